This design comes from an exercise in tuning for small area, a short achievable clock period and few clock cycles on the open sky130 flow, not from production work. Function was checked by simulation only, so behaviour that the tests miss may differ from the original. The runs stand in the order in which they began. Some may have run side by side, so a run need not build on the results above it, and the first need not be the original design. The series may have gaps, and a smaller design here may also do less where the tests do not look. Power is estimated from default activity; no workload was simulated.

`flow/config.mk`:
```
export PLATFORM = sky130hd
export DESIGN_NAME = matrix_inv_2x2
export DESIGN_NICKNAME = matrix_inv_2x2
export VERILOG_FILES = /design/flow/design.v
export SDC_FILE = /design/flow/constraint.sdc
export NUM_CORES = 4
export LEC_CHECK = 0
export CAP_MARGIN = 20
export CORE_MARGIN = 2
export CORE_UTILIZATION = 45
export PLACE_DENSITY = 0.6
export SETUP_SLACK_MARGIN = 5
export SLEW_MARGIN = 20
```
`flow/design.v`:
```
`timescale 1ns / 1ps
module matrix_inv_2x2(
    input                   I_sys_clk       ,
    input                   I_sys_rstn      ,
    input                   I_s_valid       ,
    input       [7:0]       I_ch_a          ,
    input       [7:0]       I_ch_b          ,
    output                  O_s_ready       ,
    output  reg             O_A_inv_valid   ,
    output      [63:0]      O_A11_inv       ,
    output      [63:0]      O_A12_inv       ,
    output      [63:0]      O_A21_inv       ,
    output      [63:0]      O_A22_inv
    );
    localparam KS = 2;           
    localparam KW = 2;           
    localparam D  = 8;           
    localparam YW   = ((32 + D - 1) / D) * D;       
    localparam N12  = (12 + D - 1) / D;             
    localparam N16  = (16 + D - 1) / D;
    localparam N17  = (17 + D - 1) / D;
    localparam N24  = (24 + D - 1) / D;
    localparam N32  = (32 + D - 1) / D;
    localparam NSQ  = 16 / KS;
    localparam NWD  = 18 / KW;   
    localparam PW   = 24 + D + 2;                   
    localparam  PH_ACC   = 5'd0,
                PH_LAST  = 5'd1,
                PH_AMP   = 5'd2,
                PH_AMPW  = 5'd3,
                PH_SQ1   = 5'd4,
                PH_W11   = 5'd5,
                PH_S     = 5'd6,
                PH_SW    = 5'd7,
                PH_SQ2   = 5'd8,
                PH_PREP  = 5'd9,
                PH_WDIV  = 5'd10,
                PH_P12   = 5'd11,
                PH_P22   = 5'd12,
                PH_P11   = 5'd13,
                PH_R22   = 5'd14,
                PH_R11   = 5'd15,
                PH_R12   = 5'd16,
                PH_P2    = 5'd17,
                PH_P2W   = 5'd18,
                PH_PREP2 = 5'd19,
                PH_DV12  = 5'd20,
                PH_DV11  = 5'd21,
                PH_DV22  = 5'd22,
                PH_A21   = 5'd23,
                PH_A22   = 5'd24,
                PH_A11   = 5'd25,
                PH_A12   = 5'd26,
                PH_A12W  = 5'd27;
    localparam  M_AMP = 0, M_S = 1, M_P12 = 2, M_P22 = 3, M_P11 = 4, M_R22 = 5,
                M_R11 = 6, M_R12 = 7, M_P2 = 8, M_A21 = 9, M_A22 = 10, M_A11 = 11,
                M_A12 = 12, NM = 13;
    localparam  W_NONE = 3'd0, W_H12 = 3'd1, W_H22 = 3'd2, W_H11 = 3'd3, W_R22 = 3'd4,
                W_R11 = 3'd5, W_R12 = 3'd6, W_A21 = 3'd7;
    localparam  W_A22 = 4'd8, W_A11 = 4'd9;
    reg     [4:0]       ph, ph_n;
    reg                 fin;
    reg     [NM-1:0]    ms, ms_n;    
    reg     [3:0]       cnt;         
    reg     [2:0]       scnt;        
    assign  O_s_ready = (ph == PH_ACC);
    wire    s_fire    = I_s_valid && O_s_ready;
    reg     [7:0]       xa_r, xb_r;
    reg                 v_r, first_r;
    reg     [15:0]      a11, a12, a22;
    always @(posedge I_sys_clk) begin
        xa_r    <= I_ch_a;
        xb_r    <= I_ch_b;
        first_r <= (scnt == 3'd0);
    end
    wire    [15:0]      m_aa = $signed(xa_r) * $signed(xa_r);
    wire    [15:0]      m_ab = $signed(xa_r) * $signed(xb_r);
    wire    [15:0]      m_bb = $signed(xb_r) * $signed(xb_r);
    always @(posedge I_sys_clk) begin
        if (v_r) begin
            a11 <= (first_r ? 16'd0 : a11) + m_aa;
            a12 <= (first_r ? 16'd0 : a12) + m_ab;
            a22 <= (first_r ? 16'd0 : a22) + m_bb;
        end
    end
    reg     [43:0]      acc;             
    reg     [PW-1:0]    prd;             
    reg     [YW-1:0]    ysh1, ysh2;
    reg     [15:0]      root;            
    reg     [16:0]      sq_rem;
    reg     [16:0]      wr1, wr2;        
    reg     [1:0]       wn1, wn2;        
    reg                 wneg1, wneg2, dz;
    reg     [16:0]      q1, q2;          
    reg     [11:0]      H11, H12, H22;   
    reg     [23:0]      R11, R12, R22;   
    reg     [23:0]      rr;              
    reg     [31:0]      qa;              
    reg     [4:0]       bi;              
    reg                 s11, s22, s12, n11, n22, z12;
    reg     [43:0]      A11;
    reg     [28:0]      A21, A22;
    wire    [15:0]      w11m = {wr1[13:0], wn1};    
    function [YW-1:0] yal;
        input [31:0] v;
        input integer n;
        reg   [63:0] t;
        begin
            t   = {{32{v[31]}}, v} << (YW - n * D);
            yal = t[YW-1:0];
        end
    endfunction
    wire    [23:0]  xa11 = {{8{a11[15]}}, a11};
    wire    [23:0]  xa12 = {{8{a12[15]}}, a12};
    wire    [23:0]  xa22 = {{8{a22[15]}}, a22};
    wire    [23:0]  xh11 = {{12{H11[11]}}, H11};
    wire    [23:0]  xh12 = {{12{H12[11]}}, H12};
    wire    [23:0]  xh22 = {{12{H22[11]}}, H22};
    wire    [23:0]  X1 = ({24{ms[M_AMP]}} & xa11) |
                         ({24{ms[M_S]}}   & {8'd0, w11m}) |
                         ({24{ms[M_P12] | ms[M_P11]}} & {7'd0, q1}) |
                         ({24{ms[M_P22]}} & {7'd0, q2}) |
                         ({24{ms[M_R11]}} & xa11) |
                         ({24{ms[M_R22] | ms[M_R12]}} & xa12) |
                         ({24{ms[M_P2]}}  & R22) |
                         ({24{ms[M_A21] | ms[M_A11]}} & xh12) |
                         ({24{ms[M_A22] | ms[M_A12]}} & xh22);
    wire    [23:0]  X2 = ({24{ms[M_AMP] | ms[M_S] | ms[M_R11]}} & xa12) |
                         ({24{ms[M_R22] | ms[M_R12]}} & xa22) |
                         ({24{ms[M_A11]}} & xh11) |
                         ({24{ms[M_A12]}} & xh12);
    wire    [YW-1:0] Y1 = ({YW{ms[M_AMP]}} & yal({{16{a11[15]}}, a11}, N16)) |
                          ({YW{ms[M_S]}}   & yal({16'd0, w11m}, N16)) |
                          ({YW{ms[M_P11]}} & yal({15'd0, q1}, N17)) |
                          ({YW{ms[M_P12] | ms[M_P22]}} & yal({15'd0, q2}, N17)) |
                          ({YW{ms[M_R22]}} & yal({{20{H12[11]}}, H12}, N12)) |
                          ({YW{ms[M_R11] | ms[M_R12]}} & yal({{20{H11[11]}}, H11}, N12)) |
                          ({YW{ms[M_P2]}}  & yal({{8{R11[23]}}, R11}, N24)) |
                          ({YW{ms[M_A21] | ms[M_A22]}} & yal({15'd0, q2}, N17)) |
                          ({YW{ms[M_A11] | ms[M_A12]}} & yal(qa, N32));
    wire    [YW-1:0] Y2 = ({YW{ms[M_AMP] | ms[M_S]}} & yal({{16{a12[15]}}, a12}, N16)) |
                          ({YW{ms[M_R22]}} & yal({{20{H22[11]}}, H22}, N12)) |
                          ({YW{ms[M_R11] | ms[M_R12]}} & yal({{20{H12[11]}}, H12}, N12)) |
                          ({YW{ms[M_A11] | ms[M_A12]}} & yal({15'd0, q1}, N32));
    wire            y1s = ms[M_AMP] | ms[M_R22] | ms[M_R11] | ms[M_R12] | ms[M_P2];
    wire            y2s = ms[M_AMP] | ms[M_S] | ms[M_R22] | ms[M_R11] | ms[M_R12];
    reg     [3:0]   mul_n;
    always @* begin
        mul_n = 4'd1;
        if (ms[M_AMP] | ms[M_S])                           mul_n = N16;
        if (ms[M_P12] | ms[M_P22] | ms[M_P11])              mul_n = N17;
        if (ms[M_R22] | ms[M_R11] | ms[M_R12])              mul_n = N12;
        if (ms[M_P2])                                      mul_n = N24;
        if (ms[M_A21] | ms[M_A22])                         mul_n = N17;
        if (ms[M_A11] | ms[M_A12])                         mul_n = N32;
    end
    wire            mul_on = |ms;
    wire            mfirst = (cnt == 4'd0);
    wire            mul_last = (cnt == mul_n - 4'd1);
    wire    [D-1:0] d1 = mfirst ? Y1[YW-1 -: D] : ysh1[YW-1 -: D];
    wire    [D-1:0] d2 = mfirst ? Y2[YW-1 -: D] : ysh2[YW-1 -: D];
    wire    [D:0]   sd1 = {mfirst & y1s & d1[D-1], d1};
    wire    [D:0]   sd2 = {mfirst & y2s & d2[D-1], d2};
    wire signed [PW-1:0] pr1 = $signed(X1) * $signed(sd1);
    wire signed [PW-1:0] pr2 = $signed(X2) * $signed(sd2);
    reg             b_on, b_first, b_last, r_rdy;
    reg     [3:0]   b_dst, r_dst;
    reg     [3:0]   dst;             
    always @* begin
        dst = W_NONE;
        if (ms[M_P12]) dst = W_H12;
        if (ms[M_P22]) dst = W_H22;
        if (ms[M_P11]) dst = W_H11;
        if (ms[M_R22]) dst = W_R22;
        if (ms[M_R11]) dst = W_R11;
        if (ms[M_R12]) dst = W_R12;
        if (ms[M_A21]) dst = W_A21;
        if (ms[M_A22]) dst = W_A22;
        if (ms[M_A11]) dst = W_A11;
    end
    reg     [31:0]  sq_op_n;
    reg     [16:0]  sq_rem_n;
    reg     [15:0]  sq_root_n;
    reg     [18:0]  sq_sh, sq_tr;
    reg     [19:0]  sq_df;
    integer         k;
    always @* begin
        sq_op_n = acc[31:0]; sq_rem_n = sq_rem; sq_root_n = root;
        for (k = 0; k < KS; k = k + 1) begin
            sq_sh = {sq_rem_n, sq_op_n[31:30]};
            sq_tr = {1'b0, sq_root_n, 2'b01};
            sq_df = {1'b0, sq_sh} - {1'b0, sq_tr};
            sq_rem_n  = sq_df[19] ? sq_sh[16:0] : sq_df[16:0];
            sq_root_n = {sq_root_n[14:0], ~sq_df[19]};
            sq_op_n   = {sq_op_n[29:0], 2'b00};
        end
    end
    wire    [16:0]  wdv = {1'b0, root};
    reg     [16:0]  wr1_n, wr2_n, q1_n, q2_n;
    reg     [1:0]   wn1_n, wn2_n;
    reg     [17:0]  wsh1, wsh2;
    reg     [18:0]  wdf1, wdf2;
    always @* begin
        wr1_n = wr1; wr2_n = wr2; wn1_n = wn1; wn2_n = wn2; q1_n = q1; q2_n = q2;
        for (k = 0; k < KW; k = k + 1) begin
            wsh1  = {wr1_n, wn1_n[1]};
            wsh2  = {wr2_n, wn2_n[1]};
            wn1_n = {wn1_n[0], 1'b0};
            wn2_n = {wn2_n[0], 1'b0};
            wdf1  = {1'b0, wsh1} - {2'b0, wdv};
            wdf2  = {1'b0, wsh2} - {2'b0, wdv};
            wr1_n = wdf1[18] ? wsh1[16:0] : wdf1[16:0];
            wr2_n = wdf2[18] ? wsh2[16:0] : wdf2[16:0];
            q1_n  = {q1_n[15:0], ~wdf1[18] & ~dz};
            q2_n  = {q2_n[15:0], ~wdf2[18] & ~dz};
        end
    end
    wire            dv_r12 = (ph == PH_DV12);
    wire    [23:0]  rdv = dv_r12 ? acc[23:0] : ((ph == PH_DV11) ? R11 : R22);
    wire    [7:0]   nb8 = dv_r12 ? R12[23:16] :
                          ((bi >= 5'd16 && bi <= 5'd23) ? (8'd1 << (5'd23 - bi)) : 8'd0);
    wire            nb1 = dv_r12 ? R12[23] : (bi == 5'd16);
    wire    [24:0]  rsh = {rr, nb1};
    wire    [25:0]  rdf = {1'b0, rsh} - {2'b0, rdv};
    wire            rge = ~rdf[25];
    wire            skip8 = (bi >= 5'd7) && (rr[23:16] == 8'd0) && ({rr[15:0], nb8} < rdv);
    wire            rdone = skip8 ? (bi == 5'd7) : (bi == 5'd0);
    wire            in_div = (ph == PH_DV12) || (ph == PH_DV11) || (ph == PH_DV22);
    assign O_A11_inv = {{20{A11[43]}}, A11};
    assign O_A12_inv = {{20{acc[43]}}, acc};     
    assign O_A21_inv = {{35{A21[28]}}, A21};
    assign O_A22_inv = {{35{A22[28]}}, A22};
    wire    [15:0]  w11  = a11 - root;
    wire    [15:0]  w11a = w11[15] ? -w11 : w11;
    wire    [15:0]  a12a = a12[15] ? -a12 : a12;
    wire    [23:0]  p2v  = acc[31:8];
    wire    [23:0]  p1v  = 24'd0 - R12;
    wire    [23:0]  p1a  = p1v[23] ? -p1v : p1v;
    wire    [23:0]  p2a  = p2v[23] ? -p2v : p2v;
    wire    [23:0]  r11a = R11[23] ? -R11 : R11;
    wire    [23:0]  r22a = R22[23] ? -R22 : R22;
    wire            c11  = R11[23];
    wire            c22  = R22[23];
    wire            c12  = (p1v[23] ^ p2v[23]) | ((p1a == 24'h800000) && (p2a == 24'd1));
    wire            cn22 = (R22 != 24'd0) && (r22a <= 24'h010000);
    wire            cf   = cn22 ? c22 : c12;     
    wire    [11:0]  H11n = -H11;
    wire    [11:0]  H12n = -H12;
    wire    [11:0]  H22n = -H22;
    always @(posedge I_sys_clk) begin
        if (mul_on) begin
            prd  <= pr1 + pr2;
            ysh1 <= (mfirst ? Y1 : ysh1) << D;
            ysh2 <= (mfirst ? Y2 : ysh2) << D;
        end
        if (b_on)
            acc <= (b_first ? 44'd0 : (acc << D)) + {{(44-PW){prd[PW-1]}}, prd};
        else if (ph == PH_SQ1 || ph == PH_SQ2)
            acc[31:0] <= sq_op_n;
        else if (ph == PH_PREP2)
            acc[23:0] <= p2a;
        if (ph == PH_AMPW || ph == PH_SW) begin
            sq_rem <= 17'd0;
            root   <= 16'd0;
        end
        else if (ph == PH_SQ1 || ph == PH_SQ2) begin
            sq_rem <= sq_rem_n;
            root   <= sq_root_n;
        end
        else if (ph == PH_PREP) begin
            root <= root[15] ? -root : root;
            dz   <= (root == 16'd0);
        end
        if (ph == PH_W11) begin
            {wr1, wn1} <= {3'd0, w11a};
            {wr2, wn2} <= {3'd0, a12a};
            wneg1 <= w11[15];
            wneg2 <= a12[15];
        end
        else if (ph == PH_WDIV) begin
            wr1 <= wr1_n; wr2 <= wr2_n; wn1 <= wn1_n; wn2 <= wn2_n;
        end
        if (ph == PH_PREP || ph == PH_PREP2) begin
            q1 <= 17'd0; q2 <= 17'd0;
        end
        else if (ph == PH_WDIV) begin
            q1 <= q1_n; q2 <= q2_n;
        end
        else if (ph == PH_DV11) begin
            q1 <= skip8 ? {q1[8:0], 8'd0} : {q1[15:0], rge};
        end
        else if (ph == PH_DV22) begin
            q2 <= skip8 ? {q2[8:0], 8'd0} : {q2[15:0], rge};
        end
        if (r_rdy) begin
            case (r_dst)
                W_H12: H12 <= (wneg1 ^ wneg2) ? {acc[34:24], 1'b0} + {(acc[23:0] != 24'd0), 1'b0}
                                              : 12'd0 - {acc[34:24], 1'b0};
                W_H22: H22 <= 12'h100 - {acc[34:24], 1'b0};
                W_H11: H11 <= 12'h100 - {acc[34:24], 1'b0};
                W_R22: R22 <= acc[23:0];
                W_R11: R11 <= acc[23:0];
                W_R12: R12 <= acc[23:0];
                W_A21: A21 <= acc[28:0];
                W_A22: A22 <= acc[28:0];
                W_A11: A11 <= acc;
                default: ;
            endcase
        end
        if (ph == PH_PREP2) begin
            H11 <= c11 ? H11n : H11;
            H12 <= cf  ? H12n : H12;
            H22 <= cf  ? H22n : H22;
        end
        if (ph == PH_A21 && mul_last && (s22 ^ s12)) H12 <= H12n;
        if (ph == PH_A22 && mul_last && (s22 ^ s12)) H22 <= H22n;
        if (ph == PH_A11 && mul_last && (s12 ^ s11)) H12 <= H12n;
        if (ph == PH_PREP2) begin
            R11 <= r11a;
            R22 <= r22a;
            R12 <= p1a;                              
            s11 <= c11;
            s22 <= c22;
            s12 <= c12;
            z12 <= (p1v == 24'd0) || (p2v == 24'd0);
            n11 <= (R11 != 24'd0) && (r11a <= 24'h010000);
            n22 <= cn22;
            qa  <= 32'd0;
            A21 <= 29'd0;
            A22 <= 29'd0;
        end
        if (in_div && ph_n != ph) begin              
            rr <= 24'd0;
            bi <= 5'd16;
        end
        else if (in_div) begin
            if (skip8) begin
                rr <= {rr[15:0], nb8};
                bi <= bi - 5'd8;
            end
            else begin
                rr <= rge ? rdf[23:0] : rsh[23:0];
                bi <= bi - 5'd1;
            end
        end
        else begin
            rr <= 24'd0;
            bi <= (ph == PH_PREP2) ? 5'd31 : 5'd16;
        end
        if (ph == PH_DV12 && !z12) begin
            qa  <= skip8 ? {qa[23:0], 8'd0} : {qa[30:0], rge};
            R12 <= skip8 ? {R12[15:0], 8'd0} : {R12[22:0], 1'b0};
        end
    end
    always @* begin
        ph_n = ph; fin = 1'b0;
        case (ph)
            PH_ACC:   if (s_fire && scnt == 3'd7) ph_n = PH_LAST;
            PH_LAST:  ph_n = PH_AMP;
            PH_AMP:   if (mul_last) ph_n = PH_AMPW;
            PH_AMPW:  ph_n = PH_SQ1;
            PH_SQ1:   if (cnt == NSQ - 1) ph_n = PH_W11;
            PH_W11:   ph_n = PH_S;
            PH_S:     if (mul_last) ph_n = PH_SW;
            PH_SW:    ph_n = PH_SQ2;
            PH_SQ2:   if (cnt == NSQ - 1) ph_n = PH_PREP;
            PH_PREP:  ph_n = PH_WDIV;
            PH_WDIV:  if (cnt == NWD - 1) ph_n = PH_P12;
            PH_P12:   if (mul_last) ph_n = PH_P22;
            PH_P22:   if (mul_last) ph_n = PH_P11;
            PH_P11:   if (mul_last) ph_n = PH_R22;
            PH_R22:   if (mul_last) ph_n = PH_R11;
            PH_R11:   if (mul_last) ph_n = PH_R12;
            PH_R12:   if (mul_last) ph_n = PH_P2;
            PH_P2:    if (mul_last) ph_n = PH_P2W;
            PH_P2W:   ph_n = PH_PREP2;
            PH_PREP2: ph_n = PH_DV12;
            PH_DV12:  if (z12 || rdone) ph_n = n11 ? PH_DV11 : (n22 ? PH_DV22 : PH_A11);
            PH_DV11:  if (rdone) ph_n = n22 ? PH_DV22 : PH_A11;
            PH_DV22:  if (rdone) ph_n = PH_A21;
            PH_A21:   if (mul_last) ph_n = PH_A22;
            PH_A22:   if (mul_last) ph_n = PH_A11;
            PH_A11:   if (mul_last) ph_n = PH_A12;
            PH_A12:   if (mul_last) ph_n = PH_A12W;
            PH_A12W:  begin ph_n = PH_ACC; fin = 1'b1; end
            default:  ph_n = PH_ACC;
        endcase
        ms_n = {NM{1'b0}};
        case (ph_n)
            PH_AMP: ms_n[M_AMP] = 1'b1;
            PH_S:   ms_n[M_S]   = 1'b1;
            PH_P12: ms_n[M_P12] = 1'b1;
            PH_P22: ms_n[M_P22] = 1'b1;
            PH_P11: ms_n[M_P11] = 1'b1;
            PH_R22: ms_n[M_R22] = 1'b1;
            PH_R11: ms_n[M_R11] = 1'b1;
            PH_R12: ms_n[M_R12] = 1'b1;
            PH_P2:  ms_n[M_P2]  = 1'b1;
            PH_A21: ms_n[M_A21] = 1'b1;
            PH_A22: ms_n[M_A22] = 1'b1;
            PH_A11: ms_n[M_A11] = 1'b1;
            PH_A12: ms_n[M_A12] = 1'b1;
            default: ;
        endcase
    end
    always @(posedge I_sys_clk or negedge I_sys_rstn) begin
        if (!I_sys_rstn) begin
            ph            <= PH_ACC;
            ms            <= {NM{1'b0}};
            cnt           <= 4'd0;
            scnt          <= 3'd0;
            v_r           <= 1'b0;
            b_on          <= 1'b0;
            b_first       <= 1'b0;
            b_last        <= 1'b0;
            b_dst         <= 4'd0;
            r_rdy         <= 1'b0;
            r_dst         <= 4'd0;
            O_A_inv_valid <= 1'b0;
        end
        else begin
            v_r           <= s_fire;
            O_A_inv_valid <= fin;
            ph            <= ph_n;
            ms            <= ms_n;
            cnt           <= (ph_n != ph) ? 4'd0 : cnt + 4'd1;
            if (s_fire) scnt <= scnt + 3'd1;
            b_on          <= mul_on;
            b_first       <= mul_on & mfirst;
            b_last        <= mul_on & mul_last;
            b_dst         <= dst;
            r_rdy         <= b_last;
            r_dst         <= b_dst;
        end
    end
endmodule
```
`flow/constraint.sdc`:
```
create_clock -name core_clock -period 12.0 [get_ports {I_sys_clk}]
set_input_delay 2.4000 -clock core_clock [delete_from_list [all_inputs] [get_ports {I_sys_clk}]]
set_output_delay 2.4000 -clock core_clock [all_outputs]
set_load 0.01 [all_outputs]
```
`flow/run.sh`:
```
#!/bin/bash
# synth_recipe.tcl (not shown) runs the flow's synth.tcl, then flattens the netlist and writes it again
# the make line also repeats each setting of config.mk as NAME=value (left out here)
make -C /OpenROAD-flow-scripts/flow DESIGN_CONFIG=/design/flow/config.mk WORK_HOME=/design/flow/orfs CLKGATE_MAP_FILE= SYNTH_SCRIPT=/design/flow/synth_recipe.tcl finish
```
==> results.json, run 1 <==
{
  "start_util_pct": 45.2,
  "hold_ws_ns": 0.343,
  "place.port_buffers": 276,
  "synth_top_area_share_pct": 18.9,
  "antenna_found_initial": 3,
  "grt_max_degree": 71,
  "cts_sinks": 612,
  "area_growth_pct": 15.5,
  "clkPwrFrac_pct": 38.7,
  "wl_met2_mm": 96.8,
  "post-route-period-util_pct": 66.7,
  "netlist_top_cells_area": "edfxtp_1 19%, fa_1 18%, ha_1 9.4%",
  "drtIter0Drc": 5936,
  "internal_power_mw": 4.43,
  "p_comb_share_pct": 23.9,
  "p_switching_mw": 1.85,
  "ys_ff_latch": 612,
  "critical_path_arrival_ns": 8.44,
  "synthDistinctLibCells": 105,
  "dr_total_vias": 54100,
  "gp_congestion": 0.983,
  "placed_cell_area_mm2": 0.0671,
  "die_h_um": 378,
  "grt_pass1_vias": 52200,
  "ios": 277,
  "rsz0062_at_grt": "yes",
  "crit_path_max_fanout": 7,
  "grt_pass1_wl_mm": 327,
  "met1_length_mm": 91.4,
  "cts_tree": "built",
  "wirelength_mm": 220,
  "dieArea_mm2": 0.143,
  "synth_cells": 7065,
  "endpoint_kind": "register",
  "numCtsBuffers": 76,
  "first_pass_iters": 10,
  "core-area_mm2": 0.139,
  "syn_area_mm2": 0.0630,
  "hold_class": "register to register",
  "sequentialPowerShare_pct": 37.4,
  "crit_required_ns": 12.44,
  "mostFrequentLayoutCell": "nand2_1",
  "grt_overflow": 0,
  "drive_gt1_share_pct": 10.5,
  "num_rows": 137,
  "critPathKind": "register to register",
  "setup-violations-final": 0,
  "fin_crit_ns": 8.00,
  "synth_top_cell_by_area": "edfxtp_1",
  "fp.dieW_um": 378,
  "fin_skew_ns": 0.0622,
  "dp.cells": 8866,
  "cts_root_buffer": "clkbuf_16",
  "finalMaxSlewViolations": 0,
  "ys_seq_area_share_pct": 26.1,
  "finalSetupTns_ns": 0,
  "hold_violations": 0,
  "clkSlewWorstSetupHoldPaths_ns": 0.06,
  "ant_nets": 0,
  "nets": 8344,
  "outcome": "no timing/DRC/antenna violations",
  "instances_no_fill": 9228,
  "wl_per_cell_um": 23.9,
  "drc": 0,
  "max_cap_violations": 0,
  "worstMarginPinSlew_ns": 1.11,
  "mostFrequentLayoutCells": "890 x nand2_1, 729 x inv_1, 560 x fa_1",
  "clock.fmax_ghz": 0.125,
  "synth_ff_type": "edfxtp_1",
  "p_per_area_mw_per_mm2": 86.4,
  "slew_headroom_pct": 25.8,
  "start_kind": "register",
  "synth_edf_count": 396,
  "total_power_mw": 6.28,
  "fill_cells": 12800,
  "dpl.hpwl_mm": 162,
  "cts_buffer_depth": 3,
  "grt_usage_pct": 30.1,
  "async_flop_share_pct": 6.37,
  "fin_area_mm2": 0.0727,
  "total_leakage_power_nw": 31.1,
  "synth_warnings": 1,
  "met3_length_mm": 20.7,
  "synth.avg_cell_area_um2": 8.91,
  "p_sw_share_pct": 29.4,
  "clk_latency_ns": 0.73,
  "highest_layer": "met5",
  "vias_per_cell": 5.86,
  "htreeDepth": 3,
  "peakVddDrop_mv": 0.102
}
[synthesized netlist by cell type, types with 12 or more instances]
| master | number |
|---|---|
| nand2b_1 | 70 |
| nand4_1 | 28 |
| fa_1 | 570 |
| buf_4 | 113 |
| o211ai_1 | 30 |
| xnor2_1 | 279 |
| mux2i_1 | 66 |
| nor3_1 | 99 |
| o41ai_1 | 15 |
| mux2_2 | 23 |
| o31ai_1 | 39 |
| or4_1 | 23 |
| buf_1 | 36 |
| a21o_1 | 68 |
| a22o_1 | 26 |
| nor2b_1 | 120 |
| nor2_1 | 562 |
| dfrtp_1 | 39 |
| a222oi_1 | 57 |
| a22oi_1 | 22 |
| and3_1 | 60 |
| or3_1 | 52 |
| a31oi_1 | 49 |
| a211oi_1 | 31 |
| dfxtp_1 | 177 |
| edfxtp_1 | 396 |
| a21oi_1 | 541 |
| o21ai_0 | 277 |
| nor4_1 | 31 |
| clkbuf_1 | 289 |
| nand3_1 | 93 |
| a32oi_1 | 13 |
| o21a_1 | 49 |
| and2_1 | 94 |
| ha_1 | 472 |
| xor2_1 | 150 |
| and4_1 | 12 |
| or2_2 | 24 |
| nand2_1 | 912 |
| inv_1 | 751 |
| a221oi_1 | 49 |
| o21bai_1 | 34 |
[worst paths after layout]
| kind | startpoint | end | slack (ns) | depth (start not counted) |
|---|---|---|---|---|
| setup / recovery | ms[6] | prd[33] | 4.00 | 25 |
| min in group asynchronous | I_sys_rstn | ms[1] | 1.82 | 2 |
| setup reg to reg | ms[6] | prd[33] | 4.00 | 25 |
| hold / removal | b_dst[0] | r_dst[0] | 0.34 | 0 |
| hold reg to reg | b_dst[0] | r_dst[0] | 0.34 | 0 |
| max in group asynchronous | I_sys_rstn | ms[0] | 9.67 | 2 |
[what timing repair did]
| action | CTS | global route |
|---|---|---|
| cloned | 7 | 8 |
| resized for setup | 125 | 158 |
| pin swaps | 57 | 85 |
| buffers inserted | 91 | 108 |
| hold buffers | 0 | 0 |
| setup endpoints to repair | 58 | 55 |
[worst max-delay path, stage by stage, from the launching register on]
cell	delay, ns
dfrtp_4	0.53
buf_6	0.17
a222oi_1	0.91
nand2_1	0.25
or3_4	0.51
nor2_4	0.11
fa_1	0.42
inv_2	0.07
fa_1	0.41
fa_1	0.54
inv_2	0.04
fa_1	0.57
fa_1	0.44
fa_1	0.56
ha_4	0.23
ha_4	0.24
a21o_1	0.19
a21oi_2	0.14
nor2b_1	0.06
o21ai_1	0.12
nand2b_1	0.09
a221o_1	0.39
a311o_1	0.33
a21oi_2	0.18
o21ai_1	0.07
nor3b_1	0.14
[flip-flops by register name, summed over array words and instances (netlist names), 16 cells and up]
| name | count |
|---|---|
| A11 | 44 |
| acc | 44 |
| prd | 34 |
| qa | 32 |
| A21 | 29 |
| A22 | 29 |
| R11 | 24 |
| R12 | 24 |
| R22 | 24 |
| rr | 24 |
| ysh1 | 24 |
| ysh2 | 24 |
| q1 | 17 |
| q2 | 17 |
| sq_rem | 17 |
| wr1 | 17 |
| wr2 | 17 |
| a11 | 16 |
| a12 | 16 |
| a22 | 16 |
| root | 16 |
[stage by stage]
step                      utilization [%]  setup WS, ns
after global routing                 52.2          3.87
after CTS                            51.0          4.31
after detailed placement             48.2          3.16
after global placement               48.2          3.22
final                                52.2          4.00
after floorplan                         -          4.52
[logic make-up after synthesis]
group                    count (synthesis)  share of synthesized area, %
buffers and inverters                 1211                          7.97
AND/OR/NAND/NOR                       2233                          16.3
flip-flops                             612                          26.1
adder cells (fa/ha/maj)               1042                          27.5
multiplexers                            91                          1.50
XOR/XNOR                               429                          5.97
AO/OA/AOI/OAI                         1447                          14.7
[power by group through the flow]
| stage | Combinational [mW] | Clock [mW] | Sequential, mW |
|---|---|---|---|
| 4_1_cts | 1.53 | 2.46 | 2.35 |
| 3_3_place_gp | 1.48 | 0 | 2.39 |
| 6_report | 1.50 | 2.43 | 2.35 |
| 3_5_place_dp | 1.51 | 0 | 2.39 |
| 5_1_grt | 1.76 | 2.53 | 2.35 |
| 2_1_floorplan | 1.25 | 0 | 2.38 |
[layer usage]
| metal | track usage, % | vias to the layer above |
|---|---|---|
| met5 | 0 | - |
| met3 | 5.80 | 510 |
| met4 | 13.4 | 2 |
| li1 | - | 24400 |
| met2 | 46.6 | 2594 |
| met1 | 41.0 | 26600 |
[cell type report]
type | instances | area, um^2 | share of cell area, %
Inverter | 757 | 2870 | 3.94
Multi-Input combinational cell | 5248 | 43000 | 59.1
Tap cell | 1876 | 2350 | 3.23
Clock inverter | 38 | 515 | 0.709
Sequential cell | 612 | 16400 | 22.6
Timing Repair Buffer | 586 | 5480 | 7.53
Antenna cell | 6 | 15.0 | 0.0206
Timing Repair inverter | 2 | 12.5 | 0.0172
Clock buffer | 103 | 2050 | 2.82
Testbench counts, summed over its fixed seeds: cycles 16,363.
==> inputs of run 2 (changes only) <==
==> flow/design.v (replaced) <==
`timescale 1ns / 1ps
module matrix_inv_2x2(
    input                   I_sys_clk       ,
    input                   I_sys_rstn      ,
    input                   I_s_valid       ,
    input       [7:0]       I_ch_a          ,
    input       [7:0]       I_ch_b          ,
    output                  O_s_ready       ,
    output  reg             O_A_inv_valid   ,
    output      [63:0]      O_A11_inv       ,
    output      [63:0]      O_A12_inv       ,
    output      [63:0]      O_A21_inv       ,
    output      [63:0]      O_A22_inv
    );
    localparam KS = 2;           
    localparam KW = 2;           
    localparam D  = 8;           
    localparam YW   = ((32 + D - 1) / D) * D;       
    localparam N12  = (12 + D - 1) / D;             
    localparam N16  = (16 + D - 1) / D;
    localparam N17  = (17 + D - 1) / D;
    localparam N24  = (24 + D - 1) / D;
    localparam N32  = (32 + D - 1) / D;
    localparam NSQ  = 16 / KS;
    localparam NWD  = 18 / KW;   
    localparam PW   = 24 + D + 2;                   
    localparam  PH_ACC   = 5'd0,
                PH_LAST  = 5'd1,
                PH_LAST2 = 5'd2,
                PH_AMP   = 5'd3,
                PH_AMPW  = 5'd4,
                PH_SQ1   = 5'd5,
                PH_W11   = 5'd6,
                PH_S     = 5'd7,
                PH_SW    = 5'd8,
                PH_SQ2   = 5'd9,
                PH_PREP  = 5'd10,
                PH_WDIV  = 5'd11,
                PH_WB    = 5'd12,
                PH_P11   = 5'd13,
                PH_P12   = 5'd14,
                PH_P22   = 5'd15,
                PH_R11   = 5'd16,
                PH_R22   = 5'd17,
                PH_R12   = 5'd18,
                PH_P2    = 5'd19,
                PH_P2W   = 5'd20,
                PH_PREP2 = 5'd21,
                PH_DV12  = 5'd22,
                PH_DV11  = 5'd23,
                PH_DV22  = 5'd24,
                PH_AB    = 5'd25,
                PH_A21   = 5'd26,
                PH_A22   = 5'd27,
                PH_A11   = 5'd28,
                PH_A12   = 5'd29,
                PH_A12W  = 5'd30;
    localparam  M_AMP = 0, M_S = 1, M_P11 = 2, M_P12 = 3, M_P22 = 4, M_R11 = 5,
                M_R22 = 6, M_R12 = 7, M_P2 = 8, M_A21 = 9, M_A22 = 10, M_A11 = 11,
                M_A12 = 12, NM = 13;
    reg     [4:0]       ph, ph_n;
    reg                 fin;
    reg     [NM-1:0]    ms, ms_n;    
    reg     [3:0]       cnt;         
    reg     [2:0]       scnt;        
    assign  O_s_ready = (ph == PH_ACC);
    wire    s_fire    = I_s_valid && O_s_ready;
    reg     [7:0]       xa_r, xb_r;
    reg                 v_r, first_r;
    reg     [15:0]      a11, a12, a22;
    always @(posedge I_sys_clk) begin
        xa_r    <= I_ch_a;
        xb_r    <= I_ch_b;
        first_r <= (scnt == 3'd0);
    end
    wire    [15:0]      m_aa = $signed(xa_r) * $signed(xa_r);
    wire    [15:0]      m_ab = $signed(xa_r) * $signed(xb_r);
    wire    [15:0]      m_bb = $signed(xb_r) * $signed(xb_r);
    always @(posedge I_sys_clk) begin
        if (v_r) begin
            a11 <= (first_r ? 16'd0 : a11) + m_aa;
            a12 <= (first_r ? 16'd0 : a12) + m_ab;
            a22 <= (first_r ? 16'd0 : a22) + m_bb;
        end
    end
    reg     [43:0]      acc;             
    reg     [PW-1:0]    prd;             
    reg     [23:0]      xr1;             
    reg     [15:0]      xr2;
    reg     [D:0]       dg1, dg2;        
    reg     [YW-1:0]    ysh1, ysh2;      
    reg     [15:0]      root;            
    reg     [16:0]      sq_rem;
    reg     [16:0]      wr1, wr2;        
    reg     [1:0]       wn1, wn2;        
    reg                 wneg1, wneg2, dz;
    reg     [16:0]      q1, q2;          
    reg     [11:0]      H11, H12, H22;
    reg     [23:0]      R11, R22;        
    reg     [31:0]      R12;             
    reg     [23:0]      rr;              
    wire    [31:0]      qa = R12;        
    reg     [4:0]       bi;              
    reg                 s11, s22, s12, n11, n22, z12, hi11, hi12;
    wire                ashort = !hi11 && !hi12;
    reg     [43:0]      A11;
    reg     [28:0]      A21, A22;
    wire    [15:0]  w11  = a11 - root;
    wire    [15:0]  w11a = w11[15] ? -w11 : w11;
    wire    [15:0]  a12a = a12[15] ? -a12 : a12;
    function [YW-1:0] yal;
        input [31:0] v;
        input integer n;
        reg   [63:0] t;
        begin
            t   = {{32{v[31]}}, v} << (YW - n * D);
            yal = t[YW-1:0];
        end
    endfunction
    wire    [23:0]  xa11 = {{8{a11[15]}}, a11};
    wire    [23:0]  xa12 = {{8{a12[15]}}, a12};
    wire    [12:0]  h11s = {H11[11], H11};
    wire    [12:0]  h12s = {H12[11], H12};
    wire    [12:0]  h22s = {H22[11], H22};
    wire    [12:0]  g11_11 = s11 ? -h11s : h11s;
    wire    [12:0]  g12_11 = s11 ? -h12s : h12s;
    wire    [12:0]  g12_12 = s12 ? -h12s : h12s;
    wire    [12:0]  g22_12 = s12 ? -h22s : h22s;
    wire    [12:0]  g12_22 = s22 ? -h12s : h12s;
    wire    [12:0]  g22_22 = s22 ? -h22s : h22s;
    wire    [23:0]  X1n = ({24{ms_n[M_AMP] | ms_n[M_R11]}} & xa11) |
                          ({24{ms_n[M_S]}}   & {8'd0, w11a}) |
                          ({24{ms_n[M_P11] | ms_n[M_P12]}} & {7'd0, q1}) |
                          ({24{ms_n[M_P22]}} & {7'd0, q2}) |
                          ({24{ms_n[M_R22] | ms_n[M_R12]}} & xa12) |
                          ({24{ms_n[M_P2]}}  & R22) |
                          ({24{ms_n[M_A21]}} & {{11{g12_22[12]}}, g12_22}) |
                          ({24{ms_n[M_A22]}} & {{11{g22_22[12]}}, g22_22}) |
                          ({24{ms_n[M_A11]}} & {{11{g12_12[12]}}, g12_12}) |
                          ({24{ms_n[M_A12]}} & {{11{g22_12[12]}}, g22_12});
    wire    [15:0]  X2n = ({16{ms_n[M_AMP] | ms_n[M_S] | ms_n[M_R11]}} & a12) |
                          ({16{ms_n[M_R22] | ms_n[M_R12]}} & a22) |
                          ({16{ms_n[M_A11]}} & {{3{g11_11[12]}}, g11_11}) |
                          ({16{ms_n[M_A12]}} & {{3{g12_11[12]}}, g12_11});
    wire    [YW-1:0] Y1n = ({YW{ms_n[M_AMP]}} & yal({{16{a11[15]}}, a11}, N16)) |
                           ({YW{ms_n[M_S]}}   & yal({16'd0, w11a}, N16)) |
                           ({YW{ms_n[M_P11]}} & yal({15'd0, q1}, N17)) |
                           ({YW{ms_n[M_P12] | ms_n[M_P22] | ms_n[M_A21] | ms_n[M_A22]}} & yal({15'd0, q2}, N17)) |
                           ({YW{ms_n[M_R22]}} & yal({{20{H12[11]}}, H12}, N12)) |
                           ({YW{ms_n[M_R11] | ms_n[M_R12]}} & yal({{20{H11[11]}}, H11}, N12)) |
                           ({YW{ms_n[M_P2]}}  & yal({{8{R11[23]}}, R11}, N24)) |
                           ({YW{ms_n[M_A11] | ms_n[M_A12]}} & (ashort ? yal(qa, 2) : yal(qa, N32)));
    wire    [YW-1:0] Y2n = ({YW{ms_n[M_AMP] | ms_n[M_S]}} & yal({{16{a12[15]}}, a12}, N16)) |
                           ({YW{ms_n[M_R22]}} & yal({{20{H22[11]}}, H22}, N12)) |
                           ({YW{ms_n[M_R11] | ms_n[M_R12]}} & yal({{20{H12[11]}}, H12}, N12)) |
                           ({YW{ms_n[M_A11] | ms_n[M_A12]}} & (ashort ? yal({15'd0, q1}, 2) : yal({15'd0, q1}, N32)));
    wire            y1s_n = ms_n[M_AMP] | ms_n[M_R22] | ms_n[M_R11] | ms_n[M_R12] | ms_n[M_P2];
    wire            y2s_n = ms_n[M_AMP] | ms_n[M_S] | ms_n[M_R22] | ms_n[M_R11] | ms_n[M_R12];
    reg     [3:0]   mul_n;
    always @* begin
        mul_n = 4'd1;
        if (ms[M_AMP] | ms[M_S])                           mul_n = N16;
        if (ms[M_P11] | ms[M_P12] | ms[M_P22])             mul_n = N17;
        if (ms[M_R11] | ms[M_R22] | ms[M_R12])             mul_n = N12;
        if (ms[M_P2])                                      mul_n = N24;
        if (ms[M_A21] | ms[M_A22])                         mul_n = N17;
        if (ms[M_A11] | ms[M_A12])                         mul_n = ashort ? 4'd2 : N32;
    end
    wire            mul_on   = |ms;
    wire            mfirst   = (cnt == 4'd0);
    wire            mul_last = (cnt == mul_n - 4'd1);
    wire            mul_end  = mul_on & mul_last;
    always @* begin
        ms_n = {NM{1'b0}};
        ms_n[M_AMP] = (ph == PH_LAST2) | (ms[M_AMP] & ~mul_last);
        ms_n[M_S]   = (ph == PH_W11)   | (ms[M_S]   & ~mul_last);
        ms_n[M_P11] = (ph == PH_WB)    | (ms[M_P11] & ~mul_last);
        ms_n[M_P12] = (ms[M_P11] & mul_last) | (ms[M_P12] & ~mul_last);
        ms_n[M_P22] = (ms[M_P12] & mul_last) | (ms[M_P22] & ~mul_last);
        ms_n[M_R11] = (ms[M_P22] & mul_last) | (ms[M_R11] & ~mul_last);
        ms_n[M_R22] = (ms[M_R11] & mul_last) | (ms[M_R22] & ~mul_last);
        ms_n[M_R12] = (ms[M_R22] & mul_last) | (ms[M_R12] & ~mul_last);
        ms_n[M_P2]  = (ms[M_R12] & mul_last) | (ms[M_P2]  & ~mul_last);
        ms_n[M_A21] = (ph == PH_AB & n22)  | (ms[M_A21] & ~mul_last);
        ms_n[M_A22] = (ms[M_A21] & mul_last) | (ms[M_A22] & ~mul_last);
        ms_n[M_A11] = (ph == PH_AB & ~n22) | (ms[M_A22] & mul_last) | (ms[M_A11] & ~mul_last);
        ms_n[M_A12] = (ms[M_A11] & mul_last) | (ms[M_A12] & ~mul_last);
    end
    wire            ld_new = (ph == PH_LAST2) | (ph == PH_W11) | (ph == PH_WB) | (ph == PH_AB) |
                             (mul_end & ~(ms[M_AMP] | ms[M_S] | ms[M_P2] | ms[M_A12]));
    wire signed [PW-1:0] pr1 = $signed(xr1) * $signed(dg1);
    wire signed [PW-1:0] pr2 = $signed(xr2) * $signed(dg2);
    reg             b_on, b_first, b_last;
    reg     [NM-1:0] b_ms;
    wire    [43:0]  acc_nx = (b_first ? 44'd0 : (acc << D)) + {{(44-PW){prd[PW-1]}}, prd};
    reg     [31:0]  sq_op_n;
    reg     [16:0]  sq_rem_n;
    reg     [15:0]  sq_root_n;
    reg     [18:0]  sq_sh, sq_tr;
    reg     [19:0]  sq_df;
    integer         k;
    always @* begin
        sq_op_n = acc[31:0]; sq_rem_n = sq_rem; sq_root_n = root;
        for (k = 0; k < KS; k = k + 1) begin
            sq_sh = {sq_rem_n, sq_op_n[31:30]};
            sq_tr = {1'b0, sq_root_n, 2'b01};
            sq_df = {1'b0, sq_sh} - {1'b0, sq_tr};
            sq_rem_n  = sq_df[19] ? sq_sh[16:0] : sq_df[16:0];
            sq_root_n = {sq_root_n[14:0], ~sq_df[19]};
            sq_op_n   = {sq_op_n[29:0], 2'b00};
        end
    end
    wire    [16:0]  wdv = {1'b0, root};
    reg     [16:0]  wr1_n, wr2_n, q1_n, q2_n;
    reg     [1:0]   wn1_n, wn2_n;
    reg     [17:0]  wsh1, wsh2;
    reg     [18:0]  wdf1, wdf2;
    always @* begin
        wr1_n = wr1; wr2_n = wr2; wn1_n = wn1; wn2_n = wn2; q1_n = q1; q2_n = q2;
        for (k = 0; k < KW; k = k + 1) begin
            wsh1  = {wr1_n, wn1_n[1]};
            wsh2  = {wr2_n, wn2_n[1]};
            wn1_n = {wn1_n[0], 1'b0};
            wn2_n = {wn2_n[0], 1'b0};
            wdf1  = {1'b0, wsh1} - {2'b0, wdv};
            wdf2  = {1'b0, wsh2} - {2'b0, wdv};
            wr1_n = wdf1[18] ? wsh1[16:0] : wdf1[16:0];
            wr2_n = wdf2[18] ? wsh2[16:0] : wdf2[16:0];
            q1_n  = {q1_n[15:0], ~wdf1[18] & ~dz};
            q2_n  = {q2_n[15:0], ~wdf2[18] & ~dz};
        end
    end
    wire            dv_r12 = (ph == PH_DV12);
    wire    [23:0]  rdv = dv_r12 ? acc[23:0] : ((ph == PH_DV11) ? R11 : R22);
    wire    [7:0]   nb8 = dv_r12 ? R12[31:24] :
                          ((bi >= 5'd16 && bi <= 5'd23) ? (8'd1 << (5'd23 - bi)) : 8'd0);
    wire            nb1 = dv_r12 ? R12[31] : (bi == 5'd16);
    wire    [24:0]  rsh = {rr, nb1};
    wire    [25:0]  rdf = {1'b0, rsh} - {2'b0, rdv};
    wire            rge = ~rdf[25];
    wire            skip8 = (bi >= 5'd7) && (rr[23:16] == 8'd0) && ({rr[15:0], nb8} < rdv);
    wire            rdone = skip8 ? (bi == 5'd7) : (bi == 5'd0);
    wire            in_div = (ph == PH_DV12) || (ph == PH_DV11) || (ph == PH_DV22);
    assign O_A11_inv = {{20{A11[43]}}, A11};
    assign O_A12_inv = {{20{acc[43]}}, acc};     
    assign O_A21_inv = {{35{A21[28]}}, A21};
    assign O_A22_inv = {{35{A22[28]}}, A22};
    wire    [23:0]  p2v  = acc[31:8];
    wire    [23:0]  p1v  = 24'd0 - R12[23:0];
    wire    [23:0]  p1a  = p1v[23] ? -p1v : p1v;
    wire    [23:0]  p2a  = p2v[23] ? -p2v : p2v;
    wire    [23:0]  r11a = R11[23] ? -R11 : R11;
    wire    [23:0]  r22a = R22[23] ? -R22 : R22;
    always @(posedge I_sys_clk) begin
        if (ld_new) begin
            xr1  <= X1n;
            xr2  <= X2n;
            dg1  <= {y1s_n & Y1n[YW-1], Y1n[YW-1 -: D]};
            dg2  <= {y2s_n & Y2n[YW-1], Y2n[YW-1 -: D]};
            ysh1 <= Y1n << D;
            ysh2 <= Y2n << D;
        end
        else begin
            dg1  <= {1'b0, ysh1[YW-1 -: D]};
            dg2  <= {1'b0, ysh2[YW-1 -: D]};
            ysh1 <= ysh1 << D;
            ysh2 <= ysh2 << D;
        end
        if (mul_on)
            prd  <= pr1 + pr2;
        if (b_on)
            acc <= acc_nx;
        else if (ph == PH_SQ1 || ph == PH_SQ2)
            acc[31:0] <= sq_op_n;
        else if (ph == PH_PREP2)
            acc[23:0] <= p2a;
        if (ph == PH_AMPW || ph == PH_SW) begin
            sq_rem <= 17'd0;
            root   <= 16'd0;
        end
        else if (ph == PH_SQ1 || ph == PH_SQ2) begin
            sq_rem <= sq_rem_n;
            root   <= sq_root_n;
        end
        else if (ph == PH_PREP) begin
            root <= root[15] ? -root : root;
            dz   <= (root == 16'd0);
        end
        if (ph == PH_W11) begin
            {wr1, wn1} <= {3'd0, w11a};
            {wr2, wn2} <= {3'd0, a12a};
            wneg1 <= w11[15];
            wneg2 <= a12[15];
        end
        else if (ph == PH_WDIV) begin
            wr1 <= wr1_n; wr2 <= wr2_n; wn1 <= wn1_n; wn2 <= wn2_n;
        end
        if (ph == PH_PREP || ph == PH_PREP2) begin
            q1 <= 17'd0; q2 <= 17'd0;
        end
        else if (ph == PH_WDIV) begin
            q1 <= q1_n; q2 <= q2_n;
        end
        else if (ph == PH_DV11) begin
            q1 <= skip8 ? {q1[8:0], 8'd0} : {q1[15:0], rge};
            if (!skip8 && rge && bi == 5'd16) hi11 <= 1'b1;
        end
        else if (ph == PH_DV22) begin
            q2 <= skip8 ? {q2[8:0], 8'd0} : {q2[15:0], rge};
        end
        if (b_last) begin
            if (b_ms[M_P11]) H11 <= 12'h100 - {acc_nx[34:24], 1'b0};
            if (b_ms[M_P12]) H12 <= (wneg1 ^ wneg2) ? {acc_nx[34:24], 1'b0} + {(acc_nx[23:0] != 24'd0), 1'b0}
                                                    : 12'd0 - {acc_nx[34:24], 1'b0};
            if (b_ms[M_P22]) H22 <= 12'h100 - {acc_nx[34:24], 1'b0};
            if (b_ms[M_R11]) R11 <= acc_nx[23:0];
            if (b_ms[M_R22]) R22 <= acc_nx[23:0];
            if (b_ms[M_R12]) R12[23:0] <= acc_nx[23:0];
            if (b_ms[M_A21]) A21 <= acc_nx[28:0];
            if (b_ms[M_A22]) A22 <= acc_nx[28:0];
            if (b_ms[M_A11]) A11 <= acc_nx;
        end
        if (ph == PH_PREP2) begin
            R11 <= r11a;
            R22 <= r22a;
            R12 <= {p1a, 8'd0};                      
            hi11 <= 1'b0;
            hi12 <= 1'b0;
            s11 <= R11[23];
            s22 <= R22[23];
            s12 <= (p1v[23] ^ p2v[23]) | ((p1a == 24'h800000) && (p2a == 24'd1));
            z12 <= (p1v == 24'd0) || (p2v == 24'd0);
            n11 <= (R11 != 24'd0) && (r11a <= 24'h010000);
            n22 <= (R22 != 24'd0) && (r22a <= 24'h010000);
            A21 <= 29'd0;
            A22 <= 29'd0;
        end
        if (in_div && ph_n != ph) begin              
            rr <= 24'd0;
            bi <= 5'd16;
        end
        else if (in_div) begin
            if (skip8) begin
                rr <= {rr[15:0], nb8};
                bi <= bi - 5'd8;
            end
            else begin
                rr <= rge ? rdf[23:0] : rsh[23:0];
                bi <= bi - 5'd1;
            end
        end
        else begin
            rr <= 24'd0;
            bi <= (ph == PH_PREP2) ? 5'd31 : 5'd16;
        end
        if (ph == PH_DV12 && z12)
            R12 <= 32'd0;
        else if (ph == PH_DV12) begin
            R12 <= skip8 ? {R12[23:0], 8'd0} : {R12[30:0], rge};
            if (!skip8 && rge && bi >= 5'd16) hi12 <= 1'b1;
        end
    end
    always @* begin
        ph_n = ph; fin = 1'b0;
        case (ph)
            PH_ACC:   if (s_fire && scnt == 3'd7) ph_n = PH_LAST;
            PH_LAST:  ph_n = PH_LAST2;
            PH_LAST2: ph_n = PH_AMP;
            PH_AMP:   if (mul_last) ph_n = PH_AMPW;
            PH_AMPW:  ph_n = PH_SQ1;
            PH_SQ1:   if (cnt == NSQ - 1) ph_n = PH_W11;
            PH_W11:   ph_n = PH_S;
            PH_S:     if (mul_last) ph_n = PH_SW;
            PH_SW:    ph_n = PH_SQ2;
            PH_SQ2:   if (cnt == NSQ - 1) ph_n = PH_PREP;
            PH_PREP:  ph_n = PH_WDIV;
            PH_WDIV:  if (cnt == NWD - 1) ph_n = PH_WB;
            PH_WB:    ph_n = PH_P11;
            PH_P11:   if (mul_last) ph_n = PH_P12;
            PH_P12:   if (mul_last) ph_n = PH_P22;
            PH_P22:   if (mul_last) ph_n = PH_R11;
            PH_R11:   if (mul_last) ph_n = PH_R22;
            PH_R22:   if (mul_last) ph_n = PH_R12;
            PH_R12:   if (mul_last) ph_n = PH_P2;
            PH_P2:    if (mul_last) ph_n = PH_P2W;
            PH_P2W:   ph_n = PH_PREP2;
            PH_PREP2: ph_n = PH_DV12;
            PH_DV12:  if (z12 || rdone) ph_n = n11 ? PH_DV11 : (n22 ? PH_DV22 : PH_AB);
            PH_DV11:  if (rdone) ph_n = n22 ? PH_DV22 : PH_AB;
            PH_DV22:  if (rdone) ph_n = PH_AB;
            PH_AB:    ph_n = n22 ? PH_A21 : PH_A11;
            PH_A21:   if (mul_last) ph_n = PH_A22;
            PH_A22:   if (mul_last) ph_n = PH_A11;
            PH_A11:   if (mul_last) ph_n = PH_A12;
            PH_A12:   if (mul_last) ph_n = PH_A12W;
            PH_A12W:  begin ph_n = PH_ACC; fin = 1'b1; end
            default:  ph_n = PH_ACC;
        endcase
    end
    always @(posedge I_sys_clk or negedge I_sys_rstn) begin
        if (!I_sys_rstn) begin
            ph            <= PH_ACC;
            ms            <= {NM{1'b0}};
            cnt           <= 4'd0;
            scnt          <= 3'd0;
            v_r           <= 1'b0;
            b_on          <= 1'b0;
            b_first       <= 1'b0;
            b_last        <= 1'b0;
            b_ms          <= {NM{1'b0}};
            O_A_inv_valid <= 1'b0;
        end
        else begin
            v_r           <= s_fire;
            O_A_inv_valid <= fin;
            ph            <= ph_n;
            ms            <= ms_n;
            cnt           <= (ph_n != ph) ? 4'd0 : cnt + 4'd1;
            if (s_fire) scnt <= scnt + 3'd1;
            b_on          <= mul_on;
            b_first       <= mul_on & mfirst;
            b_last        <= mul_end;
            b_ms          <= ms;
        end
    end
endmodule
==> run 2 against run 1 <==
- worst hold slack improved by 0.072 ns
- critical path type unchanged
- sequential cell count increased by 36
- largest power group unchanged
- clock power increased by 9.5%
- first-iteration DRC count is 1.6% higher
- via count is 1.7% higher
- die area is 3.0% higher
- count of clock-buffer cells in the layout increased by 3
- largest cell class unchanged
- still clean on timing, DRC and antenna
==> results.json, run 2 <==
{
  "cts_root_buffer": "clkbuf_16",
  "core-area_mm2": 0.143,
  "synth.avg_cell_area_um2": 8.94,
  "place.port_buffers": 276,
  "drive_gt1_share_pct": 5.73,
  "max_cap_violations": 0,
  "synth_warnings": 1,
  "fin_crit_ns": 6.72,
  "synthDistinctLibCells": 105,
  "syn_area_mm2": 0.0648,
  "cts_tree": "built",
  "wirelength_mm": 225,
  "grtUsageMet1_pct": 41.0,
  "clock.fmax_ghz": 0.149,
  "hold_ws_ns": 0.415,
  "outcome": "no timing/DRC/antenna violations",
  "setup-violations-final": 0,
  "dpl.hpwl_mm": 172,
  "met2_usage_pct": 47.2,
  "start_util_pct": 45.2,
  "dr_total_vias": 55000,
  "die_h_um": 384,
  "grt_overflow": 0,
  "netlist_top_cells_area": "fa_1 18%, edfxtp_1 15%, ha_1 8.9%",
  "fill_cells": 13600,
  "antenna_found_initial": 14,
  "final_util_pct": 50.0,
  "critPathKind": "register to register",
  "drtIter0Drc": 6032,
  "grt_busiest_layer": "met2",
  "fin_skew_ns": 0.0518,
  "synth_top_area_share_pct": 17.7,
  "vias_per_cell": 5.96,
  "drc": 0,
  "peakVddDrop_mv": 0.107,
  "synth_cells": 7255,
  "hold_violations": 0,
  "grt_pass1_wl_mm": 335,
  "post-place-ws_ns": 4.58,
  "gp_congestion": 1.03,
  "mostFrequentLayoutCells": "825 x nand2_1, 698 x inv_1, 571 x fa_1",
  "ant_nets": 0,
  "grt_usage_pct": 30.1,
  "synth_ff_type": "edfxtp_1",
  "critical_path_arrival_ns": 7.16,
  "wl_per_cell_um": 24.4,
  "rsz0062_at_grt": "no",
  "mostFrequentLayoutCell": "nand2_1",
  "cts_buffer_depth": 3,
  "finalWorstSetupSlack_ns": 5.28,
  "p_per_area_mw_per_mm2": 92.5,
  "first_pass_iters": 13,
  "start_kind": "register",
  "finalSetupTns_ns": 0,
  "synth_edf_count": 332,
  "endpoint_kind": "register",
  "hold_buffers": 0,
  "nets": 8296,
  "total_leakage_power_nw": 30.5,
  "ys_seq_area_share_pct": 25.4,
  "finalMaxSlewViolations": 0,
  "ys_ff_latch": 648,
  "reg.largest.list": "A11 (44), acc (44), prd (34)",
  "synth_common_cells": "827 x nand2_1, 700 x inv_1, 573 x fa_1",
  "cts_sinks": 648,
  "dieArea_mm2": 0.147,
  "num_rows": 139,
  "crit_path_max_fanout": 6,
  "worstMarginPinSlew_ns": 1.15,
  "synth_top_cell_by_area": "fa_1",
  "grt_max_degree": 84,
  "fp.dieW_um": 384,
  "clkSlewWorstSetupHoldPaths_ns": 0.06,
  "total_power_mw": 6.63,
  "numCtsBuffers": 81,
  "ios": 277,
  "htreeDepth": 3,
  "post-route-period-util_pct": 56.0,
  "use_met3_pct": 5.39,
  "yosysMostFrequentCell": "nand2_1",
  "slew_headroom_pct": 22.7,
  "crit_required_ns": 12.45,
  "async_flop_share_pct": 6.02,
  "area_growth_pct": 10.6,
  "grt_pass1_vias": 52400,
  "clk_latency_ns": 0.71,
  "hold_class": "register to register"
}
[run 2: path summary, 6_finish.rpt]
check	startpoint	end	cells after the start	slack, ns
max in group asynchronous	I_sys_rstn	b_on	2	9.68
setup / recovery	xr2[4]	prd[30]	21	5.28
hold reg to reg	ysh2[12]	ysh2[20]	2	0.41
hold / removal	ysh2[12]	ysh2[20]	2	0.41
min in group asynchronous	I_sys_rstn	O_A_inv_valid	2	1.81
setup reg to reg	xr2[4]	prd[30]	21	5.28
[run 2: area by class of cell]
type                    instances  area (um^2)  share of cell area (%)
multi-input cells            5406        43500                    60.7
flip-flops and latches        648        16500                    23.1
repair buffers                397         3680                    5.14
inverters                     708         2670                    3.72
well taps                    1903         2380                    3.32
clock buffers                 106         2330                    3.24
clock inverters                46          556                   0.775
diodes                          5         12.5                  0.0174
repair inverters                1         5.00                 0.00698
[run 2: timing repair]
| item | 4_1_cts | 5_1_grt |
|---|---|---|
| cloned | 0 | 1 |
| resized for setup | 21 | 32 |
| setup endpoints to repair | 9 | 67 |
| buffers inserted | 1 | 37 |
| pin swaps | 0 | 3 |
[run 2: kinds of logic (layout without fill, tap and decap cells)]
group                    after synthesis  after routing  synth area share, %
AO/OA/AOI/OAI                       1496           1496                 15.3
XOR/XNOR                             432            432                 5.84
adder cells (fa/ha/maj)             1035           1035                 26.6
buffers and inverters               1201           1258                 7.68
flip-flops                           648            648                 25.4
multiplexers                         137            137                 2.19
other                                  0              5                    0
AND/OR/NAND/NOR                     2306           2306                 16.9
[run 2: worst max-delay path: stages (launching register included)]
cell      delay, ns
edfxtp_1       0.49
and2_1         0.22
fa_1           0.51
inv_1          0.06
fa_1           0.53
inv_1          0.05
fa_1           0.55
fa_1           0.44
fa_1           0.46
fa_1           0.52
fa_1           0.42
ha_1           0.36
o21a_1         0.16
o21ai_1        0.11
nor4b_2        0.40
o31ai_2        0.13
o21ba_2        0.24
o21ai_2        0.20
a211oi_2       0.10
o21bai_1       0.24
and4_1         0.22
nor3_1         0.05
[run 2: stage by stage]
stage	instance area [um^2]	instances
6_report	71700	9220
4_1_cts	71300	9176
3_3_place_gp	68400	9023
2_1_floorplan	64800	7255
3_5_place_dp	68400	9023
5_1_grt	71700	9215
[run 2: routing by layer]
metal	vias to the layer above	share of wire (%)
met5	-	0.044
met1	27200	41
met4	2	4.7
li1	24800	-
met2	2532	45
met3	497	8.9
[run 2: report_power, final]
group | leakage [nW] | internal, mW | total [mW] | switching [mW]
Sequential | 5.90 | 2.42 | 2.44 | 0.0144
Clock | 1.42 | 1.56 | 2.66 | 1.10
Combinational | 23.2 | 0.764 | 1.54 | 0.773
Testbench counts for the RTL of run 2, summed over its fixed seeds: cycles 16,171.
==> inputs of run 3 (changes only) <==
--- a/flow/design.v
+++ b/flow/design.v
@@ -67,18 +67,12 @@
     wire    s_fire    = I_s_valid && O_s_ready;
-    reg     [7:0]       xa_r, xb_r;
-    reg                 v_r, first_r;
     reg     [15:0]      a11, a12, a22;
+    wire                first = (scnt == 3'd0);
+    wire    [15:0]      m_aa = $signed(I_ch_a) * $signed(I_ch_a);
+    wire    [15:0]      m_ab = $signed(I_ch_a) * $signed(I_ch_b);
+    wire    [15:0]      m_bb = $signed(I_ch_b) * $signed(I_ch_b);
     always @(posedge I_sys_clk) begin
-        xa_r    <= I_ch_a;
-        xb_r    <= I_ch_b;
-        first_r <= (scnt == 3'd0);
-    end
-    wire    [15:0]      m_aa = $signed(xa_r) * $signed(xa_r);
-    wire    [15:0]      m_ab = $signed(xa_r) * $signed(xb_r);
-    wire    [15:0]      m_bb = $signed(xb_r) * $signed(xb_r);
-    always @(posedge I_sys_clk) begin
-        if (v_r) begin
-            a11 <= (first_r ? 16'd0 : a11) + m_aa;
-            a12 <= (first_r ? 16'd0 : a12) + m_ab;
-            a22 <= (first_r ? 16'd0 : a22) + m_bb;
+        if (s_fire) begin
+            a11 <= (first ? 16'd0 : a11) + m_aa;
+            a12 <= (first ? 16'd0 : a12) + m_ab;
+            a22 <= (first ? 16'd0 : a22) + m_bb;
         end
@@ -174,3 +168,3 @@
         ms_n = {NM{1'b0}};
-        ms_n[M_AMP] = (ph == PH_LAST2) | (ms[M_AMP] & ~mul_last);
+        ms_n[M_AMP] = (ph == PH_LAST)  | (ms[M_AMP] & ~mul_last);
         ms_n[M_S]   = (ph == PH_W11)   | (ms[M_S]   & ~mul_last);
@@ -188,3 +182,3 @@
     end
-    wire            ld_new = (ph == PH_LAST2) | (ph == PH_W11) | (ph == PH_WB) | (ph == PH_AB) |
+    wire            ld_new = (ph == PH_LAST)  | (ph == PH_W11) | (ph == PH_WB) | (ph == PH_AB) |
                              (mul_end & ~(ms[M_AMP] | ms[M_S] | ms[M_P2] | ms[M_A12]));
@@ -247,3 +241,3 @@
     assign O_A22_inv = {{35{A22[28]}}, A22};
-    wire    [23:0]  p2v  = acc[31:8];
+    wire    [23:0]  p2v  = acc_nx[31:8];      
     wire    [23:0]  p1v  = 24'd0 - R12[23:0];
@@ -270,3 +264,5 @@
             prd  <= pr1 + pr2;
-        if (b_on)
+        if (ph == PH_PREP2)
+            acc[23:0] <= p2a;
+        else if (b_on)
             acc <= acc_nx;
@@ -274,4 +270,2 @@
             acc[31:0] <= sq_op_n;
-        else if (ph == PH_PREP2)
-            acc[23:0] <= p2a;
         if (ph == PH_AMPW || ph == PH_SW) begin
@@ -366,4 +360,3 @@
             PH_ACC:   if (s_fire && scnt == 3'd7) ph_n = PH_LAST;
-            PH_LAST:  ph_n = PH_LAST2;
-            PH_LAST2: ph_n = PH_AMP;
+            PH_LAST:  ph_n = PH_AMP;
             PH_AMP:   if (mul_last) ph_n = PH_AMPW;
@@ -384,4 +377,3 @@
             PH_R12:   if (mul_last) ph_n = PH_P2;
-            PH_P2:    if (mul_last) ph_n = PH_P2W;
-            PH_P2W:   ph_n = PH_PREP2;
+            PH_P2:    if (mul_last) ph_n = PH_PREP2;
             PH_PREP2: ph_n = PH_DV12;
@@ -405,3 +397,2 @@
             scnt          <= 3'd0;
-            v_r           <= 1'b0;
             b_on          <= 1'b0;
@@ -413,3 +404,2 @@
         else begin
-            v_r           <= s_fire;
             O_A_inv_valid <= fin;
==> run 3 against run 2 <==
- non-clock buffer count up 26
- synthesized area is 0.64% lower
- synthesized cell count increased by 0.61%
- register-to-register slack barely moved
- worst hold slack is essentially flat
- sequential share of layout area down 0.41 points
==> results.json, run 3 <==
{
  "outcome": "no timing/DRC/antenna violations",
  "area_growth_pct": 10.8,
  "grt_usage_pct": 29.7,
  "mostFrequentLayoutCells": "910 x nand2_1, 711 x inv_1, 570 x fa_1",
  "netlist_top_cells_area": "fa_1 18%, edfxtp_1 15%, ha_1 9.0%",
  "grt_pass1_vias": 52800,
  "setup-violations-final": 0,
  "place.port_buffers": 276,
  "sequentialPowerShare_pct": 36.3,
  "ys_ff_latch": 630,
  "hold_violations": 0,
  "async_flop_share_pct": 6.03,
  "p_sw_share_pct": 29.6,
  "vias_per_cell": 5.93,
  "yosysMostFrequentCell": "nand2_1",
  "cts_tree": "built",
  "core-area_mm2": 0.142,
  "start_kind": "primary input",
  "wirelength_mm": 221,
  "num_rows": 138,
  "gp_congestion": 1.00,
  "total_leakage_power_nw": 30.4,
  "clkPwrFrac_pct": 39.5,
  "synth_warnings": 1,
  "max_stage_delay_ns": 0.52,
  "synth_common_cells": "915 x nand2_1, 716 x inv_1, 572 x fa_1",
  "finalSetupTns_ns": 0,
  "p_comb_share_pct": 24.2,
  "first_pass_iters": 8,
  "dr_total_vias": 54900,
  "synth_edf_count": 332,
  "dieArea_mm2": 0.146,
  "slew_headroom_pct": 25.8,
  "r2r_start": "xr1[13]",
  "p_switching_mw": 1.92,
  "clock.fmax_ghz": 0.147,
  "hold_class": "register to register",
  "drtIter0Drc": 6358,
  "grt_max_degree": 108,
  "mostFrequentLayoutCell": "nand2_1",
  "rrSetupSlack_ns": 5.28,
  "worstMarginPinSlew_ns": 1.11,
  "antenna_found_initial": 7,
  "htreeDepth": 3,
  "fp.dieW_um": 382,
  "clkSlewWorstSetupHoldPaths_ns": 0.07,
  "hold_ws_ns": 0.414,
  "ant_nets": 0,
  "critical_path_arrival_ns": 7.22,
  "dpl.hpwl_mm": 167,
  "crit_required_ns": 12.43,
  "critPathKind": "primary input to register",
  "numCtsBuffers": 80,
  "nets": 8345,
  "crit_path_max_fanout": 8,
  "reg.largest.list": "A11 (44), acc (44), prd (34)",
  "wl_per_cell_um": 23.9,
  "grt_pass1_wl_mm": 331,
  "hold_buffers": 0,
  "ys_seq_area_share_pct": 25.0,
  "max_cap_violations": 0,
  "synthDistinctLibCells": 105,
  "r2r.worst_path.cells": 20,
  "crit-reg2reg-capture": "prd[33]",
  "cts_buffer_depth": 3,
  "rsz0062_at_grt": "yes",
  "grt_overflow": 0,
  "synth_cells": 7299,
  "fin_crit_ns": 6.79,
  "clk_latency_ns": 0.72,
  "worstHoldStart": "ysh2[14]",
  "cts_sinks": 630,
  "drive_gt1_share_pct": 6.51,
  "min_to": "ysh2[22]",
  "ios": 277,
  "finalMaxSlewViolations": 0,
  "syn_area_mm2": 0.0644,
  "drc": 0,
  "cts_root_buffer": "clkbuf_16",
  "internal_power_mw": 4.57,
  "synth_top_area_share_pct": 17.8,
  "die_h_um": 382,
  "peakVddDrop_mv": 0.266,
  "min_path_cells": 2,
  "p_per_area_mw_per_mm2": 91.0,
  "synth.avg_cell_area_um2": 8.83,
  "start_util_pct": 45.4,
  "endpoint_kind": "register",
  "cp_cell_sequence": "clkdlybuf4s50_1, buf_12, and2_1, fa_1, inv_1, fa_1, fa_1, fa_1, inv_1, ha_1, ha_1, a21oi_2, o21bai_1, a21oi_2, nand2b_1, a21oi_1, o21ai_0, nand2b_1, a21oi_2, o21ai_0, xnor2_1",
  "crit_slowest_cell": "fa_1",
  "synth_top_cell_by_area": "fa_1",
  "critPathMostFrequentCell": "fa_1",
  "fin_skew_ns": 0.0663,
  "post-route-period-util_pct": 56.6,
  "synth_ff_type": "edfxtp_1"
}
-- run 3: cell count changes after synthesis, moves of 18 or more --
cell,before,now
a21oi_1,467,494
or3_1,55,74
nor2_1,516,463
mux2i_1,102,76
nand2b_1,110,92
nor2b_1,124,97
clkbuf_1,328,363
nand2_1,827,915
and2_1,199,234
nor3_1,145,120
o21ai_0,255,275
nand3_1,90,145
and3_1,54,36
-- run 3: metrics by stage --
step | worst slack [ns] | area (um^2) | utilization [%] | instances | power (mW)
finish | 5.21 | 71400 | 50.4 | 9249 | 6.50
global route | 4.94 | 71400 | 50.4 | 9249 | 6.83
CTS | 4.95 | 71100 | 50.2 | 9224 | 6.51
detailed placement | 3.76 | 68100 | 48.0 | 9056 | 3.94
global placement | 3.83 | 68100 | 48.0 | 9055 | 3.92
floorplan | 5.00 | 64500 | - | 7299 | 3.66
-- run 3: power by group through the flow --
stage          clock network, mW  registers [mW]  logic, mW
6_report                    2.56            2.36       1.57
2_1_floorplan                  0            2.41       1.25
3_3_place_gp                   0            2.41       1.51
3_5_place_dp                   0            2.41       1.54
5_1_grt                     2.66            2.36       1.81
4_1_cts                     2.59            2.36       1.56
-- run 3: kinds of logic (layout without fill, tap and decap cells) --
family,after synthesis,after routing,synth area share [%]
AOI/OAI and AO/OA,1513,1513,15.5
muxes,106,106,1.71
other,0,1,0
buffers and inverters,1237,1296,7.88
adders and majority gates,1037,1037,26.8
xor gates and xnor gates,437,437,5.94
and+or+nand+nor,2339,2339,17.1
DFF,630,630,25.0
-- run 3: worst max path at each step --
| stage | startpoint | to | slack (ns) |
|---|---|---|---|
| CTS | xr2[4] | prd[33] | 4.95 |
| floorplan | I_ch_b[3] | a22[14] | 5.00 |
| global route | I_ch_b[6] | a22[15] | 4.94 |
| global placement | I_ch_a[7] | a12[15] | 3.83 |
| detailed placement | I_ch_a[7] | a12[15] | 3.76 |
| finish | I_ch_b[6] | a22[15] | 5.21 |
-- run 3: cell type report --
cell class | count | area, um^2
Fill cell | 13200 | 70400
Multi-Input combinational cell | 5432 | 43500
Sequential cell | 630 | 16200
Timing Repair Buffer | 423 | 3860
Inverter | 722 | 2720
Tap cell | 1890 | 2360
Clock buffer | 98 | 2200
Clock inverter | 52 | 551
Timing Repair inverter | 1 | 5.00
Antenna cell | 1 | 2.50
-- run 3: per-layer routing --
metal	vias to the layer above	GRT usage, %	routed length [um]
met2	2459	46.0	98500
met5	-	0	19
met3	479	4.65	18800
met4	2	11.9	9740
li1	24800	-	-
met1	27100	41.4	94200
-- run 3: worst max-delay path, delay by kind of cell --
kind                     cells  cell delay (ns)
AO/OA/AOI/OAI                7             1.01
adder cells (fa/ha/maj)      6             2.58
XOR/XNOR                     1             0.14
buffers and inverters        4             0.70
AND/OR/NAND/NOR              3             0.40
-- run 3: repair_timing --
| item | 4_1_cts | 5_1_grt |
|---|---|---|
| endpoints found under the setup margin | 39 | 57 |
| gates resized for setup | 76 | 68 |
| cloned | 0 | 1 |
| buffers inserted | 18 | 23 |
| pin swaps | 3 | 11 |
Testbench counts for the RTL of run 3, summed over its fixed seeds: cycles 15,787.
==> inputs of run 4 (changes only) <==
--- a/flow/design.v
+++ b/flow/design.v
@@ -65,3 +65,3 @@
     reg     [2:0]       scnt;        
-    assign  O_s_ready = (ph == PH_ACC);
+    assign  O_s_ready = (ph == PH_ACC) || (ph == PH_A12W);
     wire    s_fire    = I_s_valid && O_s_ready;
@@ -72,9 +72,2 @@
     wire    [15:0]      m_bb = $signed(I_ch_b) * $signed(I_ch_b);
-    always @(posedge I_sys_clk) begin
-        if (s_fire) begin
-            a11 <= (first ? 16'd0 : a11) + m_aa;
-            a12 <= (first ? 16'd0 : a12) + m_ab;
-            a22 <= (first ? 16'd0 : a22) + m_bb;
-        end
-    end
     reg     [43:0]      acc;             
@@ -84,3 +77,3 @@
     reg     [D:0]       dg1, dg2;        
-    reg     [YW-1:0]    ysh1, ysh2;      
+    reg     [YW-D-1:0]  ysh1, ysh2;      
     reg     [15:0]      root;            
@@ -99,4 +92,16 @@
     wire                ashort = !hi11 && !hi12;
-    reg     [43:0]      A11;
-    reg     [28:0]      A21, A22;
+    wire            dv_r12 = (ph == PH_DV12);
+    wire    [23:0]  rdv = dv_r12 ? acc[23:0] : ((ph == PH_DV11) ? R11 : R22);
+    wire    [7:0]   nb8 = dv_r12 ? R12[31:24] :
+                          ((bi >= 5'd16 && bi <= 5'd23) ? (8'd1 << (5'd23 - bi)) : 8'd0);
+    wire            nb1 = dv_r12 ? R12[31] : (bi == 5'd16);
+    wire    [24:0]  rsh = {rr, nb1};
+    wire    [25:0]  rdf = {1'b0, rsh} - {2'b0, rdv};
+    wire            rge = ~rdf[25];
+    wire            skip8 = (bi >= 5'd7) && (rr[23:16] == 8'd0) && ({rr[15:0], nb8} < rdv);
+    wire            rdone = skip8 ? (bi == 5'd7) : (bi == 5'd0);
+    wire            in_div = (ph == PH_DV12) || (ph == PH_DV11) || (ph == PH_DV22);
+    wire    [31:0]  qax = (ph == PH_DV12) ? (z12 ? 32'd0 : (skip8 ? {R12[23:0], 8'd0} : {R12[30:0], rge})) : R12;
+    wire    [16:0]  q1x = (ph == PH_DV11) ? (skip8 ? {q1[8:0], 8'd0} : {q1[15:0], rge}) : q1;
+    wire    [16:0]  q2x = (ph == PH_DV22) ? (skip8 ? {q2[8:0], 8'd0} : {q2[15:0], rge}) : q2;
     wire    [15:0]  w11  = a11 - root;
@@ -113,2 +118,11 @@
     endfunction
+    function [YW-1:0] yalu;
+        input [31:0] v;
+        input integer n;
+        reg   [63:0] t;
+        begin
+            t    = {32'd0, v} << (YW - n * D);
+            yalu = t[YW-1:0];
+        end
+    endfunction
     wire    [23:0]  xa11 = {{8{a11[15]}}, a11};
@@ -141,3 +155,4 @@
                            ({YW{ms_n[M_P11]}} & yal({15'd0, q1}, N17)) |
-                           ({YW{ms_n[M_P12] | ms_n[M_P22] | ms_n[M_A21] | ms_n[M_A22]}} & yal({15'd0, q2}, N17)) |
+                           ({YW{ms_n[M_P12] | ms_n[M_P22] | ms_n[M_A22]}} & yal({15'd0, q2}, N17)) |
+                           ({YW{ms_n[M_A21]}} & yal({15'd0, q2x}, N17)) |
                            ({YW{ms_n[M_R22]}} & yal({{20{H12[11]}}, H12}, N12)) |
@@ -145,3 +160,3 @@
                            ({YW{ms_n[M_P2]}}  & yal({{8{R11[23]}}, R11}, N24)) |
-                           ({YW{ms_n[M_A11] | ms_n[M_A12]}} & (ashort ? yal(qa, 2) : yal(qa, N32)));
+                           ({YW{ms_n[M_A11] | ms_n[M_A12]}} & (ashort ? yalu(qax, 2) : yalu(qax, N32)));
     wire    [YW-1:0] Y2n = ({YW{ms_n[M_AMP] | ms_n[M_S]}} & yal({{16{a12[15]}}, a12}, N16)) |
@@ -149,3 +164,3 @@
                            ({YW{ms_n[M_R11] | ms_n[M_R12]}} & yal({{20{H12[11]}}, H12}, N12)) |
-                           ({YW{ms_n[M_A11] | ms_n[M_A12]}} & (ashort ? yal({15'd0, q1}, 2) : yal({15'd0, q1}, N32)));
+                           ({YW{ms_n[M_A11] | ms_n[M_A12]}} & (ashort ? yal({15'd0, q1x}, 2) : yal({15'd0, q1x}, N32)));
     wire            y1s_n = ms_n[M_AMP] | ms_n[M_R22] | ms_n[M_R11] | ms_n[M_R12] | ms_n[M_P2];
@@ -177,8 +192,10 @@
         ms_n[M_P2]  = (ms[M_R12] & mul_last) | (ms[M_P2]  & ~mul_last);
-        ms_n[M_A21] = (ph == PH_AB & n22)  | (ms[M_A21] & ~mul_last);
+        ms_n[M_A21] = (ph == PH_DV22 & rdone) | (ms[M_A21] & ~mul_last);
         ms_n[M_A22] = (ms[M_A21] & mul_last) | (ms[M_A22] & ~mul_last);
-        ms_n[M_A11] = (ph == PH_AB & ~n22) | (ms[M_A22] & mul_last) | (ms[M_A11] & ~mul_last);
+        ms_n[M_A11] = (ph == PH_DV12 & (z12 | rdone) & ~n11 & ~n22) | (ph == PH_DV11 & rdone & ~n22) |
+                      (ms[M_A22] & mul_last) | (ms[M_A11] & ~mul_last);
         ms_n[M_A12] = (ms[M_A11] & mul_last) | (ms[M_A12] & ~mul_last);
     end
-    wire            ld_new = (ph == PH_LAST)  | (ph == PH_W11) | (ph == PH_WB) | (ph == PH_AB) |
+    wire            ld_new = (ph == PH_LAST)  | (ph == PH_W11) | (ph == PH_WB) | ms_n[M_A21] & ~ms[M_A21] |
+                             (in_div & ms_n[M_A11]) |
                              (mul_end & ~(ms[M_AMP] | ms[M_S] | ms[M_P2] | ms[M_A12]));
@@ -226,15 +243,7 @@
     end
-    wire            dv_r12 = (ph == PH_DV12);
-    wire    [23:0]  rdv = dv_r12 ? acc[23:0] : ((ph == PH_DV11) ? R11 : R22);
-    wire    [7:0]   nb8 = dv_r12 ? R12[31:24] :
-                          ((bi >= 5'd16 && bi <= 5'd23) ? (8'd1 << (5'd23 - bi)) : 8'd0);
-    wire            nb1 = dv_r12 ? R12[31] : (bi == 5'd16);
-    wire    [24:0]  rsh = {rr, nb1};
-    wire    [25:0]  rdf = {1'b0, rsh} - {2'b0, rdv};
-    wire            rge = ~rdf[25];
-    wire            skip8 = (bi >= 5'd7) && (rr[23:16] == 8'd0) && ({rr[15:0], nb8} < rdv);
-    wire            rdone = skip8 ? (bi == 5'd7) : (bi == 5'd0);
-    wire            in_div = (ph == PH_DV12) || (ph == PH_DV11) || (ph == PH_DV22);
+    wire    [43:0]  A11 = {a22[11:0], a12, a11};
+    wire    [28:0]  A21 = {wr2[11:0], wr1};
+    wire    [28:0]  A22 = {sq_rem[12:0], root};
     assign O_A11_inv = {{20{A11[43]}}, A11};
-    assign O_A12_inv = {{20{acc[43]}}, acc};     
+    assign O_A12_inv = {{20{acc_nx[43]}}, acc_nx};   
     assign O_A21_inv = {{35{A21[28]}}, A21};
@@ -248,2 +257,10 @@
     always @(posedge I_sys_clk) begin
+        if (s_fire) begin
+            a11 <= (first ? 16'd0 : a11) + m_aa;
+            a12 <= (first ? 16'd0 : a12) + m_ab;
+            a22 <= (first ? 16'd0 : a22) + m_bb;
+        end
+        else if (b_last && b_ms[M_A11]) begin
+            {a22[11:0], a12, a11} <= acc_nx;
+        end
         if (ld_new) begin
@@ -253,8 +270,8 @@
             dg2  <= {y2s_n & Y2n[YW-1], Y2n[YW-1 -: D]};
-            ysh1 <= Y1n << D;
-            ysh2 <= Y2n << D;
+            ysh1 <= Y1n[YW-D-1:0];
+            ysh2 <= Y2n[YW-D-1:0];
         end
         else begin
-            dg1  <= {1'b0, ysh1[YW-1 -: D]};
-            dg2  <= {1'b0, ysh2[YW-1 -: D]};
+            dg1  <= {1'b0, ysh1[YW-D-1 -: D]};
+            dg2  <= {1'b0, ysh2[YW-D-1 -: D]};
             ysh1 <= ysh1 << D;
@@ -312,5 +329,4 @@
             if (b_ms[M_R12]) R12[23:0] <= acc_nx[23:0];
-            if (b_ms[M_A21]) A21 <= acc_nx[28:0];
-            if (b_ms[M_A22]) A22 <= acc_nx[28:0];
-            if (b_ms[M_A11]) A11 <= acc_nx;
+            if (b_ms[M_A21]) {wr2[11:0], wr1} <= acc_nx[28:0];
+            if (b_ms[M_A22]) {sq_rem[12:0], root} <= acc_nx[28:0];
         end
@@ -328,4 +344,4 @@
             n22 <= (R22 != 24'd0) && (r22a <= 24'h010000);
-            A21 <= 29'd0;
-            A22 <= 29'd0;
+            {wr2[11:0], wr1} <= 29'd0;               
+            {sq_rem[12:0], root} <= 29'd0;
         end
@@ -379,6 +395,5 @@
             PH_PREP2: ph_n = PH_DV12;
-            PH_DV12:  if (z12 || rdone) ph_n = n11 ? PH_DV11 : (n22 ? PH_DV22 : PH_AB);
-            PH_DV11:  if (rdone) ph_n = n22 ? PH_DV22 : PH_AB;
-            PH_DV22:  if (rdone) ph_n = PH_AB;
-            PH_AB:    ph_n = n22 ? PH_A21 : PH_A11;
+            PH_DV12:  if (z12 || rdone) ph_n = n11 ? PH_DV11 : (n22 ? PH_DV22 : PH_A11);
+            PH_DV11:  if (rdone) ph_n = n22 ? PH_DV22 : PH_A11;
+            PH_DV22:  if (rdone) ph_n = PH_A21;
             PH_A21:   if (mul_last) ph_n = PH_A22;
@@ -386,4 +401,4 @@
             PH_A11:   if (mul_last) ph_n = PH_A12;
-            PH_A12:   if (mul_last) ph_n = PH_A12W;
-            PH_A12W:  begin ph_n = PH_ACC; fin = 1'b1; end
+            PH_A12:   if (mul_last) begin ph_n = PH_A12W; fin = 1'b1; end
+            PH_A12W:  ph_n = (s_fire && scnt == 3'd7) ? PH_LAST : PH_ACC;
             default:  ph_n = PH_ACC;
==> run 4 against run 3 <==
- still clean on timing, DRC and antenna
- critical path depth fell by 4
- total power down 12%
- non-clock buffer count is 65 higher
- via count up 4.3%
- core utilization increased by 0.31 points
- combinational power is essentially flat
- sequential cell count shrank 110
- sequential share of layout area down 4.0 points
- critical endpoint is now O_A12_inv[56]
- largest cell class unchanged
==> results.json, run 4 <==
{
  "cts_root_buffer": "clkbuf_16",
  "cp_cell_sequence": "buf_12, nor2b_4, ha_4, a21o_1, a21o_1, a221o_1, o211ai_1, a21oi_2, o31a_1, o221a_4, o21ai_4, and3_4, nor4_4, buf_4, buf_4, buf_4, dlygate4sd2_1",
  "numCtsBuffers": 71,
  "synth_edf_count": 254,
  "use_met3_pct": 7.53,
  "largest_reg_flops": 36,
  "core-area_mm2": 0.140,
  "htreeDepth": 3,
  "area_growth_pct": 11.7,
  "total_leakage_power_nw": 30.5,
  "worstMarginPinSlew_ns": 1.15,
  "reg.largest.list": "acc (36), prd (34), R12 (32)",
  "dpl.hpwl_mm": 184,
  "critical_path_arrival_ns": 4.64,
  "met2_usage_pct": 50.0,
  "synth_top_area_share_pct": 18.1,
  "grtUsageMet1_pct": 44.7,
  "nets": 8496,
  "setup-violations-final": 0,
  "critPathMostFrequentCell": "buf_4",
  "netlist_top_cells_area": "fa_1 18%, edfxtp_1 12%, ha_1 9.2%",
  "synth_common_cells": "933 x nand2_1, 696 x inv_1, 571 x fa_1",
  "synth_cells": 7437,
  "start_kind": "register",
  "max_cap_violations": 0,
  "gp_congestion": 1.01,
  "slew_headroom_pct": 22.3,
  "mostFrequentLayoutCell": "nand2_1",
  "rrSetupSlack_ns": 5.05,
  "synth_ff_type": "edfxtp_1",
  "clock.fmax_ghz": 0.142,
  "num_rows": 137,
  "grt_max_degree": 75,
  "max_stage_delay_ns": 0.43,
  "dr_total_vias": 57300,
  "crit-reg2reg-capture": "prd[32]",
  "synth.avg_cell_area_um2": 8.51,
  "min_to": "ysh1[16]",
  "outcome": "no timing/DRC/antenna violations",
  "fin_crit_ns": 7.04,
  "ant_nets": 0,
  "place.port_buffers": 276,
  "first_pass_iters": 12,
  "crit_path_max_fanout": 16,
  "drtIter0Drc": 7047,
  "drive_gt1_share_pct": 8.72,
  "synth_top_cell_by_area": "fa_1",
  "cts_buffer_depth": 3,
  "dieArea_mm2": 0.144,
  "async_flop_share_pct": 7.31,
  "drc": 0,
  "wl_per_cell_um": 26.1,
  "wirelength_mm": 245,
  "worstPathBufferInverterCount": 5,
  "grt_usage_pct": 33.6,
  "grt_overflow": 0,
  "ios": 277,
  "fp.dieW_um": 379,
  "synth_warnings": 1,
  "clkSlewWorstSetupHoldPaths_ns": 0.06,
  "grt_pass1_vias": 54300,
  "endpoint_kind": "output pin",
  "worstHoldStart": "ysh1[8]",
  "grt_busiest_layer": "met2",
  "mostFrequentLayoutCells": "927 x nand2_1, 688 x inv_1, 565 x fa_1",
  "top_register": "acc",
  "cts_sinks": 520,
  "r2r_start": "xr2[3]",
  "finalMaxSlewViolations": 0,
  "finalSetupTns_ns": 0,
  "hold_class": "register to register",
  "start_util_pct": 45.4,
  "crit_required_ns": 9.60,
  "crit_slowest_cell": "dfrtp_2",
  "die_h_um": 379,
  "fin_skew_ns": 0.0508,
  "rsz0062_at_grt": "yes",
  "synthDistinctLibCells": 121,
  "antenna_found_initial": 20,
  "ys_seq_area_share_pct": 20.8,
  "r2r.worst_path.cells": 23,
  "critPathTopFamily": "compound AO/OA/AOI/OAI gates",
  "ys_ff_latch": 520,
  "hold_ws_ns": 0.446,
  "syn_area_mm2": 0.0633,
  "p_per_area_mw_per_mm2": 80.9,
  "min_path_cells": 1,
  "peakVddDrop_mv": 0.118,
  "yosysMostFrequentCell": "nand2_1",
  "hold_violations": 0,
  "vias_per_cell": 6.10,
  "critPathKind": "register to output pin",
  "clk_latency_ns": 0.68,
  "post-route-period-util_pct": 58.7,
  "hold_buffers": 0,
  "cts_tree": "built",
  "grt_pass1_wl_mm": 359
}
==> run 4: cell count changes in the layout (fill, tap and decap cells not counted), sizes merged, moves of 23 or more <==
cell | before | now
nand3 | 145 | 114
edfxtp | 332 | 254
o21ai | 284 | 354
clkdlybuf4s50 | 260 | 227
a31oi | 39 | 79
a211oi | 62 | 95
xnor2 | 310 | 285
a221oi | 77 | 40
buf | 152 | 217
dfxtp | 260 | 228
dlygate4sd2 | 0 | 23
inv | 725 | 702
==> run 4: area by class of cell <==
type	instances	area, um^2
clock buffer	93	2000
timing repair buffer	488	4450
sequential	520	13200
clock inverter	36	392
inverter	707	2670
antenna	13	32.5
tap	1876	2350
multi-input combinational	5652	45600
fill	13300	68800
==> run 4: layer usage <==
metal	wire length, um	vias to the layer above
met3	25300	655
met5	106	-
met2	105000	3064
li1	-	25500
met4	16500	16
met1	98700	28000
==> run 4: logic make-up after synthesis <==
group	synth area share, %
buf+inv	8.66
flops	20.8
xor+xnor	5.97
fa+ha+maj	27.3
simple gates	17.6
compound gates	17.9
mux	1.82
==> run 4: worst max-delay path by stage <==
stage / start / cells after the start / slack [ns] / end
after floorplan: dg1[3] / 24 / 5.00 / prd[32]
after global routing: xr1[4] / 23 / 4.85 / prd[32]
after CTS: b_first / 15 / 4.94 / O_A12_inv[58]
final: b_first / 17 / 4.96 / O_A12_inv[56]
after detailed placement: I_ch_b[0] / 23 / 3.78 / a12[14]
after global placement: I_ch_a[7] / 19 / 3.86 / a12[14]
==> run 4: report_power, final <==
part           switching [mW]  internal (mW)
clock network           0.933           1.33
logic                   0.853          0.746
registers                   0           1.86
==> run 4: stage by stage <==
step	util (%)	area, um^2	setup slack [ns]	power (mW)	std cells
after floorplan	-	63300	5.00	3.12	7437
after global placement	47.7	66600	3.86	3.39	9137
after detailed placement	47.7	66600	3.78	3.42	9137
after CTS	50.2	70000	4.94	5.67	9339
after global routing	50.7	70700	4.85	6.02	9373
final	50.7	70700	4.96	5.72	9385
==> run 4: what timing repair did <==
item | 4_1_cts | 5_1_grt
resized for setup | 184 | 127
pin swaps | 33 | 54
endpoints found under the setup margin | 145 | 89
hold endpoints to repair | 0 | 0
cloned | 8 | 2
setup buffers | 65 | 30
==> run 4: worst register-to-register path: stages, from the launching register on <==
cell,delay [ns]
edfxtp_1,0.52
and2_4,0.23
fa_1,0.54
inv_2,0.04
fa_1,0.49
inv_2,0.04
fa_1,0.53
fa_1,0.47
fa_1,0.52
fa_1,0.52
fa_2,0.39
ha_4,0.19
a21o_1,0.15
a21o_1,0.17
or4_4,0.46
o22a_1,0.24
o31ai_4,0.09
o21ai_2,0.13
o41ai_2,0.21
buf_4,0.18
a21oi_4,0.06
a41oi_2,0.23
a211oi_2,0.10
xor2_1,0.17
Testbench counts for the RTL of run 4, summed over its fixed seeds: cycles 15,403.
==> inputs of run 5 (changes only) <==
--- a/flow/design.v
+++ b/flow/design.v
@@ -16,3 +16,3 @@
     localparam KW = 2;           
-    localparam D  = 8;           
+    localparam D  = 9;           
     localparam YW   = ((32 + D - 1) / D) * D;       
@@ -69,5 +69,19 @@
     wire                first = (scnt == 3'd0);
-    wire    [15:0]      m_aa = $signed(I_ch_a) * $signed(I_ch_a);
+    function [15:0] sq8;
+        input [7:0] x;
+        reg   [7:0] m;
+        integer i, j;
+        begin
+            m   = x[7] ? -x : x;
+            sq8 = 16'd0;
+            for (i = 0; i < 8; i = i + 1) begin
+                sq8 = sq8 + ({15'd0, m[i]} << (2 * i));
+                for (j = i + 1; j < 8; j = j + 1)
+                    sq8 = sq8 + ({15'd0, m[i] & m[j]} << (i + j + 1));
+            end
+        end
+    endfunction
+    wire    [15:0]      m_aa = sq8(I_ch_a);
     wire    [15:0]      m_ab = $signed(I_ch_a) * $signed(I_ch_b);
-    wire    [15:0]      m_bb = $signed(I_ch_b) * $signed(I_ch_b);
+    wire    [15:0]      m_bb = sq8(I_ch_b);
     reg     [43:0]      acc;             
@@ -316,3 +330,3 @@
             q1 <= skip8 ? {q1[8:0], 8'd0} : {q1[15:0], rge};
-            if (!skip8 && rge && bi == 5'd16) hi11 <= 1'b1;
+            if (!skip8 && rge && bi >= 2 * D) hi11 <= 1'b1;
         end
@@ -369,3 +383,3 @@
             R12 <= skip8 ? {R12[23:0], 8'd0} : {R12[30:0], rge};
-            if (!skip8 && rge && bi >= 5'd16) hi12 <= 1'b1;
+            if (!skip8 && rge && bi >= 2 * D) hi12 <= 1'b1;
         end
==> run 5 against run 4 <==
- still clean
- global-route usage is 0.38 points lower
- clock power is 3% lower
- critical path depth increased by 9
- synthesized area shrank 0.61%
- final cell count is essentially flat
- via count down 1.3%
- sequential share of layout area increased by 0.34 points
- core utilization down 0.12 points
- critical path type is now register to register
- largest cell class unchanged
- largest power group unchanged
==> results.json, run 5 <==
{
  "mostFrequentLayoutCell": "nand2_1",
  "critPathKind": "register to register",
  "synth.avg_cell_area_um2": 8.47,
  "clock.fmax_ghz": 0.141,
  "synth_cells": 7431,
  "fp.dieW_um": 378,
  "critical_path_arrival_ns": 7.50,
  "gp_congestion": 1.03,
  "yosysMostFrequentCell": "nand2_1",
  "cts_buffer_depth": 3,
  "ys_ff_latch": 528,
  "ant_nets": 0,
  "netlist_top_cells_area": "fa_1 18%, edfxtp_1 12%, ha_1 8.8%",
  "area_growth_pct": 11.8,
  "reg.largest.list": "acc (35), prd (35), R12 (32)",
  "async_flop_share_pct": 7.20,
  "grt_usage_pct": 33.2,
  "cts_tree": "built",
  "synth_ff_type": "edfxtp_1",
  "grt_pass1_wl_mm": 354,
  "p_per_area_mw_per_mm2": 70.5,
  "rsz0062_at_grt": "yes",
  "vias_per_cell": 6.02,
  "numCtsBuffers": 68,
  "dr_total_vias": 56500,
  "dieArea_mm2": 0.143,
  "synth_top_cell_by_area": "fa_1",
  "setup-violations-final": 0,
  "first_pass_iters": 14,
  "start_kind": "register",
  "outcome": "no timing/DRC/antenna violations",
  "drc": 0,
  "clk_latency_ns": 0.69,
  "fin_crit_ns": 7.08,
  "hold_buffers": 0,
  "num_rows": 137,
  "hold_ws_ns": 0.421,
  "cts_root_buffer": "clkbuf_16",
  "grt_overflow": 0,
  "drtIter0Drc": 6685,
  "ys_seq_area_share_pct": 21.1,
  "peakVddDrop_mv": 0.132,
  "ios": 277,
  "slew_headroom_pct": 23.0,
  "grt_pass1_vias": 54300,
  "hold_violations": 0,
  "worstMarginPinSlew_ns": 1.15,
  "post-route-period-util_pct": 59.0,
  "core-area_mm2": 0.139,
  "start_util_pct": 45.2,
  "dpl.hpwl_mm": 182,
  "wl_per_cell_um": 25.8,
  "total_leakage_power_nw": 31.0,
  "antenna_found_initial": 23,
  "mostFrequentLayoutCells": "798 x nand2_1, 771 x inv_1, 547 x fa_1",
  "endpoint_kind": "register",
  "syn_area_mm2": 0.0629,
  "max_cap_violations": 0,
  "grt_max_degree": 88,
  "crit_path_max_fanout": 3,
  "hold_class": "register to register",
  "finalSetupTns_ns": 0,
  "synth_top_area_share_pct": 17.6,
  "htreeDepth": 3,
  "synth_edf_count": 254,
  "place.port_buffers": 276,
  "die_h_um": 378,
  "nets": 8464,
  "clkSlewWorstSetupHoldPaths_ns": 0.06,
  "finalMaxSlewViolations": 0,
  "cts_sinks": 528,
  "synthDistinctLibCells": 107,
  "wirelength_mm": 242,
  "synth_warnings": 1,
  "drive_gt1_share_pct": 8.60,
  "fin_skew_ns": 0.0401,
  "crit_required_ns": 12.43,
  "synth_common_cells": "804 x nand2_1, 779 x inv_1, 554 x fa_1"
}
run 5: power breakdown:
group / switching (mW) / internal, mW / leakage, nW
sequential: 0 / 1.87 / 4.77
combinational: 0.483 / 0.405 / 25.1
clock: 0.953 / 1.25 / 1.13
total: 1.44 / 3.52 / 31.0
run 5: per-stage QoR:
stage          setup WS (ns)  util [%]  cells  cell area [um^2]  total power, mW
3_3_place_gp            3.96      47.6   9129             66300             2.78
3_5_place_dp            3.81      47.6   9129             66300             2.80
4_1_cts                 4.91      49.9   9326             69500             4.97
6_report                4.92      50.6   9390             70400             4.96
2_1_floorplan           5.00         -   7435             63000             2.62
5_1_grt                 4.72      50.5   9381             70300             5.16
run 5: timing repair:
item	4_1_cts	5_1_grt
gates resized for setup	130	150
pin swaps	24	46
gates cloned	3	7
setup buffers	68	47
endpoints found under the setup margin	76	78
run 5: cells by family after synthesis:
family / after synthesis / share of synthesized area, %
other: 2 / 0.0119
flip-flops: 528 / 21.1
AO/OA/AOI/OAI: 1692 / 17.4
AND/OR/NAND/NOR: 2232 / 16.9
multiplexers: 179 / 2.92
XOR/XNOR: 425 / 5.94
adder cells (fa/ha/maj): 997 / 26.4
buffers and inverters: 1376 / 9.24
run 5: layout make-up:
cell class / instances / area [um^2]
clock inverters: 42 / 468
multi-input cells: 5535 / 44500
fillers: 13200 / 68800
flip-flops and latches: 528 / 13400
diodes: 10 / 25.0
inverters: 794 / 2990
repair buffers: 521 / 4770
clock buffers: 84 / 1840
well taps: 1876 / 2350
run 5: worst paths after layout:
| kind | from | to | slack (ns) | cells past startpoint |
|---|---|---|---|---|
| min in group asynchronous | I_sys_rstn | b_ms[10] | 1.87 | 1 |
| max in group asynchronous | I_sys_rstn | b_on | 9.43 | 1 |
| min | ysh2[8] | ysh2[17] | 0.42 | 2 |
| max | xr2[4] | prd[32] | 4.92 | 26 |
| max reg2reg | xr2[4] | prd[32] | 4.92 | 26 |
| min reg2reg | ysh2[8] | ysh2[17] | 0.42 | 2 |
run 5: layer usage:
layer | share of wire, % | vias to the layer above | track usage [%]
met1 | 40 | 27600 | 43.6
met5 | 0.076 | - | 0
met3 | 9.8 | 649 | 6.69
met4 | 6.3 | 14 | 18.8
met2 | 44 | 2976 | 51.0
li1 | - | 25300 | -
run 5: worst max-delay path, cell delays in order (launching register included):
cell and delay [ns]:
edfxtp_1 0.49, buf_6 0.17, and2_4 0.13, fa_1 0.51, inv_2 0.04, fa_1 0.54, inv_2 0.04, fa_1 0.48
fa_2 0.58, fa_1 0.44, fa_1 0.51, inv_1 0.06, fa_1 0.48, inv_1 0.05, ha_2 0.17, or3_4 0.35
nor2_4 0.09, o21ai_2 0.06, a41oi_2 0.26, a21o_1 0.21, a21boi_4 0.10, o311ai_2 0.23, buf_4 0.19, a21oi_4 0.06
or3_4 0.37, a21oi_2 0.16, xnor2_1 0.08
Testbench counts for the RTL of run 5, summed over its fixed seeds: cycles 14,821.
==> inputs of run 6 (changes only) <==
--- a/flow/design.v
+++ b/flow/design.v
@@ -104,4 +104,5 @@
     reg     [4:0]       bi;              
-    reg                 s11, s22, s12, n11, n22, z12, hi11, hi12;
+    reg                 s11, s22, s12, n11, n22, z12, hi11, hi12, md11, md12;
     wire                ashort = !hi11 && !hi12;
+    wire                aone = ashort && !md11 && !md12;
     wire            dv_r12 = (ph == PH_DV12);
@@ -141,2 +142,3 @@
     endfunction
+    wire            r22one = (H12[11:D-1] == {(13-D){H12[11]}}) && (H22[11:D-1] == {(13-D){H22[11]}});
     wire    [23:0]  xa11 = {{8{a11[15]}}, a11};
@@ -171,10 +173,10 @@
                            ({YW{ms_n[M_A21]}} & yal({15'd0, q2x}, N17)) |
-                           ({YW{ms_n[M_R22]}} & yal({{20{H12[11]}}, H12}, N12)) |
+                           ({YW{ms_n[M_R22]}} & (r22one ? yal({{20{H12[11]}}, H12}, 1) : yal({{20{H12[11]}}, H12}, N12))) |
                            ({YW{ms_n[M_R11] | ms_n[M_R12]}} & yal({{20{H11[11]}}, H11}, N12)) |
                            ({YW{ms_n[M_P2]}}  & yal({{8{R11[23]}}, R11}, N24)) |
-                           ({YW{ms_n[M_A11] | ms_n[M_A12]}} & (ashort ? yalu(qax, 2) : yalu(qax, N32)));
+                           ({YW{ms_n[M_A11] | ms_n[M_A12]}} & (aone ? yalu(qax, 1) : ashort ? yalu(qax, 2) : yalu(qax, N32)));
     wire    [YW-1:0] Y2n = ({YW{ms_n[M_AMP] | ms_n[M_S]}} & yal({{16{a12[15]}}, a12}, N16)) |
-                           ({YW{ms_n[M_R22]}} & yal({{20{H22[11]}}, H22}, N12)) |
+                           ({YW{ms_n[M_R22]}} & (r22one ? yal({{20{H22[11]}}, H22}, 1) : yal({{20{H22[11]}}, H22}, N12))) |
                            ({YW{ms_n[M_R11] | ms_n[M_R12]}} & yal({{20{H12[11]}}, H12}, N12)) |
-                           ({YW{ms_n[M_A11] | ms_n[M_A12]}} & (ashort ? yal({15'd0, q1x}, 2) : yal({15'd0, q1x}, N32)));
+                           ({YW{ms_n[M_A11] | ms_n[M_A12]}} & (aone ? yal({15'd0, q1x}, 1) : ashort ? yal({15'd0, q1x}, 2) : yal({15'd0, q1x}, N32)));
     wire            y1s_n = ms_n[M_AMP] | ms_n[M_R22] | ms_n[M_R11] | ms_n[M_R12] | ms_n[M_P2];
@@ -186,6 +188,7 @@
         if (ms[M_P11] | ms[M_P12] | ms[M_P22])             mul_n = N17;
-        if (ms[M_R11] | ms[M_R22] | ms[M_R12])             mul_n = N12;
+        if (ms[M_R11] | ms[M_R12])                         mul_n = N12;
+        if (ms[M_R22])                                     mul_n = r22one ? 4'd1 : N12;
         if (ms[M_P2])                                      mul_n = N24;
         if (ms[M_A21] | ms[M_A22])                         mul_n = N17;
-        if (ms[M_A11] | ms[M_A12])                         mul_n = ashort ? 4'd2 : N32;
+        if (ms[M_A11] | ms[M_A12])                         mul_n = aone ? 4'd1 : ashort ? 4'd2 : N32;
     end
@@ -331,2 +334,3 @@
             if (!skip8 && rge && bi >= 2 * D) hi11 <= 1'b1;
+            if (!skip8 && rge && bi >= D) md11 <= 1'b1;
         end
@@ -352,2 +356,4 @@
             hi12 <= 1'b0;
+            md11 <= 1'b0;
+            md12 <= 1'b0;
             s11 <= R11[23];
@@ -384,2 +390,3 @@
             if (!skip8 && rge && bi >= 2 * D) hi12 <= 1'b1;
+            if (!skip8 && rge && bi >= D) md12 <= 1'b1;
         end
==> run 6 against run 5 <==
- still clean
- clock skew shrank 0.0024 ns
- total power grew 0.69%
- sequential power is essentially flat
- fmax shrank 0.78%
- sequential cell count grew 2
- worst hold slack gained 0.022 ns
- core utilization grew 0.37 points
- first-iteration DRC count grew 3.5%
- wire length grew 6.0%
- critical path depth shrank 10
- highest routed layer unchanged
==> results.json, run 6 <==
{
  "die_h_um": 378,
  "hold_ws_ns": 0.443,
  "crit_slowest_cell": "edfxtp_1",
  "crit_required_ns": 9.60,
  "synth_common_cells": "914 x nand2_1, 779 x inv_1, 554 x fa_1",
  "cts_tree": "built",
  "worstPathBufferInverterCount": 3,
  "syn_area_mm2": 0.0630,
  "grt_pass1_vias": 55200,
  "sequentialPowerShare_pct": 37.7,
  "mostFrequentLayoutCells": "909 x nand2_1, 776 x inv_1, 549 x fa_1",
  "wirelength_mm": 257,
  "antenna_found_initial": 22,
  "total_power_mw": 4.99,
  "place.port_buffers": 276,
  "peakVddDrop_mv": 0.106,
  "start_util_pct": 45.3,
  "instances_no_fill": 9467,
  "dr_total_vias": 57900,
  "post-route-period-util_pct": 59.4,
  "slew_headroom_pct": 12.7,
  "endpoint_kind": "output pin",
  "hold_class": "register to register",
  "clkSlewWorstSetupHoldPaths_ns": 0.06,
  "htreeDepth": 3,
  "area_growth_pct": 12.5,
  "p_sw_share_pct": 29.2,
  "synth_top_area_share_pct": 17.6,
  "crit_path_max_fanout": 5,
  "synth_edf_count": 254,
  "ios": 277,
  "max_cap_violations": 0,
  "ys_seq_area_share_pct": 21.2,
  "critPathTopFamily": "compound AO/OA/AOI/OAI gates",
  "first_pass_iters": 11,
  "internal_power_mw": 3.54,
  "ant_nets": 0,
  "wl_per_cell_um": 27.1,
  "num_rows": 137,
  "nets": 8547,
  "synthDistinctLibCells": 115,
  "hold_violations": 0,
  "dpl.hpwl_mm": 195,
  "grt_usage_pct": 35.4,
  "fin_crit_ns": 7.13,
  "synth_top_cell_by_area": "fa_1",
  "grt_overflow": 0,
  "grt_pass1_wl_mm": 373,
  "gp_congestion": 1.04,
  "rsz0062_at_grt": "yes",
  "dp.cells": 9205,
  "drive_gt1_share_pct": 8.97,
  "clk_latency_ns": 0.70,
  "dieArea_mm2": 0.143,
  "vias_per_cell": 6.11,
  "reg.largest.list": "acc (35), prd (35), R12 (32)",
  "critPathKind": "register to output pin",
  "worstMarginPinSlew_ns": 1.30,
  "critical_path_arrival_ns": 4.73,
  "grt_max_degree": 81,
  "synth.avg_cell_area_um2": 8.41,
  "finalSetupTns_ns": 0,
  "max_stage_delay_ns": 0.45,
  "numCtsBuffers": 68,
  "p_per_area_mw_per_mm2": 70.5,
  "synth_cells": 7494,
  "clock.fmax_ghz": 0.140,
  "ys_ff_latch": 530,
  "finalMaxSlewViolations": 0,
  "fp.dieW_um": 378,
  "cts_buffer_depth": 3,
  "fin_area_mm2": 0.0709,
  "synth_warnings": 1,
  "async_flop_share_pct": 7.17,
  "start_kind": "register",
  "core-area_mm2": 0.139,
  "p_comb_share_pct": 18.9,
  "drc": 0,
  "outcome": "no timing/DRC/antenna violations",
  "drtIter0Drc": 6917,
  "placed_cell_area_mm2": 0.0666,
  "yosysMostFrequentCell": "nand2_1",
  "cts_root_buffer": "clkbuf_16",
  "p_switching_mw": 1.46,
  "clkPwrFrac_pct": 43.4,
  "synth_ff_type": "edfxtp_1",
  "cp_cell_sequence": "nor2b_4, ha_4, fa_2, a21o_1, a221o_1, o2111ai_4, a41oi_4, a221o_1, a211o_1, a21oi_2, o21bai_2, a21oi_4, buf_12, xor2_4, buf_12, clkdlybuf4s15_2",
  "total_leakage_power_nw": 31.5,
  "cts_sinks": 530,
  "fin_skew_ns": 0.0376,
  "setup-violations-final": 0,
  "netlist_top_cells_area": "fa_1 18%, edfxtp_1 12%, ha_1 8.9%",
  "mostFrequentLayoutCell": "nand2_1"
}
run 6: logic make-up (layout without fill, tap and decap cells):
| group | after synthesis | in the layout | share of synthesized area [%] |
|---|---|---|---|
| buffers and inverters | 1372 | 1450 | 9.22 |
| multiplexers | 117 | 117 | 1.96 |
| AO/OA/AOI/OAI | 1740 | 1740 | 17.9 |
| XOR/XNOR | 420 | 422 | 5.87 |
| AND/OR/NAND/NOR | 2312 | 2316 | 17.4 |
| adder cells (fa/ha/maj) | 1001 | 1001 | 26.5 |
| other | 2 | 15 | 0.0119 |
| flip-flops | 530 | 530 | 21.2 |
run 6: worst reg2reg max path, cell delays in order, from the launching register on:
cell	delay (ns)
edfxtp_1	0.56
buf_4	0.23
and2_1	0.17
fa_1	0.53
inv_1	0.05
fa_1	0.45
fa_1	0.51
inv_1	0.06
fa_1	0.55
fa_1	0.42
fa_1	0.49
inv_1	0.05
fa_1	0.48
inv_1	0.06
ha_1	0.38
a21o_1	0.26
nand2_1	0.08
o211ai_1	0.11
a22oi_2	0.18
o21ai_4	0.11
o31ai_4	0.23
nand2_1	0.09
a31o_2	0.26
a221o_1	0.31
a21oi_2	0.14
xnor2_1	0.10
run 6: cell type report:
class                   count  area [um^2]
clock inverters            31          365
clock buffers              94         1900
inverters                 792         2990
fillers                 13300        68300
well taps                1876         2350
multi-input cells        5602        44900
repair buffers            533         5010
flip-flops and latches    530        13400
diodes                      9         22.5
run 6: power groups by stage:
| stage | registers, mW | logic, mW | clock network, mW |
|---|---|---|---|
| after CTS | 1.88 | 0.916 | 2.18 |
| after detailed placement | 1.92 | 0.904 | 0 |
| after floorplan | 1.92 | 0.703 | 0 |
| after global placement | 1.92 | 0.904 | 0 |
| after global routing | 1.88 | 1.08 | 2.25 |
| final | 1.88 | 0.943 | 2.17 |
run 6: path summary, 6_finish.rpt:
check	start	slack, ns	depth (start not counted)	end
hold / removal	ysh2[8]	0.44	1	ysh2[17]
hold reg to reg	ysh2[8]	0.44	1	ysh2[17]
setup / recovery	acc[0]	4.87	16	O_A12_inv[46]
max in group asynchronous	I_sys_rstn	9.61	2	b_first
min in group asynchronous	I_sys_rstn	1.83	2	b_on
setup reg to reg	xr1[7]	4.89	25	prd[34]
run 6: through the flow:
stage	utilization, %	setup slack [ns]
finish	50.9	4.87
global route	50.9	4.64
CTS	50.5	4.85
detailed placement	47.8	3.70
global placement	47.8	3.72
floorplan	-	4.89
run 6: layer usage:
metal  wire length, um  track usage [%]
met2            111000             53.3
met4             16600             19.4
met3             26200             7.96
met1            103000             47.0
met5               126            0.137
run 6: what timing repair did:
item                                    4_1_cts  5_1_grt
setup buffers                                98       22
pin swaps                                    35       23
gates cloned                                  5        3
hold buffers                                  0        0
gates resized for setup                     220      140
endpoints found under the setup margin      204      155
Testbench counts for the RTL of run 6, summed over its fixed seeds: cycles 14,362.

[static timing again, ports no longer ideal]
In the flow no input, the clock included, has a driving cell. The finished layouts below were timed again as built, in two steps. Step 1 assumes that a clkbuf_16 drives the clock port and a buf_2 every other input. Step 2 times the ports against the registers' clock, not the clock port: input delays grow and output delays shrink by t, the midpoint of the rising clock arrivals with the driver on. Three values: no drivers, after step 1, after step 2; two values: the first two.
| run | t, ns | slack for setup (ns) | worst setup path at the end | clock arrival spread, ns | worst slew at a driven data input, ns |
|---|---|---|---|---|---|
| run 1 | 0.780 | 3.997 / 3.997 / 3.997 | register to register | 0.065 / 0.064 | 0.04 |
| run 2 | 0.758 | 5.285 / 5.285 / 5.285 | register to register | 0.053 / 0.052 | 0.05 |
| run 3 | 0.768 | 5.210 / 5.263 / 4.496 | input to register | 0.070 / 0.069 | 0.05 |
| run 4 | 0.718 | 4.962 / 4.894 / 4.611 | input to register | 0.051 / 0.051 | 0.10 |
| run 5 | 0.754 | 4.923 / 4.923 / 4.533 | input to register | 0.041 / 0.041 | 0.03 |
| run 6 | 0.751 | 4.867 / 4.794 / 4.553 | input to register | 0.038 / 0.038 | 0.04 |
After both steps every run listed still meets setup and hold. For run 3, which loses most, drivers alone change the setup slack by +0.053 ns; drivers and shift together by -0.714 ns.
